Context: an optimization exercise on an open-source flow, tuned for small area. The choices shown serve that exercise and are no tape-out recipe. Function was checked by simulation only, so behaviour that the tests miss may differ from the original. The runs stand in the order in which they began. Some may have run side by side, so a run need not build on the results above it, and the first need not be the original design. Some runs may be left out. An edit can pass the tests and still lose a function that they never use. The clock cells of runs 9 and 11 to 15 come from the design's own scripts or RTL, not from TritonCTS. The clock input has no modelled driver; a real chip could not lean on it and would need a root buffer or a full tree.

### design.v
`timescale 1ns / 1ps
module framer 
    #(parameter PREAMBLE_BITS = 64,
    parameter HEADER_BITS   = 960, 
    parameter PAYLOAD_BITS  = 8416,
    parameter CRC_BITS      = 32, 
    parameter PL_RATE = 2,
    parameter DATA_WIDTH = 8)
(
    input  wire                      clk,
    input  wire                      rst_n,
    input  wire                      start_frame,
    input  wire [1:0]                frame_type,     
    input  wire [15:0]               txfn,           
    input  wire                      payload_valid,
    input  wire [DATA_WIDTH-1:0]     payload_data,
    input  wire [15:0]               payload_len,     
    output reg                       busy,
    output reg                       frame_done,
    output reg                       frame_valid,
    output reg  [DATA_WIDTH-1:0]     frame_data
);
    localparam [63:0] PREAMBLE_VALUE = 64'h53225b1d0d73df03;
    function integer get_parity_bytes(input integer rate);
        case (rate)
            0: get_parity_bytes = 0;       
            1: get_parity_bytes = 288;     
            2: get_parity_bytes = 432;     
            3: get_parity_bytes = 624;     
            default: get_parity_bytes = 1152;   
        endcase
    endfunction
    localparam PREAMBLE_BYTES = PREAMBLE_BITS / DATA_WIDTH;   
    localparam HEADER_BYTES   = HEADER_BITS / DATA_WIDTH;     
    localparam PAYLOAD_BYTES  = PAYLOAD_BITS / DATA_WIDTH;    
    localparam CRC_BYTES      = CRC_BITS / DATA_WIDTH;        
    localparam PARITY_BYTES   = get_parity_bytes(PL_RATE);    
    localparam TOTAL_BYTES    = PREAMBLE_BYTES + HEADER_BYTES + PAYLOAD_BYTES + CRC_BYTES + PARITY_BYTES;
    localparam [2:0] ST_IDLE     = 3'd0;
    localparam [2:0] ST_PREAMBLE = 3'd1;
    localparam [2:0] ST_HEADER   = 3'd2;
    localparam [2:0] ST_PAYLOAD  = 3'd3;
    localparam [2:0] ST_CRC      = 3'd4;
    localparam [2:0] ST_PARITY   = 3'd5;
    localparam [2:0] ST_DONE     = 3'd6;
    reg [2:0]  present_state;
    reg [2:0]  next_state;
    reg [11:0] byte_cnt;           
    reg [15:0]  payload_len_reg;   
    reg [14:0]  prbs_lfsr;         
    reg [31:0]  crc_reg;           
    reg [959:0] header_reg;       
      wire prbs_bit = prbs_lfsr[14] ^ prbs_lfsr[13];
      wire [14:0] prbs_stream = {prbs_lfsr[13:0], prbs_bit};
      wire [DATA_WIDTH+14:0] prbs_ext = {prbs_stream, {DATA_WIDTH{1'b0}}};
      wire [DATA_WIDTH-1:0] prbs_data = prbs_ext[DATA_WIDTH+14 -: DATA_WIDTH];
    function [31:0] crc32_byte;
        input [31:0] crc;
        input [DATA_WIDTH-1:0] data;
        integer i;
        reg [31:0] temp_crc;
        reg [DATA_WIDTH-1:0] temp_data;
        begin
            temp_crc = crc;
            temp_data = data;
            for (i = 0; i < DATA_WIDTH; i = i + 1) 
            begin
                if (temp_crc[0] ^ temp_data[0]) 
                begin
                    temp_crc = {1'b0, temp_crc[31:1]} ^ 32'hEDB88320;
                end 
                else 
                begin
                    temp_crc = {1'b0, temp_crc[31:1]};
                end
                temp_data = {1'b0, temp_data[DATA_WIDTH-1:1]};
            end
            crc32_byte = temp_crc;
        end
    endfunction
    always @(posedge clk or negedge rst_n) begin
        if (!rst_n)
            present_state <= ST_IDLE;
        else
            present_state <= next_state;
    end
    always @(*) 
    begin
        next_state = present_state;
        case (present_state)
            ST_IDLE: begin
                if (start_frame)
                    next_state = ST_PREAMBLE;
            end
            ST_PREAMBLE: 
            begin
                if (byte_cnt == PREAMBLE_BYTES - 1)
                    next_state = ST_HEADER;
            end
            ST_HEADER: 
            begin
                if (byte_cnt == HEADER_BYTES - 1)
                    next_state = ST_PAYLOAD;
            end
            ST_PAYLOAD: 
            begin
                if (byte_cnt == PAYLOAD_BYTES - 1)
                    next_state = ST_CRC;
            end
            ST_CRC: 
            begin
                if (byte_cnt == CRC_BYTES - 1) 
                begin
                    if (PARITY_BYTES > 0)
                        next_state = ST_PARITY;
                    else
                        next_state = ST_DONE;
                end
            end
            ST_PARITY: 
            begin
                if (byte_cnt == PARITY_BYTES - 1)
                    next_state = ST_DONE;
            end
            ST_DONE: 
                    next_state = ST_IDLE;
            default: 
                next_state = ST_IDLE;
        endcase
    end
    always @(posedge clk or negedge rst_n) 
    begin
        if (!rst_n) 
        begin
            byte_cnt <= 12'd0;
        end 
        else if (present_state != ST_IDLE && present_state != ST_DONE) 
        begin
            if (present_state != next_state)
                byte_cnt <= 12'd0;
            else if (byte_cnt < 12'd4095)
                byte_cnt <= byte_cnt + 12'd1;
        end 
        else 
        begin
            byte_cnt <= 12'd0;
        end
    end
    always @(posedge clk or negedge rst_n) 
    begin
        if (!rst_n) 
        begin
            prbs_lfsr <= 15'h7FFF;
        end 
        else if (start_frame) 
        begin
            prbs_lfsr <= {1'b1, txfn[13:0]};
        end 
        else 
        begin
            prbs_lfsr <= {prbs_lfsr[13:0], prbs_bit};
        end
    end
    always @(posedge clk or negedge rst_n) 
    begin
        if (!rst_n) 
        begin
            payload_len_reg <= 16'd0;
            header_reg <= 960'd0;
            crc_reg <= 32'hFFFFFFFF;
        end 
        else if (start_frame) 
        begin
            payload_len_reg <= payload_len;
          header_reg <= {
                txfn[7:0],   
                txfn[15:8],  
                16'h0000, 16'h00,   
                {frame_type[1], PL_RATE[3:0], 3'd0},
                {7'd0, frame_type[0]},
                48'h0000000000,
                {payload_len[15:8], payload_len[7:0]},
                832'd0
            };
            crc_reg <= 32'hFFFFFFFF;
        end 
        else if (present_state == ST_PAYLOAD && payload_valid) 
        begin
            crc_reg <= crc32_byte(crc_reg, payload_data);
        end
    end
    always @(posedge clk or negedge rst_n)
     begin
        if (!rst_n) 
        begin
            frame_valid <= 1'b0;
            frame_data <= {DATA_WIDTH{1'b0}};
            busy <= 1'b0;
            frame_done <= 1'b0;
        end 
        else 
        begin
            frame_done <= 1'b0;
            busy <= (present_state != ST_IDLE) && (present_state != ST_DONE);
            if (present_state != ST_IDLE && present_state != ST_DONE) 
            begin
                frame_valid <= 1'b1;
                case (present_state)
                    ST_PREAMBLE: 
                    begin
                        frame_data <= PREAMBLE_VALUE[PREAMBLE_BITS-1 - byte_cnt*DATA_WIDTH -: DATA_WIDTH];
                    end
                    ST_HEADER: 
                    begin
                        frame_data <= header_reg[HEADER_BITS-1 - byte_cnt*DATA_WIDTH -: DATA_WIDTH];
                    end
                    ST_PAYLOAD: 
                    begin
                        frame_data <= (payload_valid && byte_cnt < payload_len_reg) ? payload_data : prbs_data;
                    end
                    ST_CRC: 
                    begin
                        frame_data <= crc_reg[CRC_BITS-1 - byte_cnt*DATA_WIDTH -: DATA_WIDTH];
                    end
                    ST_PARITY: 
                    begin
                        frame_data <= {DATA_WIDTH{1'b0}};   
                    end
                    default: begin
                        frame_data <= {DATA_WIDTH{1'b0}};
                    end
                endcase
            end 
            else 
            begin
                frame_valid <= 1'b0;
                frame_data <= {DATA_WIDTH{1'b0}};
            end
            if (present_state == ST_DONE)
                frame_done <= 1'b1;
        end
    end
endmodule
### run.sh
#!/bin/bash
# synth_recipe.tcl (not shown) runs the flow's synth.tcl, then flattens the netlist and writes it again
# the make line also repeats each setting of config.mk as NAME=value (left out here)
make -C /OpenROAD-flow-scripts/flow DESIGN_CONFIG=/design/flow/config.mk WORK_HOME=/design/flow/orfs CLKGATE_MAP_FILE= SYNTH_SCRIPT=/design/flow/synth_recipe.tcl finish
### config.mk
export PLATFORM = sky130hd
export DESIGN_NAME = framer
export DESIGN_NICKNAME = framer
export VERILOG_FILES = /design/flow/design.v
export SDC_FILE = /design/flow/constraint.sdc
export NUM_CORES = 4
export LEC_CHECK = 0
export CAP_MARGIN = 20
export CORE_MARGIN = 2
export CORE_UTILIZATION = 40
export SLEW_MARGIN = 20
### constraint.sdc
create_clock -name core_clock -period 4.0 [get_ports {clk}]
set_input_delay 0.8000 -clock core_clock [delete_from_list [all_inputs] [get_ports {clk}]]
set_output_delay 0.8000 -clock core_clock [all_outputs]
set_load 0.01 [all_outputs]
==> out/metrics.yaml, run 1 <==
critical_path:
  cp-end-kind: "register"
  crit_type: "reg2reg"
  r2r_end: "frame_data[3]"
  rrSetupSlack_ps: 810
  crit_slowest_cell: "dfrtp_1"
  crit_fanout: 19
  worstPathCellList: "inv_1 -> ha_1 -> and3b_1 -> or4b_1 -> a21oi_2 -> o211ai_1 -> o221ai_1"
  worstPathRequired_ps: 4260
  cp_top_family: "flip-flops"
  ff2ff_path_depth: 7
  critPathBufInv: 1
  slowest_delay_ps: 810
  r2r_start: "byte_cnt[3]"
  worstPathArrival_ps: 3450
  start_kind: "register"
finish:
  final_area_sq_um: 7920
  syn_to_final_growth_pct: 15.0
  drive_above_1_share_pct: 15.6
  final_util_pct: 47.4
  final_common_cell: "nor2_1"
  nets: 840
  final_cell_mix: "nor2_1 (65), dfrtp_1 (60), a21oi_1 (59)"
  antennaDiodeCount: 0
  largest_register_ff_count: 32
hold_path:
  whs_path_depth: 2
  min_path_type: "reg2reg"
  hp-start: "prbs_lfsr[4]"
  hold_end: "prbs_lfsr[5]"
drt:
  drc: 0
  routed.top_layer: "met4"
  drt_first_pass_iters: 6
  dr_wl_met3_microns: 1040
  dr.first_iter.drc_count: 423
  antenna_left: 0
  wirelength_microns: 18900
  met2_length_microns: 8900
  vias_per_cell: 5.68
  vias: 5672
  wl_per_cell_microns: 18.9
  drt-met1-wl_microns: 8590
logic_synthesis:
  yosys.cell_types.count: 70
  yosysTopAreaCellShare_pct: 21.8
  postSynthAreaPerCell_sq_um: 9.30
  seq_area_frac_synth_pct: 39.8
  yosysTopAreaCell: "dfrtp_1"
  ys_ff_latch: 107
  syn-num-nets: 807
  synthTopCellsByArea: "dfrtp_1 (22%), dfstp_2 (18%), xnor2_1 (6.9%)"
  synth_cells: 740
  ys_async_sr_fraction_pct: 100
  synth_ff_type: "dfrtp_1"
  syn_area_sq_um: 6880
  synth_edf_count: 0
  synth_warnings: 1
die:
  std_cell_rows: 47
  io-pin-count: 57
  start_util_pct: 41.2
  fp.dieArea_sq_um: 18300
  die_x_microns: 135
  die_h_microns: 135
  core_sq_um: 16700
placed_design:
  dp_hpwl_microns: 13600
  globalplace.congestion: 0.902
  portBuffers: 56
  placed_cell_area_sq_um: 7600
run_status:
  outcome: "timing/DRC/antenna clean"
global_routing:
  antenna_found_initial: 0
  grt_util_all_layers_pct: 21.4
  grt_pass1_vias: 5652
  grt_max_degree: 76
  gr-total-overflow: 0
  grt_pass1_wl_microns: 30700
clock_network:
  cts.sinks: 107
  cts_hold_buffers: 0
  root_buffer: "clkbuf_16"
  cts_resized: 0
  insertion_delay_ps: 370
  cts_buffers: 9
  clockBufferDepth: 2
  clk_pin_slew_ps: 80
  htreeDepth: 3
  cts_tree: "yes"
  postCtsSetupBuffers: 0
timing:
  max_freq_mhz: 314
  hold_viol_final: 0
  setup_viol: 0
  final.setup.tns_ps: 0
  tightest_slew_ps: 985
  fin_crit_sh_pct: 79.7
  slew-limit-headroom_pct: 34.3
  grt_setup_unrepaired: "false"
  slew_viol_final: 0
  finClkSkew_ps: 13.7
  period_minus_slack_ps: 3190
run:
  cap_violations: 0
==> worst max-delay path by stage <==
stage	slack [ps]	to	cells after the start	startpoint
5_1_grt	690	frame_data[0]	7	byte_cnt[3]
3_3_place_gp	930	frame_data[0]	7	byte_cnt[3]
3_5_place_dp	930	frame_data[3]	7	byte_cnt[3]
2_1_floorplan	1370	frame_data[1]	8	byte_cnt[3]
4_1_cts	860	frame_data[0]	7	byte_cnt[3]
6_report	810	frame_data[3]	7	byte_cnt[3]
==> Yosys cell counts (10+ instances only) <==
cell      number
a21oi_1       59
clkbuf_1      31
dfrtp_1       60
dfstp_2       47
ha_1          21
inv_1         43
mux2_2        17
nand2_1       51
nand3_1       31
nand4_1       10
nor2_1        65
nor3_1        10
o21ai_0       50
xnor2_1       54
xnor2_2       10
xor2_1        25
==> layout make-up <==
type	instances	area, sq um
fillers	1575	8780
multi-input cells	545	3800
well taps	220	275
inverters	45	169
repair buffers	65	621
clock buffers	9	225
clock inverters	7	86.3
flip-flops and latches	107	2740
==> logic make-up (layout without fill, tap and decap cells) <==
group / count (synthesis) / in the layout / share of synthesized area [%]
buf+inv: 88 / 126 / 5.07
flops: 107 / 107 / 39.8
xor+xnor: 96 / 96 / 14.8
simple gates: 216 / 216 / 15.6
mux: 26 / 26 / 4.09
fa+ha+maj: 21 / 21 / 3.82
compound gates: 186 / 186 / 16.8
==> metal layers <==
layer	up-vias	GRT usage (%)
met5	-	0
met3	28	3.25
met1	2766	29.6
met2	219	34.7
met4	0	6.71
li1	2659	-
==> worst reg2reg max path, delay by kind of cell, from the launching register on <==
| family | cells | cell delay (ps) |
|---|---|---|
| adder cells (fa/ha/maj) | 1 | 420 |
| AND/OR/NAND/NOR | 2 | 770 |
| AO/OA/AOI/OAI | 3 | 740 |
| buffers and inverters | 1 | 350 |
| flip-flops | 1 | 810 |
==> metrics by stage <==
stage | worst slack, ps | hold WS [ps] | std cells
after global routing | 694 | 485 | 998
after floorplan | 1370 | 438 | 740
after detailed placement | 929 | 452 | 982
final | 813 | 450 | 998
after CTS | 865 | 454 | 998
after global placement | 933 | 441 | 982
Power of run 1 is not shown: the default activity estimate is doubtful for this run.
==> run 2: changes to the inputs <==
==> design.v (replaced) <==
`timescale 1ns / 1ps
module framer
    #(parameter PREAMBLE_BITS = 64,
    parameter HEADER_BITS   = 960,
    parameter PAYLOAD_BITS  = 8416,
    parameter CRC_BITS      = 32,
    parameter PL_RATE = 2,
    parameter DATA_WIDTH = 8)
(
    input  wire                      clk,
    input  wire                      rst_n,
    input  wire                      start_frame,
    input  wire [1:0]                frame_type,
    input  wire [15:0]               txfn,
    input  wire                      payload_valid,
    input  wire [DATA_WIDTH-1:0]     payload_data,
    input  wire [15:0]               payload_len,
    output reg                       busy,
    output reg                       frame_done,
    output wire                      frame_valid,
    output reg  [DATA_WIDTH-1:0]     frame_data
);
    localparam [63:0] PREAMBLE_VALUE = 64'h53225b1d0d73df03;
    localparam [10:0] P_PRE  = 11'd1920;
    localparam [10:0] P_IDLE = 11'd1489;
    reg  [10:0] p;
    reg  [15:0] plen;
    reg  [15:0] txfn_r;
    reg  [1:0]  ftype;
    reg  [14:0] prbs;
    reg  [31:0] crc;
    assign frame_valid = busy;
    wire hi_end  = p[10] & ~p[9] & p[8] & p[7] & p[6] & ~p[5] & p[4];  
    wire idle    = hi_end & p[0];
    wire done    = hi_end & ~p[0];
    wire ph      = p[10] & p[9];                                      
    wire low32   = p[10] & ~p[9] & ~p[8] & ~p[7] & ~p[6] & ~p[5];     
    wire crc_sec = low32 & p[4] & p[3] & p[2];                        
    wire pay     = ~p[10] | (low32 & ~(p[4] & p[3] & p[2]));          
    wire pre     = ph & (p[6:3] == 4'b0000);
    always @(posedge clk or negedge rst_n) begin
        if (!rst_n)
            p <= P_IDLE;
        else if (idle)
            p <= start_frame ? P_PRE : P_IDLE;
        else
            p <= p + 11'd1;
    end
    always @(posedge clk) begin
        if (start_frame) begin
            plen   <= payload_len;
            txfn_r <= txfn;
            ftype  <= frame_type;
        end
    end
    always @(posedge clk) begin
        if (start_frame)
            prbs <= {1'b1, txfn[13:0]};
        else
            prbs <= {prbs[13:0], prbs[14] ^ prbs[13]};
    end
    function [31:0] crc32_byte;
        input [31:0] c;
        input [7:0]  d;
        integer i;
        begin
            for (i = 0; i < 8; i = i + 1) begin
                if (c[0] ^ d[i])
                    c = {1'b0, c[31:1]} ^ 32'hEDB88320;
                else
                    c = {1'b0, c[31:1]};
            end
            crc32_byte = c;
        end
    endfunction
    always @(posedge clk) begin
        if (start_frame)
            crc <= 32'hFFFFFFFF;
        else if (pay && payload_valid)
            crc <= crc32_byte(crc, payload_data);
    end
    reg [7:0] nd;
    always @(*) begin
        nd = 8'd0;
        if (pre)
            nd = PREAMBLE_VALUE[63 - 8*p[2:0] -: 8];
        else if (ph) begin
            case (p[6:0])
                7'd8:  nd = txfn_r[7:0];
                7'd9:  nd = txfn_r[15:8];
                7'd14: nd = {ftype[1], 4'b0010, 3'b000};
                7'd15: nd = {7'd0, ftype[0]};
                7'd22: nd = plen[15:8];
                7'd23: nd = plen[7:0];
                default: nd = 8'd0;
            endcase
        end
        else if (pay)
            nd = (payload_valid && ({5'd0, p} < plen)) ? payload_data : prbs[13:6];
        else if (crc_sec)
            nd = crc[31 - 8*p[1:0] -: 8];
    end
    always @(posedge clk or negedge rst_n) begin
        if (!rst_n) begin
            busy       <= 1'b0;
            frame_done <= 1'b0;
            frame_data <= 8'd0;
        end else begin
            busy       <= ~hi_end;
            frame_done <= done;
            frame_data <= nd;
        end
    end
endmodule
==> run 2 against run 1 <==
  * Synthesized cell count down 31%
  * Via count is 30% lower
  * Largest cell class unchanged
  * Maximum frequency down 8.2%
  * Critical path type unchanged
==> out/metrics.yaml, run 2 <==
run_status:
  outcome: "timing/DRC/antenna clean"
logic_synthesis:
  synthTopCellsByArea: "edfxtp_1 (19%), dfxtp_1 (17%), xnor2_1 (8.1%)"
  yosys.cell_types.count: 60
  yosysTopAreaCellShare_pct: 18.9
  syn_area_sq_um: 5410
  synth_common_cells: "nand2_1 (72), xnor2_1 (50), dfxtp_1 (47)"
  ys_ff_latch: 102
  synth_warnings: 1
  syn-num-nets: 575
  yosysTopAreaCell: "edfxtp_1"
  ys_async_sr_fraction_pct: 20.6
  synth_cells: 512
  seq_area_frac_synth_pct: 46.1
  synth_edf_count: 34
  synth_ff_type: "dfxtp_1"
  yosysMostFrequentCell: "nand2_1"
  postSynthAreaPerCell_sq_um: 10.6
drt:
  wl_per_cell_microns: 17.8
  vias_per_cell: 5.34
  dr.first_iter.drc_count: 352
  antenna_left: 0
  wirelength_microns: 13200
  vias: 3966
  drc: 0
  drt_first_pass_iters: 5
die:
  start_util_pct: 40.8
  std_cell_rows: 42
  core_sq_um: 13200
  die_h_microns: 120
  fp.dieArea_sq_um: 14500
  io-pin-count: 57
  die_x_microns: 120
finish:
  final_area_sq_um: 6460
  final_common_cell: "nand2_1"
  final_util_pct: 48.8
  nFillCells: 1271
  final_cell_mix: "nand2_1 (71), clkdlybuf4s50_1 (54), xnor2_1 (50)"
  antennaDiodeCount: 0
  nets: 625
  drive_above_1_share_pct: 12.0
  largest_register_ff_count: 32
  syn_to_final_growth_pct: 19.5
clock_network:
  cts.sinks: 102
  clk_pin_slew_ps: 80
  cts_hold_buffers: 0
  root_buffer: "clkbuf_16"
  cts_tree: "yes"
  insertion_delay_ps: 360
  cts_resized: 0
  htreeDepth: 3
  postCtsSetupBuffers: 0
  cts_buffers: 9
  clockBufferDepth: 2
run:
  cap_violations: 0
timing:
  tightest_slew_ps: 883
  max_freq_mhz: 288
  grt_setup_unrepaired: "false"
  setup_viol: 0
  period_minus_slack_ps: 3470
  fin_crit_sh_pct: 86.8
  hold_slack_ps: 400
  slew_viol_final: 0
  final.setup.tns_ps: 0
  finClkSkew_ps: 6.85
  hold_viol_final: 0
  slew-limit-headroom_pct: 40.7
critical_path:
  worstPathArrival_ps: 3750
  worstSetupStartpoint: "p[0]"
  crit_type: "reg2reg"
  start_kind: "register"
  crit_fanout: 15
  cp-end-kind: "register"
  r2r_start: "p[0]"
  worstPathRequired_ps: 4280
global_routing:
  antenna_found_initial: 0
  grt_pass1_wl_microns: 21900
  gr-total-overflow: 0
  grt_util_all_layers_pct: 19.6
  grt_pass1_vias: 3969
  grt_max_degree: 66
placed_design:
  dp_hpwl_microns: 9630
  globalplace.congestion: 0.877
  portBuffers: 56
  placed_cell_area_sq_um: 6140
hold_path:
  min_path_type: "in2async"
[run 2: layer usage]
metal	wire (microns)	track usage (%)	vias to the layer above
met2	5950	29.4	120
li1	-	-	1930
met4	226	6.18	0
met3	687	4.58	20
met1	6370	28.0	1896
met5	0	0	-
[run 2: worst max-delay path, cell delays in order, from the launching register on]
cell,delay [ps]
dfstp_2,530
clkinv_1,410
ha_1,960
nor2b_1,670
a21oi_1,170
o21ai_0,300
a221oi_1,150
a21oi_1,190
[run 2: layout make-up]
class / instances / area, sq um / area share (%)
clock buffers: 9 / 225 / 3.48
inverters: 17 / 63.8 / 0.987
repair buffers: 65 / 618 / 9.56
well taps: 176 / 220 / 3.41
clock inverters: 7 / 96.3 / 1.49
multi-input cells: 367 / 2740 / 42.5
flip-flops and latches: 102 / 2490 / 38.6
[run 2: logic make-up after synthesis]
logic type / after synthesis / synth area share (%)
fa+ha+maj: 17 / 3.93
flops: 102 / 46.1
simple gates: 136 / 11.9
buf+inv: 43 / 3.24
compound gates: 105 / 13.8
xor+xnor: 83 / 15.8
mux: 26 / 5.16
[run 2: final timing paths]
kind / endpoint / slack (ps) / depth (start not counted)
max in group asynchronous: p[0] / 3240 / 1
worst max-delay path: frame_data[4] / 530 / 7
min in group core_clock: prbs[3] / 460 / 1
worst min register to register: prbs[3] / 460 / 1
worst min-delay path: p[9] / 400 / 1
worst max register to register: frame_data[4] / 530 / 7
[run 2: through the flow]
step / instances / setup slack (ps)
after floorplan: 512 / 1080
after global placement: 727 / 573
after detailed placement: 727 / 507
after CTS: 743 / 453
after global routing: 743 / 379
final: 743 / 527
Power of run 2 is not shown: the default activity estimate is doubtful for this run.
==> run 3: changes to the inputs <==
==> flow/run.sh (new file) <==
#!/bin/bash
# Standard ORFS layout, with three changes:
#  - after the standard synthesis, the combinational logic is re-mapped for
#    area by ABC (flip-flops untouched: same instances, names and cells);
#  - port buffers use buf_1;
#  - the clock tree uses clkbuf_8 and no dummy loads.
set -euo pipefail
W=$(pwd)
R=$W/orfs/results/$FLOW_PLATFORM/framer/base
LIB=$FLOW_HOME/platforms/sky130hd/lib/sky130_fd_sc_hd__tt_025C_1v80.lib
YOSYS=$FLOW_HOME/../tools/install/yosys/bin/yosys
export BUFFER_PORTS_ARGS="-buffer_cell sky130_fd_sc_hd__buf_1"
export CTS_ARGS="-sink_clustering_enable -repair_clock_nets -dont_use_dummy_load -buf_list sky130_fd_sc_hd__clkbuf_8"

bash standard.sh synth > synth.log 2>&1
cp $R/1_2_yosys.v $W/std_netlist.v
sed -e "s#@LIB@#$LIB#g" -e "s#@IN@#$W/std_netlist.v#" -e "s#@TOP@#$FLOW_TOP#" \
    -e "s#@ABC@#$W/flow/area.abc#" -e "s#@OUT@#$W/resynth_netlist.v#" \
    flow/resynth.ys > resynth_run.ys
$YOSYS -l resynth.log -q resynth_run.ys > /dev/null 2>&1
cp $W/resynth_netlist.v $R/1_2_yosys.v
touch $R/1_2_yosys.v
bash standard.sh > layout.log 2>&1
==> flow/area.abc (new file) <==
strash
dch -f
map -a
mfs2
strash
dch -f
amap
topo
==> flow/resynth.ys (new file) <==
# Re-map the combinational logic of the standard synthesis netlist for area.
# Flip-flops (and tie cells) stay as they are: same instances, names and cells.
read_liberty -ignore_miss_func @LIB@
blackbox sky130_fd_sc_hd__df* sky130_fd_sc_hd__edf* sky130_fd_sc_hd__sdf* sky130_fd_sc_hd__sedf* sky130_fd_sc_hd__dl* sky130_fd_sc_hd__conb_1
read_verilog @IN@
hierarchy -top @TOP@
flatten
opt -purge
read_liberty -lib -overwrite @LIB@
abc -liberty @LIB@ -script @ABC@ -dont_use sky130_fd_sc_hd__lpflow_* -dont_use sky130_fd_sc_hd__probe*
opt_clean -purge
hilomap -singleton -hicell sky130_fd_sc_hd__conb_1 HI -locell sky130_fd_sc_hd__conb_1 LO
insbuf -buf sky130_fd_sc_hd__buf_1 A X
splitnets
opt_clean -purge
stat -liberty @LIB@
check -assert -mapped
write_verilog -noattr -nohex -nodec @OUT@
==> standard.sh (new file) <==
#!/bin/bash
# synth_recipe.tcl (not shown) runs the flow's synth.tcl, then flattens the netlist and writes it again
# the make line also repeats each setting of config.mk as NAME=value (left out here)
make -C /OpenROAD-flow-scripts/flow DESIGN_CONFIG=/design/flow/config.mk WORK_HOME=/design/flow/orfs CLKGATE_MAP_FILE= SYNTH_SCRIPT=/design/flow/synth_recipe.tcl "${@:-finish}"
removed: run.sh
==> run 3 against run 2 <==
  * Clock skew grew 30 ps
  * Cell count fell by 2.0%
  * Synthesized cell count shrank 2.0%
  * Critical endpoint is now crc[20]
  * Setup slack gained 21 ps
==> out/metrics.yaml, run 3 <==
global_routing:
  antenna_found_initial: 0
  grt_util_all_layers_pct: 22.9
  grt_max_degree: 56
  grt_pass1_wl_microns: 22400
  grt_pass1_vias: 4090
  gr-total-overflow: 0
critical_path:
  crit_fanout: 7
  start_kind: "primary input"
  worstPathCellList: "buf_1 -> nor2_1 -> a21oi_1 -> clkinv_1 -> o22ai_1 -> clkinv_1 -> o22ai_1 -> clkinv_1 -> o22ai_1 -> nand2_1 -> o21ai_0 -> clkinv_1 -> o22ai_1 -> o221ai_1"
  worstPathArrival_ps: 3680
  worstPathRequired_ps: 4230
  slowest_delay_ps: 470
  crit_type: "in2reg"
  cp-end-kind: "register"
  crit_slowest_cell: "a21oi_1"
die:
  core_sq_um: 11500
  io-pin-count: 57
  die_x_microns: 112
  start_util_pct: 41.0
  std_cell_rows: 39
  die_h_microns: 112
  fp.dieArea_sq_um: 12700
drt:
  vias_per_cell: 5.99
  dr.first_iter.drc_count: 410
  drt_first_pass_iters: 6
  wl_per_cell_microns: 19.4
  antenna_left: 0
  drc: 0
  vias: 4362
  wirelength_microns: 14100
finish:
  syn_to_final_growth_pct: 13.9
  final_cell_mix: "clkinv_1 (87), buf_1 (54), o22ai_1 (52)"
  antennaDiodeCount: 0
  drive_above_1_share_pct: 6.15
  final_common_cell: "clkinv_1"
  largest_register_ff_count: 32
  nets: 633
clock_network:
  postCtsSetupBuffers: 0
  clk_pin_slew_ps: 100
  cts_hold_buffers: 0
  insertion_delay_ps: 390
  cts_resized: 0
  root_buffer: "clkbuf_8"
  cts_tree: "yes"
  cts_buffers: 9
  cts.sinks: 102
  htreeDepth: 3
  clockBufferDepth: 2
timing:
  hold_viol_final: 0
  final.setup.tns_ps: 0
  fin_crit_sh_pct: 86.3
  max_freq_mhz: 290
  slew_viol_final: 0
  grt_setup_unrepaired: "false"
  slew-limit-headroom_pct: 34.7
  tightest_slew_ps: 971
  setup_viol: 0
  period_minus_slack_ps: 3450
  finClkSkew_ps: 37.1
hold_path:
  min_path_type: "in2async"
logic_synthesis:
  synth_cells: 502
  postSynthAreaPerCell_sq_um: 9.38
  synth_warnings: 1
  syn-num-nets: 548
  syn_area_sq_um: 4710
run_status:
  outcome: "timing/DRC/antenna clean"
placed_design:
  portBuffers: 56
  dp_hpwl_microns: 10600
  globalplace.congestion: 0.946
run:
  cap_violations: 0
-- run 3: per-stage QoR --
step	area [sq um]	instances	setup WS, ps	hold WS, ps	utilization [%]
floorplan	4710	502	499	425	-
global placement	5240	719	397	433	45.7
detailed placement	5240	719	229	435	45.7
CTS	5360	728	633	458	46.7
global route	5360	728	116	359	46.8
finish	5360	728	548	339	46.8
-- run 3: critical path, delay by kind of cell --
family / cells / cell delay [ps]
AO/OA/AOI/OAI: 7 / 1780
buffers and inverters: 5 / 980
AND/OR/NAND/NOR: 2 / 130
-- run 3: cell type report --
class                           count  area [sq um]
Fill cell                        1090          6110
Clock buffer                        9           124
Tap cell                          143           179
Multi-Input combinational cell    312          1880
Inverter                           87           327
Timing Repair Buffer               75           355
Sequential cell                   102          2490
-- run 3: path summary, 6_finish.rpt --
path | startpoint | endpoint | slack [ps] | depth (start not counted)
max | payload_data[4] | crc[20] | 550 | 14
min | rst_n | frame_data[5] | 340 | 1
max reg2reg | crc[4] | crc[20] | 750 | 13
min reg2reg | prbs[2] | prbs[3] | 450 | 1
max in group asynchronous | rst_n | frame_data[4] | 3190 | 2
min in group core_clock | prbs[2] | prbs[3] | 450 | 1
-- run 3: per-layer routing --
| layer | vias to the layer above | global-route usage [%] | wire (microns) |
|---|---|---|---|
| met5 | - | 0 | 0 |
| met2 | 173 | 35.3 | 6470 |
| met3 | 23 | 5.51 | 902 |
| met4 | 0 | 7.56 | 309 |
| met1 | 2063 | 31.9 | 6460 |
| li1 | 2103 | - | - |
Power of run 3 is not shown: the default activity estimate is doubtful for this run.
==> run 4: changes to the inputs <==
--- a/design.v
+++ b/design.v
@@ -25,6 +25,6 @@
     localparam [10:0] P_IDLE = 11'd1489;
     reg  [10:0] p;
-    reg  [15:0] plen;
-    reg  [15:0] txfn_r;
+    reg  [10:0] plen_lo;    
+    reg         plen_big;   
     reg  [1:0]  ftype;
     reg  [14:0] prbs;
@@ -39,4 +39,5 @@
     wire pay     = ~p[10] | (low32 & ~(p[4] & p[3] & p[2]));          
     wire pre     = ph & (p[6:3] == 4'b0000);
+    wire hdr_end = ph & (&p[8:0]);                                    
     always @(posedge clk or negedge rst_n) begin
         if (!rst_n)
@@ -49,7 +50,7 @@
     always @(posedge clk) begin
         if (start_frame) begin
-            plen   <= payload_len;
-            txfn_r <= txfn;
-            ftype  <= frame_type;
+            plen_lo  <= payload_len[10:0];
+            plen_big <= |payload_len[15:11];
+            ftype    <= frame_type;
         end
     end
@@ -74,10 +75,15 @@
         end
     endfunction
+    wire load_fields = start_frame & (idle | (ph & ~hdr_end));
+    wire set_ones    = (start_frame & ~load_fields) | hdr_end;
     always @(posedge clk) begin
-        if (start_frame)
+        if (load_fields)
+            crc <= {txfn[7:0], txfn[15:8], payload_len[15:8], payload_len[7:0]};
+        else if (set_ones)
             crc <= 32'hFFFFFFFF;
         else if (pay && payload_valid)
             crc <= crc32_byte(crc, payload_data);
     end
+    wire [7:0] lane = crc[31 - 8*p[1:0] -: 8];    
     reg [7:0] nd;
     always @(*) begin
@@ -87,17 +93,14 @@
         else if (ph) begin
             case (p[6:0])
-                7'd8:  nd = txfn_r[7:0];
-                7'd9:  nd = txfn_r[15:8];
+                7'd8, 7'd9, 7'd22, 7'd23: nd = lane;
                 7'd14: nd = {ftype[1], 4'b0010, 3'b000};
                 7'd15: nd = {7'd0, ftype[0]};
-                7'd22: nd = plen[15:8];
-                7'd23: nd = plen[7:0];
                 default: nd = 8'd0;
             endcase
         end
         else if (pay)
-            nd = (payload_valid && ({5'd0, p} < plen)) ? payload_data : prbs[13:6];
+            nd = (payload_valid && (plen_big || p < plen_lo)) ? payload_data : prbs[13:6];
         else if (crc_sec)
-            nd = crc[31 - 8*p[1:0] -: 8];
+            nd = lane;
     end
     always @(posedge clk or negedge rst_n) begin
==> run 4 against run 3 <==
  * Still clean on timing, DRC and antenna
  * Count of clock-buffer cells in the layout stayed put
  * Die area down 11%
  * First-iteration DRC count decreased by 22%
  * Design area decreased by 12%
  * Register-to-register slack worse by 270 ps
  * Setup slack worse by 67 ps
  * Non-clock buffer count fell by 8
  * Core utilization down 0.24 points
  * Wire length shrank 10%
  * Cell count shrank 10%
  * Clock skew shrank 14 ps
  * Critical endpoint is now crc[21]
==> out/metrics.yaml, run 4 <==
drt:
  wl_per_cell_microns: 19.4
  antenna_left: 0
  dr.first_iter.drc_count: 320
  drt_first_pass_iters: 5
  drc: 0
  vias_per_cell: 5.75
  wirelength_microns: 12700
  vias: 3768
hold_path:
  min_path_type: "in2async"
finish:
  syn_to_final_growth_pct: 14.1
  nets: 567
  nFillCells: 1018
  largest_register_ff_count: 32
  final_cell_mix: "nor2_1 (54), buf_1 (54), nand2_1 (53)"
  instances_no_fill: 655
  antennaDiodeCount: 0
  final_util_pct: 46.5
  drive_above_1_share_pct: 5.39
clock_network:
  postCtsSetupBuffers: 0
  clockBufferDepth: 2
  clk_pin_slew_ps: 70
  root_buffer: "clkbuf_8"
  cts_resized: 0
  cts_buffers: 9
  insertion_delay_ps: 370
  cts_tree: "yes"
  htreeDepth: 3
  cts.sinks: 82
  cts_hold_buffers: 0
critical_path:
  crit_cells: 15
  crit_type: "reg2reg"
  critPathBufInv: 7
  crit_slowest_cell: "dfstp_2"
  worstPathArrival_ps: 3750
  worstPathCellList: "clkinv_1 -> nor2_1 -> buf_4 -> clkinv_1 -> nor2_1 -> clkinv_1 -> nor2_1 -> nand2_1 -> nor2_1 -> clkinv_1 -> nor2_1 -> a31oi_1 -> clkinv_1 -> buf_4 -> o32a_1"
  crit_fanout: 20
  slowest_delay_ps: 590
  cp-end-kind: "register"
  worstSetupStartpoint: "p[0]"
  ff2ff_path_depth: 15
  r2r_start: "p[0]"
  worstPathRequired_ps: 4230
  cp_top_family: "buffers and inverters"
  start_kind: "register"
run:
  cap_violations: 0
logic_synthesis:
  syn_area_sq_um: 4150
  synth_warnings: 1
  postSynthAreaPerCell_sq_um: 9.35
  synth_cells: 444
  syn-num-nets: 490
timing:
  finClkSkew_ps: 22.9
  grt_setup_unrepaired: "false"
  fin_crit_sh_pct: 88.0
  final.setup.tns_ps: 0
  setup_viol: 0
  max_freq_mhz: 284
  tightest_slew_ps: 832
  slew_viol_final: 0
  period_minus_slack_ps: 3520
  slew-limit-headroom_pct: 44.3
  hold_viol_final: 0
die:
  die_x_microns: 106
  core_sq_um: 10200
  die_h_microns: 106
  io-pin-count: 57
  std_cell_rows: 37
  start_util_pct: 40.8
  fp.dieArea_sq_um: 11200
global_routing:
  grt_util_all_layers_pct: 23.7
  antenna_found_initial: 0
  gr-total-overflow: 0
  grt_max_degree: 35
  grt_pass1_vias: 3517
  grt_pass1_wl_microns: 19600
placed_design:
  globalplace.congestion: 0.955
  dp_hpwl_microns: 9890
  portBuffers: 56
  dp.cells: 646
run_status:
  outcome: "timing/DRC/antenna clean"
==> run 4: changes by cell type in the layout (fill, tap and decap cells not counted), moves of 5 or more <==
cell / delta
clkinv_1: -37
dfxtp_1: -32
o221ai_1: -32
o21ai_0: +20
o22a_1: +19
o22ai_1: -19
nand2_1: +18
edfxtp_1: +12
a22oi_1: -10
o32a_1: +10
buf_4: -8
a221oi_1: -7
nor4_1: -5
==> run 4: worst paths after layout <==
path                           end  slack [ps]
max                        crc[21]         480
min                           busy         400
max reg2reg                crc[21]         480
min reg2reg                prbs[4]         450
max in group asynchronous     p[4]        3250
min in group core_clock    prbs[4]         450
==> run 4: area by class of cell <==
| class | count | area [sq um] | share of cell area, % |
|---|---|---|---|
| Clock buffer | 9 | 124 | 2.61 |
| Timing Repair Buffer | 67 | 295 | 6.23 |
| Sequential cell | 82 | 2210 | 46.8 |
| Inverter | 50 | 188 | 3.96 |
| Tap cell | 136 | 170 | 3.59 |
| Multi-Input combinational cell | 311 | 1750 | 36.8 |
==> run 4: layer usage <==
metal / wire length, microns / share of wire (%) / up-vias / GRT usage [%]
met5: 0 / 0 / - / 0
met4: 401 / 3.2 / 0 / 10.5
met3: 934 / 7.4 / 33 / 4.82
met2: 5630 / 44 / 159 / 35.9
met1: 5710 / 45 / 1752 / 32.7
li1: - / - / 1824 / -
==> run 4: stage by stage <==
stage / worst slack, ps / hold WS [ps] / cell area, sq um
floorplan: 213 / 413 / 4150
global placement: 567 / 429 / 4610
detailed placement: 526 / 422 / 4610
CTS: 511 / 453 / 4740
global route: 107 / 436 / 4740
finish: 481 / 395 / 4740
Power of run 4 is not shown: the default activity estimate is doubtful for this run.
==> run 5: changes to the inputs <==
--- a/config.mk
+++ b/config.mk
@@ -6,6 +6,7 @@
 export NUM_CORES = 4
 export LEC_CHECK = 0
-export CAP_MARGIN = 20
+export CAP_MARGIN = 0
 export CORE_MARGIN = 2
 export CORE_UTILIZATION = 40
-export SLEW_MARGIN = 20
+export GPL_TIMING_DRIVEN = 0
+export SLEW_MARGIN = 0
==> run 5 against run 4 <==
  * Critical endpoint is now crc[28]
  * Via count down 0.85%
  * Highest routed layer unchanged
  * Cell count shrank 1.2%
  * Global-route usage decreased by 0.73 points
  * Wire length is 2.1% lower
==> out/metrics.yaml, run 5 <==
critical_path:
  worstPathRequired_ps: 3970
  worstPathCellList: "clkinv_1 -> nor2_4 -> clkinv_1 -> nor2_1 -> clkinv_1 -> nor2_1 -> nand2_1 -> nor2_1 -> clkinv_1 -> nor2_1 -> a31oi_1 -> nand2_2"
  slowest_delay_ps: 680
  crit_type: "reg2reg"
  start_kind: "register"
  critPathBufInv: 4
  cp-end-kind: "register"
  worstPathArrival_ps: 3760
  crit_slowest_cell: "nand2_2"
  crit_fanout: 32
  cp_top_family: "simple AND/OR/NAND/NOR gates"
die:
  io-pin-count: 57
  die_x_microns: 106
  die_h_microns: 106
  start_util_pct: 40.8
  fp.dieArea_sq_um: 11200
  std_cell_rows: 37
  core_sq_um: 10200
global_routing:
  grt_pass1_wl_microns: 19100
  gr-total-overflow: 0
  antenna_found_initial: 0
  grt_pass1_vias: 3579
  grt_util_all_layers_pct: 22.9
  grt_max_degree: 36
timing:
  slew-limit-headroom_pct: 24.8
  period_minus_slack_ps: 3790
  fin_crit_sh_pct: 94.6
  final.setup.tns_ps: 0
  setup_viol: 0
  max_freq_mhz: 264
  hold_viol_final: 0
  grt_setup_unrepaired: "true"
  tightest_slew_ps: 1120
  finClkSkew_ps: 12.8
  slew_viol_final: 0
finish:
  final_common_cell: "buf_1"
  multi_input_area_sq_um: 1770
  regArea_sq_um: 2210
  largest_register_ff_count: 32
  final_cell_mix: "buf_1 (56), nor2_1 (53), nand2_1 (52), o21ai_0 (52), clkinv_1 (50)"
  nFillCells: 1035
  drive_above_1_share_pct: 4.31
  syn_to_final_growth_pct: 13.5
  nets: 559
  antennaDiodeCount: 0
hold_path:
  min_path_type: "reg2reg"
drt:
  vias_per_cell: 5.77
  dr.first_iter.drc_count: 305
  antenna_left: 0
  vias: 3736
  wl_per_cell_microns: 19.2
  drc: 0
  wirelength_microns: 12400
  drt_first_pass_iters: 5
clock_network:
  cts_tree: "yes"
  insertion_delay_ps: 350
  clockBufferDepth: 2
  cts.sinks: 82
  clk_pin_slew_ps: 80
  htreeDepth: 3
  root_buffer: "clkbuf_8"
  cts_buffers: 9
logic_synthesis:
  postSynthAreaPerCell_sq_um: 9.35
  syn_area_sq_um: 4150
  syn-num-nets: 490
  synth_warnings: 1
  synth_cells: 444
placed_design:
  globalplace.congestion: 0.910
  dp_hpwl_microns: 9490
  portBuffers: 56
run_status:
  outcome: "timing/DRC/antenna clean"
run:
  cap_violations: 0
[run 5: metrics by stage]
| step | cells | hold slack [ps] | cell area, sq um | util, % | setup WS (ps) |
|---|---|---|---|---|---|
| floorplan | 444 | 413 | 4150 | - | 213 |
| global placement | 636 | 432 | 4530 | 44.5 | -1480 |
| detailed placement | 636 | 430 | 4530 | 44.5 | -1520 |
| CTS | 645 | 447 | 4680 | 45.9 | 23.6 |
| global route | 647 | 467 | 4710 | 46.3 | -93.5 |
| finish | 647 | 442 | 4710 | 46.3 | 214 |
[run 5: layer usage]
metal  track usage, %  routed length, microns  up-vias
met5                0                       0        -
met4             9.59                     350        0
met3             5.32                     824       22
met2             36.3                    5690      140
met1             30.2                    5540     1759
li1                 -                       -     1815
[run 5: final cells by class]
class,count,area share [%]
inverters,50,3.98
multi-input cells,311,37.6
repair buffers,58,5.07
clock buffers,9,2.63
well taps,136,3.61
flip-flops and latches,82,47.0
plain buffers,1,0.0797
[run 5: worst register-to-register path: stages (launching register included)]
cell	delay, ps
dfstp_2	600
clkinv_1	220
nor2_4	300
clkinv_1	220
nor2_1	210
clkinv_1	100
nor2_1	160
nand2_1	120
nor2_1	140
clkinv_1	100
nor2_1	240
a31oi_1	300
nand2_2	680
[run 5: path summary, 6_finish.rpt]
kind | startpoint | endpoint | slack (ps) | cells past startpoint
worst max-delay path | p[0] | crc[28] | 210 | 12
min in group asynchronous | rst_n | p[2] | 600 | 1
max in group asynchronous | rst_n | p[1] | 2770 | 1
worst min-delay path | prbs[2] | prbs[3] | 440 | 1
worst min register to register | prbs[2] | prbs[3] | 440 | 1
worst max register to register | p[0] | crc[28] | 210 | 12
[run 5: repair_timing]
item | in CTS | in global routing
endpoints found under the setup margin | 64 | 64
buffers inserted | 0 | 2
pin swaps | 0 | 1
hold buffers | 0 | 0
gates resized for setup | 7 | 1
Power of run 5 is not shown: the default activity estimate is doubtful for this run.
==> run 6: changes to the inputs <==
--- a/flow/run.sh
+++ b/flow/run.sh
@@ -11,5 +11,5 @@
 YOSYS=$FLOW_HOME/../tools/install/yosys/bin/yosys
 export BUFFER_PORTS_ARGS="-buffer_cell sky130_fd_sc_hd__buf_1"
-export CTS_ARGS="-sink_clustering_enable -repair_clock_nets -dont_use_dummy_load -buf_list sky130_fd_sc_hd__clkbuf_8"
+export CTS_ARGS="-sink_clustering_enable -sink_clustering_size 30 -sink_clustering_max_diameter 200 -repair_clock_nets -dont_use_dummy_load -buf_list sky130_fd_sc_hd__clkbuf_8"
 
 bash standard.sh synth > synth.log 2>&1
==> run 6 against run 5 <==
  * Still clean
  * Synthesized cell count is the same
  * Via count is the same
  * Clock skew is the same
  * Maximum frequency is the same
  * Critical path depth is the same
  * Setup slack is the same
  * Design area is the same
  * Cell count is the same
  * Wire length is the same
  * Non-clock buffer count is the same
  * Global-route usage is the same
  * Register-to-register slack is essentially flat
  * Largest cell class unchanged
  * Highest routed layer unchanged
==> out/metrics.yaml, run 6 <==
run_status:
  outcome: "timing/DRC/antenna clean"
hold_path:
  min_path_type: "reg2reg"
  whs_path_depth: 1
  hp-start: "prbs[2]"
  hold_end: "prbs[3]"
placed_design:
  portBuffers: 56
  dp_hpwl_microns: 9490
  globalplace.congestion: 0.910
  pre_cts_ws_ps: -1520
run:
  cap_violations: 0
finish:
  drive_above_1_share_pct: 4.31
  final_common_cell: "buf_1"
  antennaDiodeCount: 0
  nets: 559
  final_cell_mix: "buf_1 (56), nor2_1 (53), nand2_1 (52), o21ai_0 (52), clkinv_1 (50)"
  largest_register_ff_count: 32
  syn_to_final_growth_pct: 13.5
critical_path:
  worstPathRequired_ps: 3970
  ff2ff_path_depth: 12
  rrSetupSlack_ps: 210
  r2r_start: "p[0]"
  crit_fanout: 32
  crit_type: "reg2reg"
  cp-end-kind: "register"
  start_kind: "register"
  worstPathArrival_ps: 3760
  r2r_end: "crc[28]"
die:
  start_util_pct: 40.8
  std_cell_rows: 37
  die_x_microns: 106
  core_sq_um: 10200
  die_h_microns: 106
  fp.dieArea_sq_um: 11200
  io-pin-count: 57
timing:
  slew-limit-headroom_pct: 24.8
  fin_crit_sh_pct: 94.6
  grt_setup_unrepaired: "true"
  finClkSkew_ps: 12.8
  hold_slack_ps: 442
  tightest_slew_ps: 1120
  setup_ws_ps: 214
  slew_viol_final: 0
  hold_viol_final: 0
  setup_viol: 0
  max_freq_mhz: 264
  period_minus_slack_ps: 3790
drt:
  dr.first_iter.drc_count: 305
  vias_per_cell: 5.77
  antenna_left: 0
  vias: 3736
  drc: 0
  wl_per_cell_microns: 19.2
  drt_first_pass_iters: 5
  wirelength_microns: 12400
global_routing:
  grt_pass1_vias: 3579
  antenna_found_initial: 0
  gr-total-overflow: 0
  grt_util_all_layers_pct: 22.9
  grt_pass1_wl_microns: 19100
  grt_max_degree: 36
clock_network:
  cts.sinks: 82
  cts_buffers: 9
  htreeDepth: 3
  cts_hold_buffers: 0
  cts_tree: "yes"
  clk_pin_slew_ps: 80
  root_buffer: "clkbuf_8"
  clockBufferDepth: 2
  insertion_delay_ps: 350
logic_synthesis:
  syn-num-nets: 490
  syn_area_sq_um: 4150
  synth_warnings: 1
  synth_cells: 444
  postSynthAreaPerCell_sq_um: 9.35
-- run 6: cell counts in the layout (fill, tap and decap cells not counted) --
No cell type changed its count.
-- run 6: how the worst max path moves through the flow --
stage,start,slack (ps),to
floorplan,p[0],210,crc[0]
global placement,p[0],-1480,crc[28]
detailed placement,p[0],-1520,crc[28]
CTS,p[0],20,crc[28]
global route,p[0],-90,crc[29]
finish,p[0],210,crc[28]
-- run 6: per-layer routing --
layer  wire length [microns]  GRT usage, %  vias up
met3                     824          5.32       22
met5                       0             0        -
met1                    5540          30.2     1759
met4                     350          9.59        0
li1                        -             -     1815
met2                    5690          36.3      140
-- run 6: stage by stage --
step	area, sq um	utilization, %	TNS [ps]	instances
final	4710	46.3	0	647
after global routing	4710	46.3	-2720	647
after CTS	4680	45.9	0	645
after detailed placement	4530	44.5	-52180	636
after global placement	4530	44.5	-53400	636
after floorplan	4150	-	0	444
-- run 6: what timing repair did --
item                       in CTS  in global routing
pin swaps                       0                  1
gates resized for setup         7                  1
buffers inserted                0                  2
setup endpoints to repair      64                 64
-- run 6: area by class of cell --
cell class | count | area [sq um]
fillers | 1035 | 5470
inverters | 50 | 188
plain buffers | 1 | 3.75
well taps | 136 | 170
repair buffers | 58 | 239
flip-flops and latches | 82 | 2210
multi-input cells | 311 | 1770
clock buffers | 9 | 124
-- run 6: worst max-delay path: stages, from the launching register on --
cell	delay [ps]
dfstp_2	600
clkinv_1	220
nor2_4	300
clkinv_1	220
nor2_1	210
clkinv_1	100
nor2_1	160
nand2_1	120
nor2_1	140
clkinv_1	100
nor2_1	240
a31oi_1	300
nand2_2	680
Power of run 6 is not shown: the default activity estimate is doubtful for this run.
==> run 7: changes to the inputs <==
--- a/flow/run.sh
+++ b/flow/run.sh
@@ -11,5 +11,5 @@
 YOSYS=$FLOW_HOME/../tools/install/yosys/bin/yosys
 export BUFFER_PORTS_ARGS="-buffer_cell sky130_fd_sc_hd__buf_1"
-export CTS_ARGS="-sink_clustering_enable -sink_clustering_size 30 -sink_clustering_max_diameter 200 -repair_clock_nets -dont_use_dummy_load -buf_list sky130_fd_sc_hd__clkbuf_8"
+export CTS_ARGS="-sink_clustering_enable -sink_clustering_size 100 -sink_clustering_max_diameter 500 -sink_buffer_max_cap_derate 1.0 -repair_clock_nets -dont_use_dummy_load -buf_list sky130_fd_sc_hd__clkbuf_8"
 
 bash standard.sh synth > synth.log 2>&1
==> flow/area.abc (replaced) <==
strash
&get -n
&deepsyn -T 200
&put
dch -f
amap
topo
==> run 7 against run 6 <==
  * Critical path type is now in2reg
  * Core utilization grew 0.96 points
  * Maximum frequency grew 0.56%
  * Still clean on timing, DRC and antenna
  * Largest cell class unchanged
  * Register-to-register slack gained 50 ps
  * Critical path depth grew 1
  * Synthesized area shrank 2.3%
  * Sequential share of layout area grew 0.76 points
==> out/metrics.yaml, run 7 <==
timing:
  final.setup.tns_ps: 0
  max_freq_mhz: 266
  setup_viol: 0
  grt_setup_unrepaired: "false"
  hold_viol_final: 0
  finClkSkew_ps: 18.3
  period_minus_slack_ps: 3760
  tightest_slew_ps: 1160
  fin_crit_sh_pct: 94.1
  slew-limit-headroom_pct: 22.6
  slew_viol_final: 0
drt:
  drc: 0
  antenna_left: 0
  wirelength_microns: 12300
  dr.first_iter.drc_count: 281
  vias: 3672
  wl_per_cell_microns: 19.4
  vias_per_cell: 5.78
  drt_first_pass_iters: 7
logic_synthesis:
  syn_area_sq_um: 4060
  synth_warnings: 1
  syn-num-nets: 480
  synth_cells: 434
  postSynthAreaPerCell_sq_um: 9.35
finish:
  final_cell_mix: "clkinv_1 (66), buf_1 (56), nor2_1 (49)"
  regArea_sq_um: 2210
  antennaDiodeCount: 0
  final_common_cell: "clkinv_1"
  nFillCells: 984
  drive_above_1_share_pct: 5.38
  syn_to_final_growth_pct: 14.3
  nets: 550
  multi_input_area_sq_um: 1650
  largest_register_ff_count: 32
critical_path:
  start_kind: "primary input"
  worstPathRequired_ps: 4110
  worstPathArrival_ps: 3880
  ff2ff_path_depth: 14
  cp-end-kind: "register"
  crit_type: "in2reg"
  crit_fanout: 6
die:
  std_cell_rows: 36
  core_sq_um: 9820
  fp.dieArea_sq_um: 11000
  die_h_microns: 105
  die_x_microns: 105
  io-pin-count: 57
  start_util_pct: 41.3
global_routing:
  antenna_found_initial: 0
  gr-total-overflow: 0
  grt_util_all_layers_pct: 23.0
  grt_pass1_vias: 3400
  grt_max_degree: 39
  grt_pass1_wl_microns: 19000
clock_network:
  cts_buffers: 9
  clk_pin_slew_ps: 80
  cts_hold_buffers: 0
  insertion_delay_ps: 350
  clockBufferDepth: 2
  htreeDepth: 3
  root_buffer: "clkbuf_8"
  cts_tree: "yes"
  cts.sinks: 82
placed_design:
  portBuffers: 56
  globalplace.congestion: 0.921
  dp_hpwl_microns: 9090
hold_path:
  min_path_type: "reg2reg"
  whs_path_depth: 2
run:
  cap_violations: 0
run_status:
  outcome: "timing/DRC/antenna clean"
-- run 7: timing repair --
action,CTS,global route
hold endpoints to repair,0,0
gates cloned,1,0
gates resized for setup,5,4
pin swaps,1,0
endpoints found under the setup margin,64,58
setup buffers,2,0
-- run 7: cell type report --
cell class | instances | share of cell area (%)
Tap cell | 133 | 3.59
Sequential cell | 82 | 47.8
Inverter | 68 | 5.53
Timing Repair Buffer | 58 | 4.88
Multi-Input combinational cell | 284 | 35.5
Clock buffer | 9 | 2.67
Buffer | 1 | 0.0809
-- run 7: path summary, 6_finish.rpt --
check | from | to | slack [ps]
setup / recovery | payload_data[0] | crc[18] | 240
hold / removal | prbs[7] | frame_data[1] | 440
setup reg to reg | p[0] | crc[19] | 260
hold reg to reg | prbs[7] | frame_data[1] | 440
max in group asynchronous | rst_n | p[2] | 2640
min in group asynchronous | rst_n | frame_data[2] | 650
-- run 7: per-stage QoR --
| stage | std cells | hold WS, ps | util, % | worst slack, ps | instance area, sq um |
|---|---|---|---|---|---|
| floorplan | 434 | 420 | - | 159 | 4060 |
| global placement | 623 | 429 | 45.2 | -1470 | 4440 |
| detailed placement | 623 | 428 | 45.4 | -1230 | 4450 |
| CTS | 635 | 443 | 47.1 | 31.4 | 4620 |
| global route | 635 | 465 | 47.2 | 67.7 | 4640 |
| finish | 635 | 442 | 47.2 | 236 | 4640 |
-- run 7: layer usage --
layer	share of wire (%)	global-route usage (%)
met1	44	31.8
met2	47	37.1
met3	7.0	4.37
met4	2.2	6.10
met5	0	0
-- run 7: worst max-delay path, cell delays in order --
cell and delay [ps]:
buf_1 130, nor2_1 50, a21oi_1 570, clkinv_1 370
o22ai_1 370, clkinv_1 190, o22ai_1 360, nor2_1 70
a21oi_1 340, nor2_1 70, a21oi_1 150, nor2_1 60
o32a_1 340
Power of run 7 is not shown: the default activity estimate is doubtful for this run.
==> run 8: changes to the inputs <==
--- a/flow/run.sh
+++ b/flow/run.sh
@@ -11,5 +11,5 @@
 YOSYS=$FLOW_HOME/../tools/install/yosys/bin/yosys
 export BUFFER_PORTS_ARGS="-buffer_cell sky130_fd_sc_hd__buf_1"
-export CTS_ARGS="-sink_clustering_enable -sink_clustering_size 100 -sink_clustering_max_diameter 500 -sink_buffer_max_cap_derate 1.0 -repair_clock_nets -dont_use_dummy_load -buf_list sky130_fd_sc_hd__clkbuf_8"
+export CTS_ARGS="-sink_clustering_enable -sink_clustering_size 100 -sink_clustering_max_diameter 500 -sink_buffer_max_cap_derate 1.0 -repair_clock_nets -dont_use_dummy_load -buf_list sky130_fd_sc_hd__clkbuf_16"
 
 bash standard.sh synth > synth.log 2>&1
==> run 8 against run 7 <==
  * Via count decreased by 1.5%
  * Count of clock-buffer cells in the layout unchanged
  * Core utilization increased by 1.1 points
  * Synthesized area unchanged
  * Non-clock buffer count increased by 1
  * Still clean
  * Die area unchanged
  * Synthesized cell count unchanged
  * Sequential cell count unchanged
  * Sequential share of layout area decreased by 1.1 points
  * Critical path type unchanged
==> out/metrics.yaml, run 8 <==
drt:
  antenna_left: 0
  wl_per_cell_microns: 19.4
  wirelength_microns: 12300
  dr.first_iter.drc_count: 315
  drc: 0
  drt_first_pass_iters: 5
  vias: 3616
  vias_per_cell: 5.69
timing:
  hold_viol_final: 0
  setup_viol: 0
  slew_viol_final: 0
  finClkSkew_ps: 9.83
  tightest_slew_ps: 1150
  grt_setup_unrepaired: "false"
  fin_crit_sh_pct: 94.9
  slew-limit-headroom_pct: 23.3
  max_freq_mhz: 263
  period_minus_slack_ps: 3800
clock_network:
  htreeDepth: 3
  cts.sinks: 82
  root_buffer: "clkbuf_16"
  cts_hold_buffers: 0
  cts_buffers: 9
  clk_pin_slew_ps: 60
  clockBufferDepth: 2
  cts_tree: "yes"
  insertion_delay_ps: 330
global_routing:
  grt_pass1_wl_microns: 19100
  grt_util_all_layers_pct: 23.2
  gr-total-overflow: 0
  antenna_found_initial: 0
  grt_max_degree: 39
  grt_pass1_vias: 3393
die:
  std_cell_rows: 36
  fp.dieArea_sq_um: 11000
  start_util_pct: 41.3
  core_sq_um: 9820
  io-pin-count: 57
  die_x_microns: 105
  die_h_microns: 105
logic_synthesis:
  synth_cells: 434
  postSynthAreaPerCell_sq_um: 9.35
  syn_area_sq_um: 4060
  syn-num-nets: 480
  synth_warnings: 1
critical_path:
  crit_type: "in2reg"
  slowest_delay_ps: 580
  crit_slowest_cell: "a21oi_1"
  start_kind: "primary input"
  cp-end-kind: "register"
  cpMostUsedCell: "nor2_1"
  crit_fanout: 6
  worstPathCellList: "buf_1 -> nor2_1 -> a21oi_1 -> clkinv_1 -> o22ai_1 -> clkinv_1 -> o22ai_1 -> nor2_1 -> a21oi_1 -> nor2_1 -> a21oi_1 -> nor2_1 -> o32a_1"
  worstPathArrival_ps: 3880
  worstPathRequired_ps: 4090
placed_design:
  dp_hpwl_microns: 9090
  portBuffers: 56
  globalplace.congestion: 0.921
run:
  cap_violations: 0
run_status:
  outcome: "timing/DRC/antenna clean"
finish:
  nets: 551
  final_common_cell: "clkinv_1"
  syn_to_final_growth_pct: 17.0
  final_util_pct: 48.3
  largest_register_ff_count: 32
  drive_above_1_share_pct: 5.57
  antennaDiodeCount: 0
  final_cell_mix: "clkinv_1 (66), buf_1 (56), nor2_1 (49)"
hold_path:
  min_path_type: "reg2reg"
-- run 8: layout make-up --
class,instances,area (sq um)
fillers,974,5070
repair buffers,59,234
plain buffers,1,3.75
flip-flops and latches,82,2210
clock buffers,9,225
well taps,133,166
multi-input cells,284,1650
inverters,68,256
-- run 8: worst max-delay path, delay by kind of cell --
family | cells | cell delay (ps)
AO/OA/AOI/OAI | 6 | 2130
buffers and inverters | 3 | 700
AND/OR/NAND/NOR | 4 | 250
-- run 8: per-stage QoR --
step	hold WS, ps	worst slack [ps]	std cells	cell area [sq um]	setup TNS, ps
2_1_floorplan	420	159	434	4060	0
3_3_place_gp	429	-1470	623	4440	-71890
3_5_place_dp	428	-1230	623	4450	-55340
4_1_cts	452	39.7	636	4730	0
5_1_grt	459	73.6	636	4750	0
6_report	443	202	636	4750	0
-- run 8: worst paths after layout --
check / start / endpoint / slack (ps) / depth (start not counted)
max: payload_data[0] / crc[18] / 200 / 13
min: prbs[11] / prbs[12] / 440 / 2
max reg2reg: p[0] / crc[22] / 270 / 14
min reg2reg: prbs[11] / prbs[12] / 440 / 2
max in group asynchronous: rst_n / p[2] / 2630 / 1
min in group asynchronous: rst_n / frame_data[1] / 670 / 1
-- run 8: repair_timing --
| action | in CTS | in global routing |
|---|---|---|
| setup buffers | 3 | 0 |
| pin swaps | 1 | 0 |
| cloned | 1 | 0 |
| endpoints found under the setup margin | 64 | 58 |
| gates resized for setup | 5 | 4 |
-- run 8: metal layers --
layer  part of all wire [%]  track usage, %  wire length (microns)  vias to the layer above
met1                     46            32.2                   5670                     1690
met3                    5.3            4.43                    651                       24
met5                      0               0                      0                        -
li1                       -               -                      -                     1763
met4                    2.1            6.57                    255                        0
met2                     47            37.2                   5750                      139
Power of run 8 is not shown: the default activity estimate is doubtful for this run.
==> run 9: changes to the inputs <==
--- a/design.v
+++ b/design.v
@@ -77,12 +77,9 @@
     wire load_fields = start_frame & (idle | (ph & ~hdr_end));
     wire set_ones    = (start_frame & ~load_fields) | hdr_end;
-    always @(posedge clk) begin
-        if (load_fields)
-            crc <= {txfn[7:0], txfn[15:8], payload_len[15:8], payload_len[7:0]};
-        else if (set_ones)
-            crc <= 32'hFFFFFFFF;
-        else if (pay && payload_valid)
-            crc <= crc32_byte(crc, payload_data);
-    end
+    wire        crc_upd = pay & payload_valid;
+    wire [31:0] crc_f   = crc32_byte(crc, payload_data);
+    wire [31:0] crc_fld = {txfn[7:0], txfn[15:8], payload_len[15:8], payload_len[7:0]};
+    always @(posedge clk)
+        crc <= load_fields ? crc_fld : (set_ones ? 32'hFFFFFFFF : (crc ^ ({32{crc_upd}} & (crc_f ^ crc))));
     wire [7:0] lane = crc[31 - 8*p[1:0] -: 8];    
     reg [7:0] nd;
--- a/flow/run.sh
+++ b/flow/run.sh
@@ -4,5 +4,6 @@
 #    area by ABC (flip-flops untouched: same instances, names and cells);
 #  - port buffers use buf_1;
-#  - the clock tree uses clkbuf_8 and no dummy loads.
+#  - the clock tree is three clkbuf_16 fed by the clock port, each driving
+#    the flip-flops nearest to it (flow/flat_cts.tcl).
 set -euo pipefail
 W=$(pwd)
@@ -11,5 +12,6 @@
 YOSYS=$FLOW_HOME/../tools/install/yosys/bin/yosys
 export BUFFER_PORTS_ARGS="-buffer_cell sky130_fd_sc_hd__buf_1"
-export CTS_ARGS="-sink_clustering_enable -sink_clustering_size 100 -sink_clustering_max_diameter 500 -sink_buffer_max_cap_derate 1.0 -repair_clock_nets -dont_use_dummy_load -buf_list sky130_fd_sc_hd__clkbuf_16"
+export PRE_CTS_TCL=$W/flow/flat_cts.tcl
+export CTS_ARGS="-sink_clustering_enable -sink_clustering_size 100 -sink_clustering_max_diameter 500 -sink_buffer_max_cap_derate 1.0 -repair_clock_nets -dont_use_dummy_load -buf_list sky130_fd_sc_hd__clkbuf_8"
 
 bash standard.sh synth > synth.log 2>&1
==> flow/flat_cts.tcl (new file) <==
# Flat clock buffering: K buffers of type BUF, each driving the flip-flops
# nearest to it (k-means on the flip-flop locations), all fed by the clock port.
proc flat_clock_buffers {K bufname} {
  set block [ord::get_db_block]
  set db [ord::get_db]
  set master [$db findMaster $bufname]
  set clknet [$block findNet clk]
  set sinks {}
  foreach it [$clknet getITerms] {
    set inst [$it getInst]
    set bb [$inst getBBox]
    lappend sinks [list $it [expr {([$bb xMin]+[$bb xMax])/2}] [expr {([$bb yMin]+[$bb yMax])/2}]]
  }
  # k-means, seeded along x
  set sorted [lsort -integer -index 1 $sinks]
  set n [llength $sorted]
  set cent {}
  for {set k 0} {$k < $K} {incr k} {
    set s [lindex $sorted [expr {int(($k + 0.5) * $n / $K)}]]
    lappend cent [list [lindex $s 1] [lindex $s 2]]
  }
  for {set iter 0} {$iter < 30} {incr iter} {
    set assign {}
    foreach s $sinks {
      set best 0; set bd 1e18
      for {set k 0} {$k < $K} {incr k} {
        set c [lindex $cent $k]
        set d [expr {abs([lindex $s 1]-[lindex $c 0]) + abs([lindex $s 2]-[lindex $c 1])}]
        if {$d < $bd} {set bd $d; set best $k}
      }
      lappend assign $best
    }
    set newc {}
    for {set k 0} {$k < $K} {incr k} {
      set sx 0; set sy 0; set m 0
      foreach s $sinks a $assign {
        if {$a == $k} {set sx [expr {$sx+[lindex $s 1]}]; set sy [expr {$sy+[lindex $s 2]}]; incr m}
      }
      if {$m > 0} {lappend newc [list [expr {$sx/$m}] [expr {$sy/$m}]]} else {lappend newc [lindex $cent $k]}
    }
    set cent $newc
  }
  for {set k 0} {$k < $K} {incr k} {
    set inst [odb::dbInst_create $block $master "clkbuf_flat_$k"]
    set net [odb::dbNet_create $block "clknet_flat_$k"]
    $net setSigType CLOCK
    [$inst findITerm A] connect $clknet
    [$inst findITerm X] connect $net
    set c [lindex $cent $k]
    $inst setLocation [expr {int([lindex $c 0])}] [expr {int([lindex $c 1])}]
    $inst setPlacementStatus PLACED
    foreach s $sinks a $assign {
      if {$a == $k} {
        set it [lindex $s 0]
        $it disconnect
        $it connect $net
      }
    }
  }
  $clknet setSigType CLOCK
}

# Sourced before the CTS step: build the clock tree as three clkbuf_16,
# each driving the flip-flops nearest to it, in place of TritonCTS's H-tree.
rename clock_tree_synthesis __tritoncts_clock_tree_synthesis
proc clock_tree_synthesis {args} {
  flat_clock_buffers 3 sky130_fd_sc_hd__clkbuf_16
  set_propagated_clock [all_clocks]
}
==> run 9 against run 8 <==
  * Sequential share of layout area fell by 4.3 points
  * Synthesized area fell by 3.0%
  * Core utilization shrank 2.2 points
  * Global-route usage grew 0.29 points
  * Highest routed layer unchanged
  * Still clean
  * Design area shrank 5.9%
  * Die area shrank 2.8%
  * Wire length increased by 0.53%
  * Via count grew 5.8%
  * First-iteration DRC count shrank 27%
  * Setup slack improved by 100 ps
  * Largest cell class unchanged
==> out/metrics.yaml, run 9 <==
global_routing:
  gr-total-overflow: 0
  use_met3_pct: 2.15
  antenna_found_initial: 0
  grtUsageMet2_pct: 41.8
  top_usage_layer: "met2"
  grt_max_degree: 32
  grt_util_all_layers_pct: 23.5
  grt_pass1_wl_microns: 19300
  use_met1_pct: 31.6
  grt_pass1_vias: 3574
finish:
  antennaDiodeCount: 0
  final_cell_mix: "clkinv_1 (84), nor2_1 (79), buf_1 (56)"
  final_util_pct: 46.1
  nFillCells: 981
  largest_register_ff_count: 32
  syn_to_final_growth_pct: 13.5
  drive_above_1_share_pct: 3.67
  instances_no_fill: 678
  nets: 593
  final_common_cell: "clkinv_1"
placed_design:
  portBuffers: 56
  dp_hpwl_microns: 9840
  globalplace.congestion: 0.949
  pre_cts_ws_ps: -310
  dp.cells: 672
drt:
  wirelength_microns: 12400
  vias_per_cell: 5.64
  antenna_left: 0
  drc: 0
  dr.first_iter.drc_count: 231
  drt_first_pass_iters: 5
  vias: 3824
  wl_per_cell_microns: 18.3
clock_network:
  insertion_delay_ps: 170
  clk_pin_slew_ps: 110
critical_path:
  worstPathArrival_ps: 3760
  cp-end-kind: "register"
  crit_fanout: 31
  worstPathRequired_ps: 4070
  start_kind: "primary input"
  crit_type: "in2reg"
logic_synthesis:
  postSynthAreaPerCell_sq_um: 8.17
  synth_warnings: 1
  syn-num-nets: 528
  synth_cells: 482
  syn_area_sq_um: 3940
timing:
  slew-limit-headroom_pct: 21.5
  setup_viol: 0
  hold_viol_final: 0
  period_minus_slack_ps: 3690
  grt_setup_unrepaired: "false"
  finClkSkew_ps: 18.4
  max_freq_mhz: 271
  tightest_slew_ps: 1180
  setup_ws_ps: 306
  slew_viol_final: 0
  fin_crit_sh_pct: 92.4
  hold_slack_ps: 451
die:
  core_sq_um: 9680
  io-pin-count: 57
  start_util_pct: 40.7
  std_cell_rows: 36
  fp.dieArea_sq_um: 10700
  die_x_microns: 103
  die_h_microns: 103
hold_path:
  min_path_type: "reg2reg"
run:
  cap_violations: 0
run_status:
  outcome: "timing/DRC/antenna clean"
## run 9: path summary, 6_finish.rpt
kind,from,endpoint,slack [ps],cells past startpoint
max,start_frame,crc[17],310,7
min,prbs[4],prbs[5],450,1
max reg2reg,p[0],crc[18],330,19
min reg2reg,prbs[4],prbs[5],450,1
max in group asynchronous,rst_n,busy,2450,1
min in group asynchronous,rst_n,p[9],840,1
## run 9: per-layer routing
metal	vias to the layer above	wire, microns	share of wire [%]
li1	1899	-	-
met1	1778	5330	43
met2	126	6110	49
met3	21	695	5.6
met4	0	253	2.0
met5	-	0	0
## run 9: timing repair
action,4_1_cts,5_1_grt
cloned,0,0
resized for setup,3,6
endpoints found under the hold margin,0,0
buffers inserted,0,3
hold buffers,0,0
pin swaps,0,0
setup endpoints to repair,30,30
## run 9: critical path, cell delays in order
cell	delay, ps
buf_2	520
clkinv_1	700
nand2_2	530
clkinv_1	490
nand2_1	270
clkinv_1	110
a2111oi_0	330
## run 9: cell type report
type                            instances  area, sq um  share of cell area [%]
Buffer                                  4         78.8                    1.76
Timing Repair Buffer                   60          262                    5.85
Sequential cell                        82         1890                    42.4
Tap cell                              133          166                    3.72
Multi-Input combinational cell        313         1740                    38.9
Inverter                               86          329                    7.36
## run 9: through the flow
stage                     area [sq um]  setup TNS [ps]
after floorplan                   3940               0
after global placement            4310          -35550
after detailed placement          4340           -6770
after CTS                         4420               0
after global routing              4470               0
final                             4470               0
Power of run 9 is not shown: the default activity estimate is doubtful for this run.
==> run 10: changes to the inputs <==
--- a/flow/run.sh
+++ b/flow/run.sh
@@ -4,6 +4,5 @@
 #    area by ABC (flip-flops untouched: same instances, names and cells);
 #  - port buffers use buf_1;
-#  - the clock tree is three clkbuf_16 fed by the clock port, each driving
-#    the flip-flops nearest to it (flow/flat_cts.tcl).
+#  - the clock tree uses clkbuf_8 and no dummy loads.
 set -euo pipefail
 W=$(pwd)
@@ -12,5 +11,4 @@
 YOSYS=$FLOW_HOME/../tools/install/yosys/bin/yosys
 export BUFFER_PORTS_ARGS="-buffer_cell sky130_fd_sc_hd__buf_1"
-export PRE_CTS_TCL=$W/flow/flat_cts.tcl
 export CTS_ARGS="-sink_clustering_enable -sink_clustering_size 100 -sink_clustering_max_diameter 500 -sink_buffer_max_cap_derate 1.0 -repair_clock_nets -dont_use_dummy_load -buf_list sky130_fd_sc_hd__clkbuf_8"
 
removed: flow/flat_cts.tcl
==> run 10 against run 9 <==
  * Sequential cell count unchanged
  * Synthesized cell count unchanged
  * Wire length up 2.2%
  * Worst hold slack worse by 10 ps
  * Largest cell class unchanged
==> out/metrics.yaml, run 10 <==
run_status:
  outcome: "timing/DRC/antenna clean"
critical_path:
  crit_type: "reg2reg"
  worstPathRequired_ps: 4260
  ff2ff_path_depth: 16
  start_kind: "register"
  worstPathArrival_ps: 3940
  r2r_start: "p[0]"
  r2r_end: "crc[16]"
  crit_fanout: 29
  cp-end-kind: "register"
  rrSetupSlack_ps: 320
die:
  core_sq_um: 9680
  die_h_microns: 103
  die_x_microns: 103
  std_cell_rows: 36
  io-pin-count: 57
  fp.dieArea_sq_um: 10700
  start_util_pct: 40.7
finish:
  drive_above_1_share_pct: 5.07
  antennaDiodeCount: 0
  final_cell_mix: "clkinv_1 (83), nor2_1 (79), buf_1 (56)"
  nFillCells: 977
  multi_input_area_sq_um: 1740
  syn_to_final_growth_pct: 15.0
  final_common_cell: "clkinv_1"
  nets: 600
  regArea_sq_um: 1890
  largest_register_ff_count: 32
  final_util_pct: 46.8
global_routing:
  grt_util_all_layers_pct: 24.9
  grt_pass1_wl_microns: 19500
  grt_pass1_vias: 3609
  antenna_found_initial: 0
  grt_max_degree: 32
  gr-total-overflow: 0
timing:
  slew_viol_final: 0
  setup_viol: 0
  hold_slack_ps: 441
  period_minus_slack_ps: 3680
  tightest_slew_ps: 1180
  finClkSkew_ps: 18.5
  fin_crit_sh_pct: 92.0
  slew-limit-headroom_pct: 21.3
  max_freq_mhz: 272
  hold_viol_final: 0
clock_network:
  root_buffer: "clkbuf_8"
  cts_buffers: 9
  cts_hold_buffers: 0
  clk_pin_slew_ps: 70
  htreeDepth: 3
  insertion_delay_ps: 350
  clockBufferDepth: 2
  cts.sinks: 82
  cts_tree: "yes"
logic_synthesis:
  synth_cells: 482
  postSynthAreaPerCell_sq_um: 8.17
  syn-num-nets: 528
  synth_warnings: 1
  syn_area_sq_um: 3940
drt:
  vias_per_cell: 5.66
  drt_first_pass_iters: 5
  wirelength_microns: 12700
  antenna_left: 0
  vias: 3875
  wl_per_cell_microns: 18.5
  dr.first_iter.drc_count: 258
  drc: 0
run:
  cap_violations: 0
hold_path:
  hold_end: "prbs[5]"
  hp-start: "prbs[4]"
  whs_path_depth: 1
  min_path_type: "reg2reg"
placed_design:
  globalplace.congestion: 0.949
  dp_hpwl_microns: 9840
  portBuffers: 56
run 10: critical path: stages, from the launching register on:
cell and delay [ps]:
dfstp_2 580, clkinv_1 170, nor2_4 280, clkinvlp_4 210, nor2_1 230, clkinv_1 140
nor2_1 130, nand2_1 90, nor2_1 140, clkinv_1 90, nor2_1 190, clkinv_1 140
a31oi_2 400, nor2_1 150, inv_4 280, nor2_1 120, a211oi_1 230
run 10: through the flow:
stage / cells / cell area [sq um] / setup TNS, ps / setup WS (ps)
after floorplan: 482 / 3940 / 0 / 584
after global placement: 671 / 4310 / -35550 / -1550
after detailed placement: 672 / 4340 / -6770 / -310
after CTS: 681 / 4460 / 0 / 29.7
after global routing: 685 / 4530 / -9.92 / -9.92
final: 685 / 4530 / 0 / 320
run 10: what timing repair did:
action                                  CTS  global route
endpoints found under the setup margin   30            31
pin swaps                                 0             0
gates resized for setup                   2             7
hold endpoints to repair                  0             0
cloned                                    0             0
buffers inserted                          0             4
run 10: how the worst max path moves through the flow:
stage | from | depth (start not counted) | slack [ps] | end
after CTS | p[0] | 16 | 30 | crc[27]
after global routing | p[0] | 18 | -10 | crc[17]
after floorplan | p[1] | 17 | 580 | crc[3]
after detailed placement | p[0] | 16 | -310 | crc[27]
final | p[0] | 16 | 320 | crc[16]
after global placement | start_frame | 4 | -1550 | crc[3]
run 10: layout make-up:
| cell class | instances | share of cell area [%] |
|---|---|---|
| sequential | 82 | 41.8 |
| buffer | 1 | 0.0829 |
| multi-input combinational | 313 | 38.4 |
| tap | 133 | 3.68 |
| timing repair buffer | 61 | 5.94 |
| inverter | 86 | 7.35 |
| clock buffer | 9 | 2.74 |
run 10: metal layers:
metal	global-route usage (%)	up-vias	wire length, microns
met3	4.64	30	889
met2	41.6	154	6080
met1	32.6	1782	5350
met4	8.30	0	342
met5	0	-	0
li1	-	1909	-
Power of run 10 is not shown: the default activity estimate is doubtful for this run.
==> run 11: changes to the inputs <==
==> flow/run.sh (replaced) <==
#!/bin/bash
set -euo pipefail
W=$(pwd)
R=$W/orfs/results/$FLOW_PLATFORM/framer/base
LIB=$FLOW_HOME/platforms/sky130hd/lib/sky130_fd_sc_hd__tt_025C_1v80.lib
YOSYS=$FLOW_HOME/../tools/install/yosys/bin/yosys
export BUFFER_PORTS_ARGS="-buffer_cell sky130_fd_sc_hd__buf_1"
export PRE_CTS_TCL=$W/flow/flat_cts.tcl

bash standard.sh synth > synth.log 2>&1
cp $R/1_2_yosys.v $W/std_netlist.v

resynth() {
  local s=$1
  sed -e "s#@LIB@#$LIB#g" -e "s#@IN@#$W/std_netlist.v#" -e "s#@TOP@#$FLOW_TOP#" \
      -e "s#@ABC@#$W/flow/area$s.abc#" -e "s#@OUT@#$W/resynth_$s.v#" \
      flow/resynth.ys > resynth_$s.ys
  $YOSYS -l resynth_$s.log -q resynth_$s.ys > /dev/null 2>&1 || return 0
  python3 flow/ffname.py $W/std_netlist.v $W/eq_gold_$s.v
  python3 flow/ffname.py $W/resynth_$s.v $W/eq_gate_$s.v
  sed -e "s#@LIB@#$LIB#g" -e "s#@GOLD@#$W/eq_gold_$s.v#" -e "s#@GATE@#$W/eq_gate_$s.v#" \
      -e "s#@TOP@#$FLOW_TOP#g" flow/equiv.ys > equiv_$s.ys
  if $YOSYS -l equiv_$s.log -q equiv_$s.ys > /dev/null 2>&1; then
    grep "Chip area" resynth_$s.log | awk '{print $NF}' > area_$s.txt
  fi
}
for s in 1 2 3 4; do resynth $s & done
wait

best=""; best_area=""
for s in 1 2 3 4; do
  [[ -s area_$s.txt ]] || continue
  a=$(cat area_$s.txt)
  if [[ -z "$best" ]] || awk -v a="$a" -v b="$best_area" 'BEGIN{exit !(a<b)}'; then
    best=$s; best_area=$a
  fi
done
echo "chosen resynthesis: ${best:-none (standard netlist)} ${best_area}" > resynth_choice.txt
if [[ -n "$best" ]]; then
  cp $W/resynth_$best.v $R/1_2_yosys.v
  touch $R/1_2_yosys.v
fi
bash standard.sh > layout.log 2>&1
==> flow/area1.abc (new file) <==
strash
&get -n
&deepsyn -T 200 -S 1
&put
dch -f
amap
topo
==> flow/area2.abc (new file) <==
strash
&get -n
&deepsyn -T 200 -S 2
&put
dch -f
amap
topo
==> flow/area3.abc (new file) <==
strash
&get -n
&deepsyn -T 200 -S 3
&put
dch -f
amap
topo
==> flow/area4.abc (new file) <==
strash
&get -n
&deepsyn -T 200 -S 4
&put
dch -f
amap
topo
==> flow/equiv.ys (new file) <==
# Prove that the re-mapped netlist does what the standard synthesis netlist
# does; flip-flop outputs are matched through their instance names.
read_liberty -ignore_miss_func @LIB@
read_verilog @GOLD@
rename @TOP@ gold
read_verilog @GATE@
rename @TOP@ gate
hierarchy -check
rename -hide gold/w:_* gold/w:*.* gate/w:_* gate/w:*.*
flatten gold gate
rename -hide gold/w:*.* gate/w:*.*
opt_clean
async2sync
equiv_make gold gate equiv
hierarchy -top equiv
equiv_simple -seq 2
equiv_induct
equiv_status -assert
==> flow/ffname.py (new file) <==
import re,sys
# rename nets driven by flip-flop Q pins to names derived from the instance name
s=open(sys.argv[1]).read()
ren={}
ports=set(re.search(r'module framer\((.*?)\);',s,re.S).group(1).replace(' ','').split(','))
for m in re.finditer(r'sky130_fd_sc_hd__(?:df|edf)\w+\s+(\\\S+|\w+)\s*\((.*?)\);',s,re.S):
    inst=m.group(1); body=m.group(2)
    q=re.search(r'\.Q\(\s*(\\\S+ |[\w\[\]]+)\s*\)',body)
    if q and q.group(1).strip().split('[')[0] not in ports: ren[q.group(1).strip()]='ffq_'+re.sub(r'\W','_',inst)
# replace occurrences of net names (escaped ids end with space)
def sub(m):
    t=m.group(0); k=t.strip()
    return ren[k]+(' ' if t.endswith(' ') else '') if k in ren else t
s=re.sub(r'\\\S+ |\b[A-Za-z_]\w*(?:\[\d+\])?',sub,s)
# declare new wires
decl=''.join('  wire %s;\n'%v for v in ren.values())
s=re.sub(r'(module framer\(.*?\);\n)',lambda m:m.group(1)+decl,s,count=1,flags=re.S)
open(sys.argv[2],'w').write(s)
==> flow/flat_cts.tcl (new file) <==
# Flat clock buffering: K buffers of type BUF, each driving the flip-flops
# nearest to it (k-means on the flip-flop locations), all fed by the clock port.
proc flat_clock_buffers {K bufname} {
  set block [ord::get_db_block]
  set db [ord::get_db]
  set master [$db findMaster $bufname]
  set clknet [$block findNet clk]
  set sinks {}
  foreach it [$clknet getITerms] {
    set inst [$it getInst]
    set bb [$inst getBBox]
    lappend sinks [list $it [expr {([$bb xMin]+[$bb xMax])/2}] [expr {([$bb yMin]+[$bb yMax])/2}]]
  }
  # k-means, seeded along x
  set sorted [lsort -integer -index 1 $sinks]
  set n [llength $sorted]
  set cent {}
  for {set k 0} {$k < $K} {incr k} {
    set s [lindex $sorted [expr {int(($k + 0.5) * $n / $K)}]]
    lappend cent [list [lindex $s 1] [lindex $s 2]]
  }
  for {set iter 0} {$iter < 30} {incr iter} {
    set assign {}
    foreach s $sinks {
      set best 0; set bd 1e18
      for {set k 0} {$k < $K} {incr k} {
        set c [lindex $cent $k]
        set d [expr {abs([lindex $s 1]-[lindex $c 0]) + abs([lindex $s 2]-[lindex $c 1])}]
        if {$d < $bd} {set bd $d; set best $k}
      }
      lappend assign $best
    }
    set newc {}
    for {set k 0} {$k < $K} {incr k} {
      set sx 0; set sy 0; set m 0
      foreach s $sinks a $assign {
        if {$a == $k} {set sx [expr {$sx+[lindex $s 1]}]; set sy [expr {$sy+[lindex $s 2]}]; incr m}
      }
      if {$m > 0} {lappend newc [list [expr {$sx/$m}] [expr {$sy/$m}]]} else {lappend newc [lindex $cent $k]}
    }
    set cent $newc
  }
  for {set k 0} {$k < $K} {incr k} {
    set inst [odb::dbInst_create $block $master "clkbuf_flat_$k"]
    set net [odb::dbNet_create $block "clknet_flat_$k"]
    $net setSigType CLOCK
    [$inst findITerm A] connect $clknet
    [$inst findITerm X] connect $net
    set c [lindex $cent $k]
    $inst setLocation [expr {int([lindex $c 0])}] [expr {int([lindex $c 1])}]
    $inst setPlacementStatus PLACED
    foreach s $sinks a $assign {
      if {$a == $k} {
        set it [lindex $s 0]
        $it disconnect
        $it connect $net
      }
    }
  }
  $clknet setSigType CLOCK
}

# Sourced before the CTS step: build the clock tree as three clkbuf_16,
# each driving the flip-flops nearest to it, in place of TritonCTS's H-tree.
rename clock_tree_synthesis __tritoncts_clock_tree_synthesis
proc clock_tree_synthesis {args} {
  flat_clock_buffers 3 sky130_fd_sc_hd__clkbuf_16
  set_propagated_clock [all_clocks]
}
removed: flow/area.abc
==> run 11 against run 10 <==
  * Critical path depth shrank 4
  * Die area decreased by 0.30%
  * Synthesized area decreased by 0.32%
  * Register-to-register slack improved by 40 ps
  * Cell count is 2.3% lower
  * Largest cell class unchanged
==> out/metrics.yaml, run 11 <==
run_status:
  outcome: "timing/DRC/antenna clean"
critical_path:
  worstPathArrival_ps: 3840
  start_kind: "primary input"
  cp-end-kind: "register"
  worstPathRequired_ps: 4060
  crit_fanout: 5
  ff2ff_path_depth: 12
  crit_type: "in2reg"
die:
  io-pin-count: 57
  start_util_pct: 40.7
  fp.dieArea_sq_um: 10600
  die_h_microns: 103
  core_sq_um: 9640
  std_cell_rows: 36
  die_x_microns: 103
hold_path:
  whs_path_depth: 2
  min_path_type: "reg2reg"
drt:
  vias: 3804
  wl_per_cell_microns: 17.9
  dr.first_iter.drc_count: 329
  antenna_left: 0
  drt_first_pass_iters: 4
  wirelength_microns: 12000
  vias_per_cell: 5.69
  drc: 0
timing:
  period_minus_slack_ps: 3780
  slew-limit-headroom_pct: 25.3
  hold_slack_ps: 443
  tightest_slew_ps: 1120
  max_freq_mhz: 265
  finClkSkew_ps: 30.4
  grt_setup_unrepaired: "false"
  setup_viol: 0
  hold_viol_final: 0
  setup_ws_ps: 221
  final.setup.tns_ps: 0
  fin_crit_sh_pct: 94.5
  slew_viol_final: 0
finish:
  final_area_sq_um: 4420
  antennaDiodeCount: 0
  largest_register_ff_count: 32
  syn_to_final_growth_pct: 12.7
  final_cell_mix: "nor2_1 (96), clkinv_1 (75), buf_1 (56)"
  final_common_cell: "nor2_1"
  nets: 584
  drive_above_1_share_pct: 3.17
global_routing:
  antenna_found_initial: 0
  grt_pass1_vias: 3464
  grt_util_all_layers_pct: 22.8
  gr-total-overflow: 0
  grt_max_degree: 31
  grt_pass1_wl_microns: 18800
placed_design:
  globalplace.congestion: 0.969
  portBuffers: 56
  pre_cts_ws_ps: -981
  dp_hpwl_microns: 9260
  placed_cell_area_sq_um: 4320
logic_synthesis:
  postSynthAreaPerCell_sq_um: 8.28
  synth_cells: 474
  syn-num-nets: 520
  syn_area_sq_um: 3930
  synth_warnings: 1
run:
  cap_violations: 0
clock_network:
  cts_hold_buffers: 0
  clk_pin_slew_ps: 110
  insertion_delay_ps: 180
run 11: layout make-up:
class / count / area (sq um)
plain buffers: 4 / 78.8
multi-input cells: 314 / 1750
repair buffers: 59 / 241
flip-flops and latches: 82 / 1890
fillers: 1017 / 5220
inverters: 77 / 292
well taps: 133 / 166
run 11: path summary, 6_finish.rpt:
kind                                       from  slack, ps             to
max in group asynchronous                 rst_n       2520  frame_data[2]
worst max-delay path            payload_data[3]        220        crc[19]
worst max register to register             p[0]        360        crc[28]
min in group asynchronous                 rst_n        800           p[9]
worst min register to register          prbs[8]        440        prbs[9]
worst min-delay path                    prbs[8]        440        prbs[9]
run 11: stage by stage:
step | std cells | util, %
finish | 669 | 45.9
global route | 669 | 45.9
CTS | 669 | 45.8
detailed placement | 664 | 44.8
global placement | 663 | 44.6
floorplan | 474 | -
run 11: timing repair:
| item | CTS | global route |
|---|---|---|
| pin swaps | 1 | 0 |
| buffers inserted | 2 | 0 |
| gates resized for setup | 3 | 2 |
| endpoints found under the setup margin | 24 | 16 |
run 11: metal layers:
metal  part of all wire (%)  vias to the layer above  global-route usage [%]  wire length [microns]
met4                   0.62                        0                    1.11                     74
li1                       -                     1865                       -                      -
met5                      0                        -                       0                      0
met2                     46                      143                    37.8                   5520
met1                     47                     1790                    34.0                   5600
met3                    6.7                        6                    2.03                    802
run 11: worst max-delay path: stages:
cell and delay (ps):
buf_1 90, clkinv_1 120, o21ai_0 520, clkinv_1 270
o22ai_1 440, clkinv_1 210, o22ai_1 330, clkinv_1 220
o22ai_1 460, nor2_1 100, a211oi_1 190, nor3_1 90
Power of run 11 is not shown: the default activity estimate is doubtful for this run.
==> run 12: changes to the inputs <==
--- a/config.mk
+++ b/config.mk
@@ -8,5 +8,5 @@
 export CAP_MARGIN = 0
 export CORE_MARGIN = 2
-export CORE_UTILIZATION = 40
+export CORE_UTILIZATION = 60
 export GPL_TIMING_DRIVEN = 0
 export SLEW_MARGIN = 0
==> run 12 against run 11 <==
  * Via count is 5.1% higher
  * First-iteration DRC count is 22% higher
  * Worst hold slack better by 11 ps
  * Still clean on timing, DRC and antenna
  * Cell count is 8.4% lower
  * Global-route usage is 11 points higher
  * Die area is 32% lower
  * Clock skew is 16 ps lower
  * Critical path depth is 5 higher
  * Core utilization is 23 points higher
==> out/metrics.yaml, run 12 <==
run:
  cap_violations: 0
timing:
  tightest_slew_ps: 1060
  period_minus_slack_ps: 3670
  slew_viol_final: 0
  slew-limit-headroom_pct: 29.2
  final.setup.tns_ps: 0
  hold_viol_final: 0
  setup_viol: 0
  finClkSkew_ps: 14.5
  max_freq_mhz: 272
  fin_crit_sh_pct: 91.9
hold_path:
  min_path_type: "reg2reg"
  hp-start: "prbs[11]"
drt:
  antenna_left: 0
  vias: 3999
  drc: 0
  drt_first_pass_iters: 5
  vias_per_cell: 6.52
  wl_per_cell_microns: 20.1
  dr.first_iter.drc_count: 401
  wirelength_microns: 12300
logic_synthesis:
  synth_cells: 472
  postSynthAreaPerCell_sq_um: 8.30
  synth_warnings: 1
  syn-num-nets: 518
  syn_area_sq_um: 3920
critical_path:
  cp-end-kind: "register"
  crit_slowest_cell: "dfstp_2"
  start_kind: "register"
  worstPathCellList: "clkinv_1 -> nor2_4 -> clkinv_2 -> nor3_2 -> nand2_1 -> nor2_1 -> nand2_1 -> nor2_1 -> clkinv_1 -> nor2_1 -> clkinv_1 -> nor2_1 -> nor2_1 -> nand2_4 -> buf_12 -> nor2_1 -> a2111oi_0"
  cpMostUsedCell: "nor2_1"
  worstPathRequired_ps: 4060
  crit_fanout: 9
  r2r_start: "p[0]"
  slowest_delay_ps: 620
  crit_type: "reg2reg"
  worstSetupStartpoint: "p[0]"
  worstPathArrival_ps: 3740
die:
  io-pin-count: 57
  die_x_microns: 84.8
  start_util_pct: 61.7
  die_h_microns: 84.8
  std_cell_rows: 29
  fp.dieArea_sq_um: 7190
  core_sq_um: 6350
finish:
  final_common_cell: "nor2_1"
  final_util_pct: 69.3
  largest_register_ff_count: 32
  antennaDiodeCount: 0
  drive_above_1_share_pct: 4.48
  nFillCells: 537
  final_cell_mix: "nor2_1 (80), clkinv_1 (74), buf_1 (56)"
  nets: 584
  instances_no_fill: 613
  syn_to_final_growth_pct: 12.3
run_status:
  outcome: "timing/DRC/antenna clean"
clock_network:
  cts_hold_buffers: 0
  clk_pin_slew_ps: 110
  insertion_delay_ps: 170
placed_design:
  globalplace.congestion: 0.970
  dp_hpwl_microns: 9440
  portBuffers: 56
  dp.cells: 605
global_routing:
  grt_util_all_layers_pct: 33.5
  grt_pass1_vias: 3604
  antenna_found_initial: 0
  grt_pass1_wl_microns: 19000
  grt_max_degree: 30
  gr-total-overflow: 0
[run 12: worst max-delay path: cells and delay by family, from the launching register on]
family | cells | cell delay [ps]
simple gates | 11 | 1810
buf+inv | 5 | 790
flops | 1 | 620
compound gates | 1 | 340
[run 12: metrics by stage]
| stage | hold WS (ps) | setup slack (ps) | instance area [sq um] |
|---|---|---|---|
| CTS | 457 | 95.1 | 4330 |
| finish | 454 | 325 | 4400 |
| global route | 472 | -43.3 | 4400 |
| floorplan | 413 | 341 | 3920 |
| global placement | 417 | -992 | 4230 |
| detailed placement | 428 | -1160 | 4230 |
[run 12: cell type report]
| cell class | instances | area, sq um | share of cell area (%) |
|---|---|---|---|
| inverters | 76 | 290 | 6.60 |
| plain buffers | 4 | 78.8 | 1.79 |
| well taps | 77 | 96.3 | 2.19 |
| repair inverters | 1 | 3.75 | 0.0853 |
| multi-input cells | 313 | 1780 | 40.4 |
| repair buffers | 60 | 260 | 5.91 |
| flip-flops and latches | 82 | 1890 | 43.0 |
[run 12: per-layer routing]
| layer | wire, microns | share of wire [%] | vias up | track usage [%] |
|---|---|---|---|---|
| li1 | - | - | 1870 | - |
| met5 | 0 | 0 | - | 0 |
| met4 | 288 | 2.3 | 0 | 6.64 |
| met1 | 5130 | 42 | 1869 | 46.8 |
| met3 | 1000 | 8.1 | 29 | 1.85 |
| met2 | 5920 | 48 | 231 | 58.4 |
[run 12: timing repair]
| action | CTS | global route |
|---|---|---|
| gates cloned | 1 | 0 |
| setup buffers | 0 | 4 |
| gates resized for setup | 10 | 8 |
| endpoints found under the setup margin | 32 | 24 |
| pin swaps | 0 | 1 |
[run 12: worst paths after layout]
path / endpoint / slack (ps) / cells past startpoint
max reg2reg: crc[17] / 330 / 17
max: crc[17] / 330 / 17
max in group asynchronous: frame_data[2] / 2570 / 1
min in group asynchronous: p[9] / 790 / 1
min reg2reg: prbs[12] / 450 / 2
min: prbs[12] / 450 / 2
Power of run 12 is not shown: the default activity estimate is doubtful for this run.
==> run 13: changes to the inputs <==
--- a/flow/flat_cts.tcl
+++ b/flow/flat_cts.tcl
@@ -61,9 +61,9 @@
 }
 
-# Sourced before the CTS step: build the clock tree as three clkbuf_16,
+# Sourced before the CTS step: build the clock tree as four clkbuf_16,
 # each driving the flip-flops nearest to it, in place of TritonCTS's H-tree.
 rename clock_tree_synthesis __tritoncts_clock_tree_synthesis
 proc clock_tree_synthesis {args} {
-  flat_clock_buffers 3 sky130_fd_sc_hd__clkbuf_16
+  flat_clock_buffers 4 sky130_fd_sc_hd__clkbuf_16
   set_propagated_clock [all_clocks]
 }
--- a/config.mk
+++ b/config.mk
@@ -8,5 +8,5 @@
 export CAP_MARGIN = 0
 export CORE_MARGIN = 2
-export CORE_UTILIZATION = 60
+export CORE_UTILIZATION = 40
 export GPL_TIMING_DRIVEN = 0
 export SLEW_MARGIN = 0
==> run 13 against run 12 <==
  * Still clean on timing, DRC and antenna
  * Cell count increased by 8.5%
  * Maximum frequency fell by 0.34%
  * Synthesized cell count unchanged
  * First-iteration DRC count is 29% lower
  * Sequential share of layout area is 0.40 points lower
  * Via count is 6.3% lower
  * Synthesized area unchanged
  * Design area rose by 0.94%
  * Worst hold slack worse by 5.6 ps
  * Critical path depth fell by 6
  * Critical path type is now in2reg
  * Largest cell class unchanged
  * Highest routed layer unchanged
==> out/metrics.yaml, run 13 <==
die:
  die_x_microns: 103
  start_util_pct: 40.7
  fp.dieArea_sq_um: 10600
  std_cell_rows: 36
  core_sq_um: 9640
  io-pin-count: 57
  die_h_microns: 103
global_routing:
  antenna_found_initial: 0
  grt_util_all_layers_pct: 23.8
  gr-total-overflow: 0
  grt_max_degree: 29
  grt_pass1_vias: 3504
  grt_pass1_wl_microns: 19400
critical_path:
  cp-end-kind: "register"
  ff2ff_path_depth: 14
  critical_path.endpoint: "crc[22]"
  start_kind: "primary input"
  worstSetupStartpoint: "payload_data[2]"
  worstPathCellList: "buf_1 -> clkinv_1 -> o21ai_1 -> clkinv_1 -> o22ai_1 -> clkinv_1 -> o22ai_1 -> clkinv_1 -> o22ai_1 -> o22ai_1 -> a211oi_1"
  worstPathArrival_ps: 3780
  r2r_end: "crc[7]"
  rrSetupSlack_ps: 510
  slowest_delay_ps: 540
  r2r_start: "p[0]"
  crit_slowest_cell: "o22ai_1"
  crit_type: "in2reg"
  worstPathRequired_ps: 4090
  crit_fanout: 6
logic_synthesis:
  syn-num-nets: 518
  synth_warnings: 1
  syn_area_sq_um: 3920
  synth_cells: 472
  postSynthAreaPerCell_sq_um: 8.30
run:
  cap_violations: 0
drt:
  dr.first_iter.drc_count: 283
  drc: 0
  vias: 3749
  drt_first_pass_iters: 5
  wirelength_microns: 12400
  vias_per_cell: 5.64
  wl_per_cell_microns: 18.7
  antenna_left: 0
placed_design:
  portBuffers: 56
  dp_hpwl_microns: 9700
  globalplace.congestion: 0.983
finish:
  nFillCells: 1028
  syn_to_final_growth_pct: 13.3
  nets: 580
  largest_register_ff_count: 32
  drive_above_1_share_pct: 3.95
  final_cell_mix: "nor2_1 (80), clkinv_1 (73), buf_1 (56)"
  final_util_pct: 46.1
  final_common_cell: "nor2_1"
  antennaDiodeCount: 0
timing:
  max_freq_mhz: 271
  hold_slack_ps: 448
  slew_viol_final: 0
  hold_viol_final: 0
  finClkSkew_ps: 36.0
  period_minus_slack_ps: 3690
  tightest_slew_ps: 1140
  grt_setup_unrepaired: "false"
  fin_crit_sh_pct: 92.2
  final.setup.tns_ps: 0
  slew-limit-headroom_pct: 24.3
  setup_viol: 0
clock_network:
  cts_resized: 7
  cts_hold_buffers: 0
  insertion_delay_ps: 170
  postCtsSetupBuffers: 0
  clk_pin_slew_ps: 100
run_status:
  outcome: "timing/DRC/antenna clean"
hold_path:
  min_path_type: "reg2reg"
==> run 13: per-stage QoR <==
step,area [sq um],instances,setup WS (ps)
finish,4440,665,313
global route,4440,665,15.1
CTS,4420,665,79.7
detailed placement,4300,661,-994
global placement,4300,661,-1050
floorplan,3920,472,341
==> run 13: worst min-delay path by stage <==
stage                  from      end  depth (start not counted)
floorplan           prbs[3]  prbs[4]                          1
finish              prbs[4]  prbs[5]                          1
global placement    prbs[4]  prbs[5]                          1
CTS                 prbs[4]  prbs[5]                          1
detailed placement  prbs[4]  prbs[5]                          1
global route        prbs[4]  prbs[5]                          1
==> run 13: worst max-delay path: cells and delay by family <==
family,cells,cell delay [ps]
AO/OA/AOI/OAI,6,1990
buffers and inverters,5,980
==> run 13: area by class of cell <==
class / instances / area (sq um) / area share (%)
Buffer: 5 / 104 / 2.34
Timing Repair Buffer: 56 / 211 / 4.76
Multi-Input combinational cell: 313 / 1780 / 40.0
Tap cell: 133 / 166 / 3.75
Inverter: 76 / 289 / 6.51
Sequential cell: 82 / 1890 / 42.6
==> run 13: routing by layer <==
| metal | routed length, microns | vias to the layer above | track usage [%] |
|---|---|---|---|
| met4 | 262 | 0 | 3.95 |
| li1 | - | 1864 | - |
| met5 | 0 | - | 0 |
| met3 | 474 | 16 | 0.881 |
| met1 | 5650 | 1766 | 33.5 |
| met2 | 6050 | 103 | 41.5 |
Power of run 13 is not shown: the default activity estimate is doubtful for this run.
==> run 14: changes to the inputs <==
--- a/flow/flat_cts.tcl
+++ b/flow/flat_cts.tcl
@@ -61,9 +61,9 @@
 }
 
-# Sourced before the CTS step: build the clock tree as four clkbuf_16,
+# Sourced before the CTS step: build the clock tree as three buf_12,
 # each driving the flip-flops nearest to it, in place of TritonCTS's H-tree.
 rename clock_tree_synthesis __tritoncts_clock_tree_synthesis
 proc clock_tree_synthesis {args} {
-  flat_clock_buffers 4 sky130_fd_sc_hd__clkbuf_16
+  flat_clock_buffers 3 sky130_fd_sc_hd__buf_12
   set_propagated_clock [all_clocks]
 }
==> run 14 against run 13 <==
  * Still clean
  * Design area is 1.4% lower
  * Maximum frequency decreased by 2.2%
  * Die area is 0.12% higher
  * Wire length is 2.4% lower
  * First-iteration DRC count up 22%
  * Clock skew decreased by 15 ps
  * Critical path type unchanged
  * Critical endpoint is now crc[18]
  * Largest cell class unchanged
==> out/metrics.yaml, run 14 <==
run_status:
  outcome: "timing/DRC/antenna clean"
critical_path:
  worstPathArrival_ps: 3820
  worstPathCellList: "buf_1 -> nor2_1 -> a21oi_1 -> clkinv_1 -> o22ai_1 -> clkinv_1 -> o22ai_1 -> clkinv_1 -> o22ai_1 -> nor2_1 -> a211oi_1 -> nor3_1"
  crit_type: "in2reg"
  slowest_delay_ps: 640
  cp_top_family: "compound AO/OA/AOI/OAI gates"
  ff2ff_path_depth: 13
  rrSetupSlack_ps: 460
  critPathBufInv: 4
  crit_fanout: 10
  worstPathRequired_ps: 4050
  crit_slowest_cell: "a21oi_1"
  cp-end-kind: "register"
  start_kind: "primary input"
  r2r_end: "crc[8]"
  r2r_start: "p[6]"
finish:
  syn_to_final_growth_pct: 11.6
  final_cell_mix: "nor2_1 (90), clkinv_1 (76), buf_1 (56)"
  antennaDiodeCount: 0
  largest_register_ff_count: 32
  nFillCells: 1034
  final_common_cell: "nor2_1"
  drive_above_1_share_pct: 2.42
  nets: 585
drt:
  vias: 3808
  dr.first_iter.drc_count: 344
  wl_per_cell_microns: 18.1
  antenna_left: 0
  drt_first_pass_iters: 6
  wirelength_microns: 12100
  vias_per_cell: 5.68
  drc: 0
die:
  fp.dieArea_sq_um: 10600
  die_x_microns: 103
  start_util_pct: 40.7
  io-pin-count: 57
  core_sq_um: 9640
  std_cell_rows: 36
  die_h_microns: 103
logic_synthesis:
  postSynthAreaPerCell_sq_um: 8.23
  syn_area_sq_um: 3920
  synth_cells: 477
  syn-num-nets: 523
  synth_warnings: 1
timing:
  max_freq_mhz: 265
  finClkSkew_ps: 20.8
  fin_crit_sh_pct: 94.3
  period_minus_slack_ps: 3770
  final.setup.tns_ps: 0
  tightest_slew_ps: 1180
  hold_viol_final: 0
  slew-limit-headroom_pct: 21.4
  hold_slack_ps: 452
  setup_ws_ps: 228
  grt_setup_unrepaired: "false"
  slew_viol_final: 0
  setup_viol: 0
placed_design:
  dp_hpwl_microns: 9350
  pre_cts_ws_ps: -1280
  globalplace.congestion: 0.924
  portBuffers: 56
hold_path:
  min_path_type: "reg2reg"
  whs_path_depth: 2
  hp-start: "prbs[10]"
  hold_end: "prbs[11]"
global_routing:
  grt_pass1_vias: 3629
  grt_pass1_wl_microns: 19100
  antenna_found_initial: 0
  gr-total-overflow: 0
  grt_max_degree: 33
  grt_util_all_layers_pct: 23.1
clock_network:
  cts_hold_buffers: 0
  clk_pin_slew_ps: 120
  postCtsSetupBuffers: 0
  insertion_delay_ps: 150
run:
  cap_violations: 0
run 14: worst min-delay path, delay by kind of cell, from the launching register on:
family | cells | cell delay (ps)
buf+inv | 1 | 50
flops | 1 | 320
compound gates | 1 | 50
run 14: through the flow:
stage                     util, %  area [sq um]  cells
after global routing         45.4          4380    670
after CTS                    45.4          4370    670
final                        45.4          4380    670
after global placement       44.6          4300    666
after floorplan                 -          3920    477
after detailed placement     44.6          4300    666
run 14: timing repair:
action / in CTS / in global routing
resized for setup: 3 / 2
pin swaps: 0 / 0
setup endpoints to repair: 30 / 12
gates cloned: 1 / 0
run 14: final cells by class:
class / count / area (sq um) / area share, %
Buffer: 4 / 63.8 / 1.46
Timing Repair Buffer: 56 / 218 / 4.97
Tap cell: 133 / 166 / 3.80
Multi-Input combinational cell: 318 / 1750 / 39.9
Timing Repair inverter: 1 / 3.75 / 0.0857
Sequential cell: 82 / 1890 / 43.2
Inverter: 76 / 287 / 6.54
run 14: per-layer routing:
layer	global-route usage (%)	up-vias	share of wire, %
met1	32.7	1814	47
met2	38.6	107	46
met3	1.56	23	4.4
met5	0	-	0
li1	-	1864	-
met4	5.47	0	3.0
run 14: how the worst max path moves through the flow:
stage | startpoint | endpoint | slack (ps) | cells after the start
6_report | payload_data[5] | crc[18] | 230 | 12
5_1_grt | p[6] | crc[8] | 40 | 13
4_1_cts | start_frame | crc[13] | 160 | 7
3_5_place_dp | start_frame | crc[28] | -1280 | 5
3_3_place_gp | start_frame | crc[28] | -1110 | 5
2_1_floorplan | p[0] | crc[10] | 1080 | 12
Power of run 14 is not shown: the default activity estimate is doubtful for this run.
==> run 15: changes to the inputs <==
--- a/flow/run.sh
+++ b/flow/run.sh
@@ -27,7 +27,9 @@
 for s in 1 2 3 4; do resynth $s & done
 wait
+for s in 5 6 7 8; do resynth $s & done
+wait
 
 best=""; best_area=""
-for s in 1 2 3 4; do
+for s in 1 2 3 4 5 6 7 8; do
   [[ -s area_$s.txt ]] || continue
   a=$(cat area_$s.txt)
==> flow/area5.abc (new file) <==
strash
&get -n
&deepsyn -T 200 -S 5
&put
dch -f
amap
topo
==> flow/area6.abc (new file) <==
strash
&get -n
&deepsyn -T 200 -S 6
&put
dch -f
amap
topo
==> flow/area7.abc (new file) <==
strash
&get -n
&deepsyn -T 200 -S 7
&put
dch -f
amap
topo
==> flow/area8.abc (new file) <==
strash
&get -n
&deepsyn -T 200 -S 8
&put
dch -f
amap
topo
==> run 15 against run 14 <==
  * Still clean
  * Core utilization is 0.13 points higher
  * Via count down 1.5%
  * Die area fell by 0.37%
  * Register-to-register slack got worse by 140 ps
  * Wire length fell by 0.82%
  * Critical path depth fell by 2
  * Design area is 0.29% higher
  * Global-route usage rose by 0.20 points
  * Synthesized cell count decreased by 1.0%
  * Sequential share of layout area down 0.12 points
==> out/metrics.yaml, run 15 <==
drt:
  antenna_left: 0
  dr.first_iter.drc_count: 164
  vias: 3752
  wirelength_microns: 12000
  drc: 0
  vias_per_cell: 5.64
  drt_first_pass_iters: 5
  wl_per_cell_microns: 18.1
timing:
  hold_slack_ps: 460
  hold_viol_final: 0
  fin_crit_sh_pct: 92.0
  slew_viol_final: 0
  grt_setup_unrepaired: "false"
  tightest_slew_ps: 1110
  slew-limit-headroom_pct: 26.0
  finClkSkew_ps: 7.76
  max_freq_mhz: 272
  period_minus_slack_ps: 3680
  setup_ws_ps: 320
  setup_viol: 0
hold_path:
  hold_end: "prbs[9]"
  whs_path_depth: 2
  hp-start: "prbs[8]"
  min_path_type: "reg2reg"
die:
  std_cell_rows: 36
  die_x_microns: 103
  die_h_microns: 103
  io-pin-count: 57
  start_util_pct: 40.6
  core_sq_um: 9640
  fp.dieArea_sq_um: 10600
critical_path:
  crit_type: "reg2reg"
  worstPathCellList: "nand3_1 -> nor4_1 -> a21oi_1 -> nand2b_1 -> nor2_1 -> clkinvlp_4 -> nor2_1 -> clkinv_1 -> o22ai_1 -> nor3_1"
  rrSetupSlack_ps: 320
  start_kind: "register"
  ff2ff_path_depth: 10
  worstPathRequired_ps: 4040
  slowest_delay_ps: 720
  r2r_start: "p[10]"
  cp-end-kind: "register"
  crit_fanout: 14
  r2r_end: "crc[27]"
  worstPathArrival_ps: 3720
  crit_slowest_cell: "nor2_1"
  cpMostUsedCell: "nor2_1"
logic_synthesis:
  syn-num-nets: 518
  synth_cells: 472
  syn_area_sq_um: 3910
  synth_warnings: 1
  postSynthAreaPerCell_sq_um: 8.28
clock_network:
  postCtsSetupBuffers: 0
  clk_pin_slew_ps: 110
  cts_hold_buffers: 0
  insertion_delay_ps: 140
finish:
  final_util_pct: 45.6
  drive_above_1_share_pct: 2.82
  largest_register_ff_count: 32
  antennaDiodeCount: 0
  final_common_cell: "nor2_1"
  syn_to_final_growth_pct: 12.4
  final_cell_mix: "nor2_1 (86), clkinv_1 (64), buf_1 (56)"
  nets: 580
  nFillCells: 1001
run:
  cap_violations: 0
placed_design:
  dp_hpwl_microns: 9500
  pre_cts_ws_ps: -480
  portBuffers: 56
  globalplace.congestion: 0.922
global_routing:
  grt_max_degree: 36
  gr-total-overflow: 0
  top_usage_layer: "met2"
  grt_pass1_vias: 3468
  use_met3_pct: 2.24
  use_met1_pct: 32.0
  antenna_found_initial: 0
  grt_util_all_layers_pct: 23.3
  grt_pass1_wl_microns: 18900
  grtUsageMet2_pct: 39.0
run_status:
  outcome: "timing/DRC/antenna clean"
[run 15: cell type report]
type | instances | area [sq um] | share of cell area (%)
flip-flops and latches | 82 | 1890 | 43.1
multi-input cells | 324 | 1780 | 40.6
inverters | 65 | 248 | 5.64
repair buffers | 57 | 239 | 5.44
well taps | 133 | 166 | 3.79
plain buffers | 4 | 63.8 | 1.45
[run 15: worst max path at each step]
stage	depth (start not counted)	startpoint	slack (ps)	end
2_1_floorplan	13	p[0]	570	crc[19]
6_report	10	p[10]	320	crc[27]
4_1_cts	14	p[0]	7	crc[29]
3_3_place_gp	5	start_frame	-1070	crc[18]
5_1_grt	10	p[10]	20	crc[29]
3_5_place_dp	14	p[0]	-480	crc[16]
[run 15: worst max-delay path, delay by kind of cell (launching register included)]
family | cells | cell delay (ps)
AND/OR/NAND/NOR | 6 | 1840
buffers and inverters | 2 | 740
flip-flops | 1 | 590
AO/OA/AOI/OAI | 2 | 400
[run 15: per-layer routing]
layer  up-vias  part of all wire [%]
met1      1755                    44
met5         -                     0
met3        30                   5.1
met2       111                    47
met4         0                   3.7
li1       1856                     -
[run 15: stage by stage]
stage                     instance area [sq um]  instances  TNS, ps
after floorplan                            3910        472        0
after detailed placement                   4310        662   -12630
after global routing                       4390        665        0
after CTS                                  4380        665        0
after global placement                     4290        661   -29590
final                                      4390        665        0
[run 15: repair_timing]
action / in CTS / in global routing
cloned: 0 / 0
gates resized for setup: 1 / 4
endpoints found under the setup margin: 32 / 32
Power of run 15 is not shown: the default activity estimate is doubtful for this run.

## static timing again, ports no longer ideal
How much do the figures lean on ideal ports? The routed layouts below were timed once more, with nothing changed but the port constraints. Step 1: set_driving_cell puts a clkbuf_16 on clk and a buf_2 on each other input, an assumption about the parent block. Step 2, shift: input delay + t, output delay - t, t = (earliest + latest rising clock arrival at the registers) / 2. This alone moves slack from input paths to output paths. Three values: ideal ports, drivers, drivers and shift; two values: the first two.
| run | t, ns | setup slack, ns | hold slack, ns | worst setup path at the end | latest minus earliest clock arrival (ns) |
|---|---|---|---|---|---|
| run 1 | 0.402 | 0.813 / 0.813 / 0.813 | 0.450 / 0.450 / 0.450 | register to register | 0.016 / 0.015 |
| run 2 | 0.400 | 0.527 / 0.527 / 0.527 | 0.400 / 0.384 / 0.459 | register to register | 0.007 / 0.007 |
| run 3 | 0.406 | 0.548 / 0.560 / 0.154 | 0.339 / 0.329 / 0.453 | input to register | 0.037 / 0.038 |
| run 4 | 0.391 | 0.481 / 0.481 / 0.481 | 0.395 / 0.385 / 0.453 | register to register | 0.023 / 0.023 |
| run 5 | 0.381 | 0.214 / 0.214 / 0.214 | 0.442 / 0.442 / 0.442 | register to register | 0.013 / 0.013 |
| run 6 | 0.381 | 0.214 / 0.214 / 0.214 | 0.442 / 0.442 / 0.442 | register to register | 0.013 / 0.013 |
| run 7 | 0.378 | 0.236 / 0.247 / -0.131 | 0.442 / 0.442 / 0.442 | input to register | 0.019 / 0.018 |
| run 8 | 0.368 | 0.202 / 0.219 / -0.150 | 0.443 / 0.443 / 0.443 | input to register | 0.011 / 0.011 |
| run 9 | 0.237 | 0.306 / 0.332 / 0.119 | 0.451 / 0.451 / 0.451 | input to register | 0.018 / 0.018 |
| run 10 | 0.379 | 0.320 / 0.320 / 0.073 | 0.441 / 0.441 / 0.441 | input to register | 0.019 / 0.019 |
| run 11 | 0.235 | 0.221 / 0.262 / 0.027 | 0.443 / 0.443 / 0.443 | input to register | 0.031 / 0.030 |
| run 12 | 0.232 | 0.325 / 0.325 / 0.171 | 0.454 / 0.454 / 0.454 | input to register | 0.015 / 0.015 |
| run 13 | 0.231 | 0.313 / 0.370 / 0.139 | 0.448 / 0.448 / 0.448 | input to register | 0.036 / 0.036 |
| run 14 | 0.214 | 0.228 / 0.273 / 0.059 | 0.452 / 0.452 / 0.452 | input to register | 0.021 / 0.021 |
| run 15 | 0.208 | 0.320 / 0.320 / 0.291 | 0.460 / 0.460 / 0.460 | input to register | 0.008 / 0.008 |
With both steps, setup timing fails in run 7 and run 8, where it was met with ideal ports. For run 3, which loses most, drivers alone change the setup slack by +0.012 ns; drivers and shift together by -0.394 ns.
